Context: an optimization exercise on an open-source flow, tuned for small area, a short achievable clock period and few clock cycles. The choices shown serve that exercise and are no tape-out recipe.
In this exercise RTL edits were held to simulation tests only and were not proved equivalent to the original.
Order is by start time. A run may have started before the one above it ended, and the first run may already hold edits.
Some runs may be left out. An edit can pass the tests and still lose a function that they never use.
Power figures rest on the tool's default switching activity, not on a simulated workload.

===== flow/config.mk =====
export PLATFORM = sky130hd
export DESIGN_NAME = mammal
export DESIGN_NICKNAME = mammal
export VERILOG_FILES = /design/flow/design.v
export SDC_FILE = /design/flow/constraint.sdc
export NUM_CORES = 4
export LEC_CHECK = 0
export CAP_MARGIN = 20
export CORE_MARGIN = 2
export CORE_UTILIZATION = 40
export SLEW_MARGIN = 20

===== flow/constraint.sdc =====
create_clock -name core_clock -period 6.0 [get_ports {clk}]
set_input_delay 1.2000 -clock core_clock [delete_from_list [all_inputs] [get_ports {clk}]]
set_output_delay 1.2000 -clock core_clock [all_outputs]
set_load 0.01 [all_outputs]

===== flow/design.v =====
module mammal (
      input clk,
      input rst,
      input [15:0] data_in,
      output logic [15:0] data_out,
      output logic [11:0] address,
      output memwt,
      input INT,
      output logic intack
);
logic [11:0] pc,ir;  
logic [11:0] interruptreg;  
logic [4:0] state;  
logic [15:0] regbank [7:0]; 
logic zeroflag;  
logic intflag;  
logic [15:0] result;  
logic zeroresult;
localparam FETCH=5'b00000,
LDI=5'b00001,
LD=5'b00010,
ST=5'b00011,
JZ=5'b00100,
JMP=5'b00101,
ALU=5'b00111,
PUSH=5'b01000,
POP1=5'b01001,
CALL=5'b01010,
RET1=5'b01011,
STI=5'b01100,
CLI=5'b01101,
IRET1=5'b01110,
POP2= 5'b10000,
RET2= 5'b10001,
IRET2=5'b10010,
IRET3=5'b10011,
INT1= 5'b10100,
INT2= 5'b10101,
INT3= 5'b10110;
always_ff @(posedge clk)
begin
    if (rst)
    begin
        state <= FETCH;
        zeroflag <= 0;
        pc <= 0;
        intflag <= 0;  
    end
    else
    case(state)
    FETCH:
    begin
        if ( {1'b0,data_in[15:12] }==JZ)
            if (zeroflag)
               state <= JMP;
            else
               state <= FETCH;
        else
            state <= { 1'b0, data_in[15:12] };
        ir<=data_in[11:0];
        pc<=pc+1;
    end
    LDI:
    begin
        regbank[ ir[2:0] ] <= data_in;
        pc<=pc+1;
       if ( intflag & INT )
              state <= INT1;
       else
              state <= FETCH;
      end
     LD:
     begin
         regbank[ir[2:0]] <= data_in;
         if ( intflag & INT )
              state <= INT1;
         else
              state <= FETCH;
      end
      ST:
      begin
          if ( intflag & INT )
              state <= INT1;
         else
              state <= FETCH;
      end
      JMP:
      begin
           pc <= pc+ir;
           if ( intflag & INT )
                state <= INT1;
           else
                state <= FETCH;
       end
       ALU:
       begin
           regbank[ir[2:0]]<=result;
           zeroflag<=zeroresult;
           if ( intflag & INT )
                  state <= INT1;
           else
                  state <= FETCH;
           end
      PUSH:
      begin
           regbank[7]<=regbank[7]-1;
           if ( intflag & INT )
               state <= INT1;
           else
               state <= FETCH;
      end
      POP1:
      begin
           regbank[7]<=regbank[7]+1;
           state <= POP2;
      end
     POP2:  
     begin
           regbank[ir[2:0]] <= data_in;
           if ( intflag & INT )
                state <= INT1;
           else
                state <= FETCH;
      end
CALL:
begin
regbank[7]<=regbank[7]-1;
pc<=pc+ir;
if ( intflag & INT )
state <= INT1;
else
state <= FETCH;
end
RET1:
begin
regbank[7]<=regbank[7]+1;
state <= RET2;
end
RET2:
begin
pc<=data_in[11:0];
if ( intflag & INT )
state <= INT1;
else
state <= FETCH;
end
INT1:
begin
regbank[7]<=regbank[7]-1;
intflag <= 0;
state <= INT2;
end
INT2:
begin
regbank[7]<=regbank[7]-1;
interruptreg <= 12'(data_in+16'h07f0);
state <= INT3;
end
INT3:
begin
pc<=data_in[11:0];
state <= FETCH;
end
IRET1:
begin
regbank[7]<=regbank[7]+1;
state <= IRET2;
end
IRET2:
begin
regbank[7]<=regbank[7]+1;
zeroflag <= data_in[0];
state <= IRET3;
end
IRET3:
begin
pc <= data_in;
if ( intflag & INT )
state <= INT1;
else
state <= FETCH;
end
STI:
begin
intflag <= 1;
if ( intflag & INT )
state <= INT1;
else
state <= FETCH;
end
CLI:
begin
intflag <= 0;
state <= FETCH;
end
endcase
end
always_comb
case (state)
LD: address=regbank[ir[5:3]][11:0];
ST: address=regbank[ir[5:3]][11:0];
PUSH: address=regbank[7][11:0];
POP2: address=regbank[7][11:0];
CALL: address=regbank[7][11:0];
RET2: address=regbank[7][11:0];
INT1: address=regbank[7][11:0];
INT2: address=regbank[7][11:0];
INT3: address=interruptreg;
IRET1: address=regbank[7][11:0];
IRET2: address=regbank[7][11:0];
IRET3: address=regbank[7][11:0];
default: address=pc;
endcase
assign memwt=(state==ST)||(state==PUSH)||(state==CALL) || (state==INT1) || (state==INT2);
always_comb
begin
case (state)
INT2: intack = 1'b1;
default: intack = 1'b0;
endcase
end
always_comb
begin
case (state)
CALL: data_out = {4'b0,pc};
INT1: data_out = {4'b0,pc};
INT2: data_out = {15'b0, zeroflag};
default: data_out = regbank[ir[8:6]];
endcase
end
always_comb  
case (ir[11:9])
3'h0: result = regbank[ir[8:6]]+regbank[ir[5:3]];  
3'h1: result = regbank[ir[8:6]]-regbank[ir[5:3]];  
3'h2: result = regbank[ir[8:6]]&regbank[ir[5:3]];  
3'h3: result = regbank[ir[8:6]]|regbank[ir[5:3]];  
3'h4: result = regbank[ir[8:6]]^regbank[ir[5:3]];  
3'h7: case (ir[8:6])
3'h0: result = !regbank[ir[5:3]];
3'h1: result = regbank[ir[5:3]];
3'h2: result = regbank[ir[5:3]]+1;
3'h3: result = regbank[ir[5:3]]-1;
default: result=16'h0000;
endcase
default: result=16'h0000;
endcase
assign zeroresult = ~|result;
endmodule

===== flow/run.sh =====
#!/bin/bash
# synth_recipe.tcl (not shown) runs the flow's synth.tcl, then flattens the netlist and writes it again
# the make line also repeats each setting of config.mk as NAME=value (left out here)
make -C /OpenROAD-flow-scripts/flow DESIGN_CONFIG=/design/flow/config.mk WORK_HOME=/design/flow/orfs CLKGATE_MAP_FILE= SYNTH_SCRIPT=/design/flow/synth_recipe.tcl finish

==> results of run 1 <==
layout by cell type (no fill, tap or decap), types with 17 or more instances in the layout:
cell / instances
dfxtp_1: 22
nor3_1: 35
edfxtp_1: 152
mux4_2: 60
mux2i_1: 45
ha_1: 76
xor2_1: 21
xnor2_1: 39
nand2_1: 111
nor2_1: 96
nand3_1: 23
a211oi_1: 21
a21oi_1: 78
clkbuf_16: 17
buf_4: 58
and2_1: 17
inv_1: 66
o21ai_0: 73
clkdlybuf4s50_1: 48
logic make-up after synthesis:
kind of cell             synth area share, %
AND/OR/NAND/NOR                        14.07
multiplexers                           16.28
flip-flops                             37.68
XOR/XNOR                               3.910
buffers and inverters                  4.775
AO/OA/AOI/OAI                          15.92
adder cells (fa/ha/maj)                7.372
worst paths after layout:
path,startpoint,to,slack [ps]
worst max-delay path,register,regbank[0][14],400
worst max register to register,register,regbank[0][14],400
worst min-delay path,ir[3],register,510
worst min register to register,ir[3],register,510
synthesized netlist by cell type (13+ instances only):
library cell    n
a222oi_1       16
clkbuf_1       58
xor2_1         21
o21ai_0        76
edfxtp_1      152
ha_1           76
nand3_1        23
nor3_1         36
a211oi_1       21
xnor2_1        39
a31oi_1        14
nand2_1       111
a21oi_1        80
mux2i_1        45
o211ai_1       16
dfxtp_1        25
nand2b_1       13
nor2b_1        13
nor2_1        100
mux4_2         60
and2_1         17
inv_1          66
registers in the layout, indices dropped and copies added (netlist names), named ones only:
| register | count |
|---|---|
| state | 5 |
| interruptreg | 12 |
| zeroflag | 1 |
| pc | 12 |
| ir | 12 |
| intflag | 1 |
| regbank | 128 |
final cells by class:
cell class,count,area [µm²]
flip-flops and latches,177,5069
inverters,73,276.5
clock inverters,15,167.7
clock buffers,17,425.4
multi-input cells,970,7792
fillers,3107,18070
repair buffers,106,915.9
well taps,448,560.5
routing by layer:
metal	GRT usage, %	vias to the layer above	routed length, µm
li1	-	5080	-
met1	34.24	5432	18880
met2	39.55	552	20120
met3	4.315	80	3591
met4	10.16	0	1679
met5	0	-	0
tightest hold or removal path, stage by stage, from the launching register on:
cell      delay [ps]
edfxtp_1         350
nand2_1           50
nand2_1           80
power by group through the flow:
stage / clock network (mW) / logic (mW) / registers, mW
finish: 1.13 / 7.02 / 1.91
global route: 1.19 / 7.57 / 1.94
CTS: 1.15 / 6.87 / 1.90
detailed placement: 0 / 6.83 / 1.93
global placement: 0 / 6.82 / 1.93
floorplan: 0 / 4.79 / 1.71
through the flow:
step           instances  setup slack, ps
2_1_floorplan       1301             1253
6_report            1806            397.1
5_1_grt             1806            125.7
3_5_place_dp        1774            347.7
3_3_place_gp        1774            518.4
4_1_cts             1806            314.4
==> impl_metrics.toml, run 1 <==
[status]
status = "complete, no violations"

[synth]
yosys_warnings = 1
synth_top_flop_cell = "edfxtp_1"
synth_area_um2 = 13440
yosys-top-cells-area = "edfxtp_1 34%, mux4_2 10%, ha_1 7.1%"
seq_area_frac_synth_pct = 37.68
synth-edff-count = 152
yosys_register_bits = 177
synthArstFlopShare_pct = 0
yosysUniqueCellTypes = 83
synthCells = 1301
netlist.area_leader.share_pct = 33.96
synth_nets = 1398
avgSynthCellArea_um2 = 10.33
yosysTopAreaCell = "edfxtp_1"

[pwr]
power.internal_mw = 5.097
p_clk_share_pct = 11.2
seqPwrFrac_pct = 19.0
powerDensity_nw_per_um2 = 661.1
finalPower_mw = 10.05
peakVddDrop_mv = 0.2212
sw_frac_of_total_pct = 49.30
pwr-share-comb_pct = 69.8
p_leak_nw = 5.473
p_sw_mw = 4.957

[cells_and_area]
syn2layout_area_growth_pct = 13.13
diodes = 0
final_area_um2 = 15210
final_nets = 1442
drive_above_1_share_pct = 14.21
post-route-util_pct = 45.69

[clock_network]
ctsResizeCount = 0
h-tree-depth = 4
hold_buffers = 0
clock_sinks = 177
cts_root_buf = "clkbuf_16"
path_clk_slew_ps = 70
postCtsSetupBuffers = 0
cts_tree = "yes"
cts_buffer_depth = 2
worst_skew_pair.late_latency_ps = 450
cts-buffers-inserted = 17

[grt]
grt_pass1_wl_um = 66030
grt_use_total_pct = 25.05
grt_max_degree = 34
antenna_found_initial = 0
overflow = 0
grt_pass1_vias = 10650

[route]
drt_iter0_drc = 1376
drc = 0
via_per_inst = 6.171
routed_wirelength_um = 44270
wire_per_inst_um = 24.51
num_vias = 11140
first_pass_iters = 7
antenna_left = 0

[floorplan]
die-area_um2 = 35090
rows = 67
pin_count = 49
core_um2 = 33280
die_h_um = 187.3
initial_core_util_pct = 40.39
die_w_um = 187.3

[placement]
dp_hpwl_um = 33550
gp_congestion = 0.9965
port_buffers = 48
placed_area_um2 = 14610

[timing]
drv_slew = 0
max_slew.worst_pin.slew_ps = 1081
period_needed_ps = 5603
rsz0062_at_grt = "false"
fin_crit_sh_pct = 93.38
fin_setup_tns_ps = 0
fmaxAchievable_ghz = 0.1785
slew_headroom_pct = 27.53
whs_ps = 510.2
hold_violations = 0
finalSetupViolCount = 0
clock_skew_ps = 15.34

[worst_setup_path]
cpMostUsedCell = "a21oi_1"
critPathTopFamily = "compound AO/OA/AOI/OAI gates"
crit_path_max_incr_delay_ps = 660
crit_path_cell_trace = "buf_4 > mux4_1 > mux2i_4 > ha_1 > inv_1 > or3_1 > o31ai_1 > xnor2_1 > ha_1 > a21boi_0 > nand3_1 > a21boi_0 > o21ai_0 > a21oi_1 > mux2i_1 > a211oi_1 > a21oi_1 > a21oi_1 > o21ai_1"
crit_fanout = 23
r2r_cells = 19
crit_path_start_kind = "register"
cp_num_buf_inv = 2
required_ps = 6110
cp_slowest_cell = "dfxtp_2"
end_kind = "register"
crit_arrival_ps = 5720
crit_cells = 19
timing_worst_setup_path_type = "reg -> reg"

[run]
maxCapViolations = 0

[min_path]
min_path_type = "reg -> reg"
min_path_cells = 2
Testbench counts, summed over its fixed seeds: cycles 145,846.
==> inputs of run 2 (changes only) <==
==> flow/design.v (replaced) <==
module mammal (
      input clk,
      input rst,
      input [15:0] data_in,
      output logic [15:0] data_out,
      output logic [11:0] address,
      output memwt,
      input INT,
      output logic intack
);
logic [11:0] pc;
logic [15:0] ir;
logic xv;                  
logic zeroflag, intflag;
logic [15:0] regbank [7:0];
localparam S_RUN=3'd0, S_IRET2=3'd1, S_INT1=3'd2, S_INT2=3'd3, S_INT3=3'd4, S_HALT=3'd5;
logic [2:0] st;
localparam OP_NOP=4'd0, OP_LDI=4'd1, OP_LD=4'd2, OP_ST=4'd3, OP_JZ=4'd4, OP_JMP=4'd5,
           OP_ALU=4'd7, OP_PUSH=4'd8, OP_POP=4'd9, OP_CALL=4'd10, OP_RET=4'd11,
           OP_STI=4'd12, OP_CLI=4'd13, OP_IRET=4'd14;
wire [3:0] xop = ir[15:12];
wire run = (st == S_RUN);
wire x_ldi  = run & xv & (xop == OP_LDI);
wire x_ld   = run & xv & (xop == OP_LD);
wire x_st   = run & xv & (xop == OP_ST);
wire x_jz   = run & xv & (xop == OP_JZ);     
wire x_jmp  = run & xv & (xop == OP_JMP);    
wire x_alu  = run & xv & (xop == OP_ALU);
wire x_push = run & xv & (xop == OP_PUSH);
wire x_pop  = run & xv & (xop == OP_POP);
wire x_call = run & xv & (xop == OP_CALL);
wire x_ret  = run & xv & (xop == OP_RET);
wire x_sti  = run & xv & (xop == OP_STI);
wire x_cli  = run & xv & (xop == OP_CLI);
wire x_iret = run & xv & (xop == OP_IRET);
wire s_iret2 = (st == S_IRET2);
wire s_int1 = (st == S_INT1);
wire s_int2 = (st == S_INT2);
wire s_int3 = (st == S_INT3);
wire x_mem = x_ldi | x_ld | x_st | x_push | x_pop | x_call | x_ret | x_iret;
wire jz_taken = x_jz & zeroflag;             
wire int_point = x_ldi | x_ld | x_st | x_jmp | jz_taken | x_alu | x_push | x_pop |
                 x_call | x_ret | x_sti | s_iret2;
wire take_int = int_point & intflag & INT;
wire fetch = run & ~x_mem & ~jz_taken & ~take_int;
wire [3:0] fop = data_in[15:12];
wire f_jmp  = (fop == OP_JMP) | ((fop == OP_JZ) & zeroflag & ~x_alu);
wire f_jzp  = (fop == OP_JZ) & x_alu;        
wire f_halt = (fop == 4'd6) | (fop == 4'd15);
wire f_none = (fop == OP_NOP) | ((fop == OP_JZ) & ~zeroflag & ~x_alu);
wire [15:0] ra = regbank[ir[8:6]];
wire [15:0] rb = regbank[ir[5:3]];
wire [15:0] sp = regbank[7];
wire [11:0] sp_inc = sp[11:0] + 12'd1;
wire [11:0] boff = fetch ? data_in[11:0] : ir[11:0];
wire [11:0] btarget = pc + boff + {11'd0, fetch};
logic [15:0] result;
always_comb
case (ir[11:9])
3'h0: result = ra + rb;
3'h1: result = ra - rb;
3'h2: result = ra & rb;
3'h3: result = ra | rb;
3'h4: result = ra ^ rb;
3'h7: case (ir[8:6])
      3'h0: result = {15'd0, ~|rb};
      3'h1: result = rb;
      3'h2: result = rb + 16'd1;
      3'h3: result = rb - 16'd1;
      default: result = 16'h0000;
      endcase
default: result = 16'h0000;
endcase
wire wr_en = x_alu | x_ldi | x_ld | x_pop;
wire [15:0] wdata = x_alu ? result : data_in;
wire sp_dec = x_push | x_call | s_int1 | s_int2;
wire sp_inc_en = x_pop | x_ret | x_iret | s_iret2;
always_ff @(posedge clk) begin
    for (int i = 0; i < 7; i++)
        if (wr_en && ir[2:0] == 3'(i)) regbank[i] <= wdata;
    if (wr_en && ir[2:0] == 3'd7) regbank[7] <= wdata;
    else if (sp_dec) regbank[7] <= sp - 16'd1;
    else if (sp_inc_en) regbank[7] <= sp + 16'd1;
end
always_ff @(posedge clk) begin
    if (rst) begin
        st <= S_RUN;
        xv <= 1'b0;
        pc <= 12'd0;
        zeroflag <= 1'b0;
        intflag <= 1'b0;
    end else begin
        if (x_alu) zeroflag <= ~|result;
        if (x_iret) zeroflag <= data_in[0];
        if (x_sti) intflag <= 1'b1;
        if (x_cli | s_int1) intflag <= 1'b0;
        case (st)
        S_RUN: begin
            if (fetch) begin
                ir <= (fop == OP_JZ && f_jmp) ? {OP_JMP, data_in[11:0]} : data_in;
                xv <= ~f_none & ~f_halt;
                if (f_halt) st <= S_HALT;
                if (f_jmp) pc <= btarget;
                else pc <= pc + 12'd1;
            end else begin
                xv <= 1'b0;
                if (x_ldi) pc <= pc + 12'd1;
                if (x_call | jz_taken) pc <= btarget;
                if (x_ret) pc <= data_in[11:0];
                if (x_iret) st <= S_IRET2;
            end
            if (take_int) st <= S_INT1;
        end
        S_IRET2: begin
            pc <= data_in[11:0];
            st <= take_int ? S_INT1 : S_RUN;
        end
        S_INT1: st <= S_INT2;
        S_INT2: begin
            ir[11:0] <= data_in[11:0] + 12'h7f0;
            st <= S_INT3;
        end
        S_INT3: begin
            pc <= data_in[11:0];
            st <= S_RUN;
        end
        default: st <= S_HALT;
        endcase
    end
end
always_comb begin
    if (x_ld | x_st) address = rb[11:0];
    else if (x_push | x_call | s_int1 | s_int2) address = sp[11:0];
    else if (x_pop | x_ret | x_iret | s_iret2) address = sp_inc;
    else if (s_int3) address = ir[11:0];
    else address = pc;
end
assign memwt = x_st | x_push | x_call | s_int1 | s_int2;
assign intack = s_int2;
always_comb begin
    if (x_call | s_int1) data_out = {4'b0, pc};
    else if (s_int2) data_out = {15'b0, zeroflag};
    else data_out = ra;
end
endmodule
==> impl_metrics.toml, run 2 <==
[cells_and_area]
syn2layout_area_growth_pct = 12.40
drive_above_1_share_pct = 10.37
max_flop_register = "regbank"
largest_register_ffs = 128
largest_registers = "regbank x128, ir x16, pc x12"
diodes = 0
instances_no_fill = 1991
layout.area.seq_um2 = 4684
final_cell_mix = "150 x nor2_1, 150 x nand2_1, 144 x edfxtp_1"
final_area_um2 = 15240
fillers = 3234
multi_input_area_um2 = 8274
final_nets = 1643

[min_path]
min_path_type = "reg -> reg"
hp-start = "xv"
worstHoldEndpoint = "xv"
min_path_cells = 2

[clock_network]
path_clk_slew_ps = 80
cts_tree = "yes"
cts-buffers-inserted = 17
clock_sinks = 162
cts_root_buf = "clkbuf_16"
cts_buffer_depth = 2
h-tree-depth = 4
worst_skew_pair.late_latency_ps = 450

[synth]
yosys_warnings = 2
synth-simple-area-share_pct = 15.97
avgSynthCellArea_um2 = 9.052
synthCells = 1498
synthTopCellsByCount = "151 x nor2_1, 150 x nand2_1, 144 x edfxtp_1"
synth-adder-area-share_pct = 8.950
synthMuxAreaShare_pct = 8.922
yosys-top-cells-area = "edfxtp_1 32%, ha_1 8.2%, mux2i_1 4.4%"
synthArstFlopShare_pct = 0
synth_area_um2 = 13560
synth-edff-count = 144
yosysUniqueCellTypes = 85
yosys_register_bits = 162
yosysTopAreaCell = "edfxtp_1"
yosysMostFrequentCell = "nor2_1"
synth_nets = 1611
synth_compound_area_share_pct = 21.93
synth_xor_area_share_pct = 5.038
synth_top_flop_cell = "edfxtp_1"
synth_top_family_by_area = "compound AO/OA/AOI/OAI gates"
seq_area_frac_synth_pct = 34.55
netlist.area_leader.share_pct = 31.89

[pwr]
powerDensity_nw_per_um2 = 502.4
finalPower_mw = 7.657
p_clk_share_pct = 14.4
peakVddDrop_mv = 0.2995
sw_frac_of_total_pct = 48.12
pwr-share-comb_pct = 63.8
power.internal_mw = 3.973
p_leak_nw = 5.804
seqPwrFrac_pct = 21.9
p_sw_mw = 3.684

[timing]
finalSetupViolCount = 0
period_needed_ps = 5647
max_slew.worst_pin.slew_ps = 926.1
setup_slack_ps = 352.9
fmaxAchievable_ghz = 0.1771
fin_crit_sh_pct = 94.12
clock_skew_ps = 15.78
rsz0062_at_grt = "false"
slew_headroom_pct = 38.26
hold_violations = 0
drv_slew = 0
fin_setup_tns_ps = 0

[worst_setup_path]
cp_num_buf_inv = 1
cpMostUsedCell = "o21ai_0"
critPathTopFamily = "compound AO/OA/AOI/OAI gates"
crit_arrival_ps = 5860
r2r_cells = 16
required_ps = 6210
rr_endpoint = "regbank[7][14]"
timing.rr.start = "ir[4]"
crit_fanout = 18
cp_slowest_cell = "edfxtp_1"
timing_worst_setup_path_type = "reg -> reg"
crit_path_max_incr_delay_ps = 710
end_kind = "register"
r2r_slack_ps = 350
crit_path_cell_trace = "inv_1 > nand2_1 > o22ai_2 > nand3_1 > nor4_2 > a21oi_1 > xnor2_1 > ha_1 > o2111ai_1 > o21ai_0 > a31oi_1 > o21ai_0 > xor2_1 > a221oi_1 > o21ai_0 > mux2_2"
crit_path_start_kind = "register"

[route]
drt_iter0_drc = 1634
num_vias = 12540
antenna_left = 0
routed_wirelength_um = 49230
routed-wl-met2_um = 21870
wire_per_inst_um = 24.73
maxUsedRoutingLayer = "met4"
first_pass_iters = 6
route.met3.wl_um = 4566
met1_length_um = 21190
drc = 0
via_per_inst = 6.298

[floorplan]
die_h_um = 188.1
pin_count = 49
die-area_um2 = 35390
die_w_um = 188.1
core_um2 = 33450
initial_core_util_pct = 40.54
rows = 67

[grt]
grt_max_degree = 31
antenna_found_initial = 0
overflow = 0
grt_pass1_vias = 11610
grt_pass1_wl_um = 73210
grt_use_total_pct = 27.63

[placement]
port_buffers = 48
dp_cells = 1959
placed_area_um2 = 14660
dp_hpwl_um = 36840
dp_worst_setup_slack_ps = 423.5
gp_congestion = 0.9885

[run]
maxCapViolations = 0

[status]
status = "complete, no violations"
[run 2: cell count changes after synthesis, moves of 13 or more]
cell      delta
a21oi_1     +37
a221oi_1    +24
ha_1        +13
mux2_2      +16
mux2i_1     +14
mux4_2      -44
nand2_1     +39
nor2_1      +51
o22ai_1     +14
[run 2: worst max-delay path by stage]
stage / from / to / slack, ps / cells after the start
6_report: ir[4] / regbank[7][14] / 350 / 16
5_1_grt: ir[4] / regbank[7][13] / 60 / 16
3_5_place_dp: ir[4] / regbank[7][13] / 420 / 16
4_1_cts: ir[4] / regbank[7][15] / 400 / 17
2_1_floorplan: st[0] / pc[10] / 1250 / 25
3_3_place_gp: ir[4] / regbank[7][13] / 580 / 16
[run 2: area by class of cell]
cell class | instances | area share (%)
multi-input combinational | 1181 | 54.29
sequential | 162 | 30.73
timing repair buffer | 106 | 6.009
tap | 448 | 3.678
clock buffer | 17 | 2.791
inverter | 62 | 1.527
clock inverter | 15 | 0.9769
[run 2: layer usage]
layer	vias to the layer above	global-route usage (%)
met5	-	0
met4	0	10.12
met3	93	5.409
met2	680	42.22
met1	6070	38.78
li1	5697	-
[run 2: power groups by stage]
| stage | logic [mW] | clock network (mW) | registers [mW] |
|---|---|---|---|
| 2_1_floorplan | 3.40 | 0 | 1.52 |
| 6_report | 4.88 | 1.10 | 1.67 |
| 3_3_place_gp | 4.73 | 0 | 1.69 |
| 5_1_grt | 5.28 | 1.15 | 1.69 |
| 4_1_cts | 4.78 | 1.11 | 1.66 |
| 3_5_place_dp | 4.76 | 0 | 1.69 |
[run 2: what timing repair did]
item	4_1_cts	5_1_grt
endpoints found under the setup margin	0	1
buffers inserted	0	0
gates resized for setup	0	1
hold buffers	0	0
[run 2: worst register-to-register path, cell delays in order (launching register included)]
cell and delay (ps):
edfxtp_1 710, inv_1 240, nand2_1 390, o22ai_2 570
nand3_1 260, nor4_2 480, a21oi_1 180, xnor2_1 160
ha_1 360, o2111ai_1 150, o21ai_0 290, a31oi_1 170
o21ai_0 220, xor2_1 90, a221oi_1 360, o21ai_0 390
mux2_2 400
[run 2: metrics by stage]
step                      utilization, %  hold WS (ps)
after floorplan                        -         456.4
after global placement             43.83         467.6
after detailed placement           43.83         485.4
after CTS                          45.55         497.3
after global routing               45.57         560.0
final                              45.57         494.7
[run 2: kinds of logic (layout without fill, tap and decap cells)]
family	Yosys count	count (layout)
muxes	98	98
DFF	162	162
AOI/OAI and AO/OA	441	441
buffers and inverters	155	200
adders and majority gates	94	94
xor gates and xnor gates	78	78
and+or+nand+nor	470	470
Testbench counts for the RTL of run 2, summed over its fixed seeds: cycles 108,649.
==> inputs of run 3 (changes only) <==
--- a/flow/design.v
+++ b/flow/design.v
@@ -53,5 +53,23 @@
 wire [15:0] sp = regbank[7];
-wire [11:0] sp_inc = sp[11:0] + 12'd1;
-wire [11:0] boff = fetch ? data_in[11:0] : ir[11:0];
-wire [11:0] btarget = pc + boff + {11'd0, fetch};
+wire sp_dn = x_push | x_call | s_int1 | s_int2;
+logic [15:0] sp_t;
+always_comb begin
+    sp_t[0] = 1'b1;
+    for (int i = 1; i < 16; i++) sp_t[i] = sp_t[i-1] & (sp[i-1] ^ sp_dn);
+end
+wire [15:0] sp_pm = sp ^ sp_t;
+wire use_din = (fetch & f_jmp) | s_int2;
+wire use_ir = jz_taken | x_call;
+wire [11:0] boff = use_din ? data_in[11:0] : (use_ir ? ir[11:0] : 12'd0);
+wire pcin = fetch | x_ldi;
+wire [12:0] psum = {pc, 1'b1} + {boff, pcin};
+wire [11:0] pc_add = psum[12:1];
+wire alu_add = (ir[11:9] == 3'h0);
+wire alu_sub = (ir[11:9] == 3'h1);
+wire alu_inc = (ir[11:9] == 3'h7) & (ir[8:6] == 3'h2);
+wire alu_dec = (ir[11:9] == 3'h7) & (ir[8:6] == 3'h3);
+wire [15:0] ax = (alu_add | alu_sub) ? ra : {16{alu_dec}};
+wire [15:0] by = alu_sub ? ~rb : rb;
+wire acin = alu_sub | alu_inc;
+wire [16:0] asum = {ax, 1'b1} + {by, acin};
 logic [15:0] result;
@@ -59,4 +77,3 @@
 case (ir[11:9])
-3'h0: result = ra + rb;
-3'h1: result = ra - rb;
+3'h0, 3'h1: result = asum[16:1];
 3'h2: result = ra & rb;
@@ -67,4 +84,3 @@
       3'h1: result = rb;
-      3'h2: result = rb + 16'd1;
-      3'h3: result = rb - 16'd1;
+      3'h2, 3'h3: result = asum[16:1];
       default: result = 16'h0000;
@@ -75,4 +91,3 @@
 wire [15:0] wdata = x_alu ? result : data_in;
-wire sp_dec = x_push | x_call | s_int1 | s_int2;
-wire sp_inc_en = x_pop | x_ret | x_iret | s_iret2;
+wire sp_en = sp_dn | x_pop | x_ret | x_iret | s_iret2;
 always_ff @(posedge clk) begin
@@ -81,4 +96,3 @@
     if (wr_en && ir[2:0] == 3'd7) regbank[7] <= wdata;
-    else if (sp_dec) regbank[7] <= sp - 16'd1;
-    else if (sp_inc_en) regbank[7] <= sp + 16'd1;
+    else if (sp_en) regbank[7] <= sp_pm;
 end
@@ -102,8 +116,6 @@
                 if (f_halt) st <= S_HALT;
-                if (f_jmp) pc <= btarget;
-                else pc <= pc + 12'd1;
+                pc <= pc_add;
             end else begin
                 xv <= 1'b0;
-                if (x_ldi) pc <= pc + 12'd1;
-                if (x_call | jz_taken) pc <= btarget;
+                if (x_ldi | x_call | jz_taken) pc <= pc_add;
                 if (x_ret) pc <= data_in[11:0];
@@ -117,5 +129,8 @@
         end
-        S_INT1: st <= S_INT2;
+        S_INT1: begin
+            pc <= 12'h7f0;
+            st <= S_INT2;
+        end
         S_INT2: begin
-            ir[11:0] <= data_in[11:0] + 12'h7f0;
+            pc <= pc_add;
             st <= S_INT3;
@@ -133,5 +148,4 @@
     else if (x_push | x_call | s_int1 | s_int2) address = sp[11:0];
-    else if (x_pop | x_ret | x_iret | s_iret2) address = sp_inc;
-    else if (s_int3) address = ir[11:0];
-    else address = pc;
+    else if (x_pop | x_ret | x_iret | s_iret2) address = sp_pm[11:0];
+        else address = pc;
 end
==> impl_metrics.toml, run 3 <==
[route]
drc = 0
route.met3.wl_um = 4149
wire_per_inst_um = 25.62
via_per_inst = 6.319
routed_wirelength_um = 44330
num_vias = 10930
antenna_left = 0
routed-wl-met2_um = 19590
met1_length_um = 18630
drt_iter0_drc = 1293
maxUsedRoutingLayer = "met4"
first_pass_iters = 8

[floorplan]
die_w_um = 177.8
rows = 63
pin_count = 49
die_h_um = 177.8
die-area_um2 = 31600
initial_core_util_pct = 40.64
core_um2 = 29720

[status]
status = "complete, no violations"

[timing]
fmaxAchievable_ghz = 0.1753
finalSetupViolCount = 0
hold_violations = 0
period_needed_ps = 5704
slew_headroom_pct = 26.19
rsz0062_at_grt = "false"
max_slew.worst_pin.slew_ps = 1096
setup_slack_ps = 296.2
clock_skew_ps = 11.70
fin_setup_tns_ps = 0
fin_crit_sh_pct = 95.06
drv_slew = 0

[synth]
synthCells = 1285
yosys-top-cells-area = "edfxtp_1 36%, ha_1 6.1%, a21oi_1 4.4%"
yosysTopAreaCell = "edfxtp_1"
netlist.area_leader.share_pct = 35.81
yosysUniqueCellTypes = 78
synth_top_flop_cell = "edfxtp_1"
synth_nets = 1365
seq_area_frac_synth_pct = 38.79
yosys_register_bits = 162
synth_area_um2 = 12080
synth-edff-count = 144
yosys_warnings = 2
avgSynthCellArea_um2 = 9.398
yosysMostFrequentCell = "edfxtp_1"
synthArstFlopShare_pct = 0
synthTopCellsByCount = "144 x edfxtp_1, 113 x nor2_1, 109 x nand2_1"

[placement]
port_buffers = 48
gp_congestion = 0.9559
dp_worst_setup_slack_ps = 765.9
dp_hpwl_um = 33070
placed_area_um2 = 13200
dp_cells = 1698

[clock_network]
worst_skew_pair.late_latency_ps = 450
cts_buffer_depth = 2
cts-buffers-inserted = 17
cts_root_buf = "clkbuf_16"
path_clk_slew_ps = 70
clock_sinks = 162
cts_tree = "yes"
h-tree-depth = 4
hold_buffers = 0

[cells_and_area]
largest_register_ffs = 128
final_area_um2 = 13760
final_nets = 1407
syn2layout_area_growth_pct = 13.96
final_cell_mix = "144 x edfxtp_1, 109 x nand2_1, 108 x nor2_1"
drive_above_1_share_pct = 11.72
max_flop_register = "regbank"
instances_no_fill = 1730
diodes = 0
final_common_cell = "edfxtp_1"
largest_registers = "regbank x128, ir x16, pc x12"

[worst_setup_path]
critPathTopFamily = "compound AO/OA/AOI/OAI gates"
crit_path_start_kind = "register"
timing_worst_setup_path_type = "reg -> out"
cp_slowest_cell = "or4b_1"
end_kind = "primary output"
crit_path_max_incr_delay_ps = 780
crit_path_cell_trace = "or4b_1 > o31a_2 > nor3_2 > mux2i_1 > a21oi_2 > o21ai_1 > xor2_1 > o21ai_0 > a21boi_0 > clkdlybuf4s50_1"
required_ps = 4800
cp_num_buf_inv = 1
crit_fanout = 17
crit_arrival_ps = 4500

[grt]
grt_use_total_pct = 28.27
grt_max_degree = 27
overflow = 0
grt_pass1_wl_um = 65590
grt_pass1_vias = 10220
antenna_found_initial = 0

[pwr]
peakVddDrop_mv = 0.2512
powerDensity_nw_per_um2 = 460.5
p_leak_nw = 5.140
finalPower_mw = 6.337

[run]
maxCapViolations = 0

[min_path]
min_path_type = "reg -> reg"
-- run 3: changes by cell type after synthesis, moves of 8 or more --
cell / previous run / this run
a22oi_1: 8 / 18
a22o_1: 6 / 15
a31oi_1: 18 / 5
nand3_1: 34 / 17
nand2_1: 150 / 109
nor2_1: 151 / 113
a21oi_1: 117 / 105
nand2b_1: 20 / 28
a221oi_1: 29 / 14
mux2i_1: 59 / 47
xor2_1: 33 / 23
ha_1: 89 / 59
-- run 3: where the power goes --
part / internal (mW) / total [mW] / switching, mW
clock network: 0.578 / 1.08 / 0.505
registers: 1.41 / 1.71 / 0.306
logic: 1.44 / 3.54 / 2.10
-- run 3: metrics by stage --
step	hold WS [ps]	util, %
6_report	539.5	46.31
5_1_grt	574.2	46.31
4_1_cts	531.3	46.31
3_5_place_dp	522.2	44.43
3_3_place_gp	512.8	44.42
2_1_floorplan	480.5	-
-- run 3: worst paths after layout --
kind                          to  slack (ps)    start  depth (start not counted)
setup / recovery     address[10]         300    st[2]                         10
hold / removal           intflag         540  intflag                          2
setup reg to reg  regbank[7][15]         690    ir[6]                         18
hold reg to reg          intflag         540  intflag                          2
-- run 3: area by class of cell --
cell class                      count  area, µm²
Fill cell                        2805      15960
Multi-Input combinational cell    973       6835
Sequential cell                   162       4684
Timing Repair Buffer              114      975.9
Tap cell                          390      488.0
Clock buffer                       18      429.2
Inverter                           59      221.5
Clock inverter                     14      127.6
-- run 3: cells by family after synthesis --
family	count (synthesis)	synth area share [%]
xor+xnor	62	4.496
buf+inv	150	4.942
mux	84	8.838
compound gates	400	22.08
simple gates	366	14.41
fa+ha+maj	61	6.444
flops	162	38.79
-- run 3: what timing repair did --
item                                   CTS  global route
resized for setup                        0             1
endpoints found under the hold margin    0             0
setup endpoints to repair                0             2
buffers inserted                         0             0
-- run 3: worst register-to-register path: stages (launching register included) --
cell and delay, ps:
edfxtp_1 600, inv_1 350, nand2_1 360, nor2_1 180, a21oi_1 60, o221a_2 320, inv_1 150, a21oi_1 130
fa_1 440, a211oi_1 430, o21ai_0 170, o21ai_0 220, o311ai_0 190, buf_4 180, a41oi_1 250, xnor2_1 170
a21oi_1 90, a21oi_1 620, mux2_2 280
-- run 3: per-layer routing --
| layer | global-route usage (%) | up-vias |
|---|---|---|
| li1 | - | 4918 |
| met1 | 39.16 | 5315 |
| met2 | 42.88 | 599 |
| met3 | 5.163 | 100 |
| met4 | 12.81 | 0 |
| met5 | 0 | - |
Testbench counts for the RTL of run 3, summed over its fixed seeds: cycles 108,649.
==> inputs of run 4 (changes only) <==
==> flow/design.v (replaced) <==
module mammal (
      input clk,
      input rst,
      input [15:0] data_in,
      output logic [15:0] data_out,
      output logic [11:0] address,
      output memwt,
      input INT,
      output logic intack
);
localparam OP_NOP=4'd0, OP_LDI=4'd1, OP_LD=4'd2, OP_ST=4'd3, OP_JZ=4'd4, OP_JMP=4'd5,
           OP_ALU=4'd7, OP_PUSH=4'd8, OP_POP=4'd9, OP_CALL=4'd10, OP_RET=4'd11,
           OP_STI=4'd12, OP_CLI=4'd13, OP_IRET=4'd14;
logic [11:0] pc;
logic [3:0] xop;           
logic [11:0] ir;           
logic [7:0] sa, sb;        
logic zeroflag, intflag;
logic [15:0] regbank [7:0];
logic c_dec, c_inv, c_cin, c_sum, c_and, c_or, c_xor, c_b, c_not;
logic s_iretw, s_iret2, s_int1, s_int2, s_int3, s_halt;
logic [11:0] spq;          
wire x_ldi  = (xop == OP_LDI);
wire x_ld   = (xop == OP_LD);
wire x_st   = (xop == OP_ST);
wire x_jz   = (xop == OP_JZ);     
wire x_jmp  = (xop == OP_JMP);    
wire x_alu  = (xop == OP_ALU);
wire x_push = (xop == OP_PUSH);
wire x_pop  = (xop == OP_POP);
wire x_call = (xop == OP_CALL);
wire x_ret  = (xop == OP_RET);
wire x_sti  = (xop == OP_STI);
wire x_cli  = (xop == OP_CLI);
wire x_iret = (xop == OP_IRET);
wire busy = s_iretw | s_iret2 | s_int1 | s_int2 | s_int3 | s_halt;
wire x_mem = x_ldi | x_ld | x_st | x_push | x_pop | x_call | x_ret | x_iret;
wire jz_taken = x_jz & zeroflag;             
wire int_point = x_ldi | x_ld | x_st | x_jmp | jz_taken | x_alu | x_push | x_pop |
                 x_call | x_ret | x_sti | s_iret2;
wire take_int = int_point & intflag & INT;
wire fetch_raw = ~busy & ~x_mem & ~jz_taken & ~(x_alu & (ir[2:0] == 3'd7));
wire fetch = fetch_raw & ~take_int;
wire [3:0] fop = data_in[15:12];
wire f_jz   = (fop == OP_JZ);
wire f_jmp  = (fop == OP_JMP) | (f_jz & zeroflag & ~x_alu);
wire f_halt = (fop == 4'd6) | (fop == 4'd15);
wire f_none = (fop == OP_NOP) | (f_jz & ~zeroflag & ~x_alu);
logic [15:0] ra, rb;
always_comb begin
    ra = 16'd0;
    rb = 16'd0;
    for (int i = 0; i < 8; i++) begin
        ra = ra | ({16{sa[i]}} & regbank[i]);
        rb = rb | ({16{sb[i]}} & regbank[i]);
    end
end
wire [15:0] sp = regbank[7];
wire sp_dn = x_push | x_call | s_int1 | s_int2;
logic [15:0] sp_t;
always_comb begin
    sp_t[0] = 1'b1;
    for (int i = 1; i < 16; i++) sp_t[i] = sp_t[i-1] & (sp[i-1] ^ sp_dn);
end
wire [15:0] sp_pm = sp ^ sp_t;
wire use_ir = jz_taken | x_call;
wire [11:0] boff = use_ir ? ir[11:0] : data_in[11:0];
wire [12:0] psum = {pc, 1'b1} + {boff, fetch_raw};
wire [11:0] pc_add = psum[12:1];
wire [11:0] pc_inc = pc + 12'd1;
wire [15:0] ax = ra | {16{c_dec}};      
wire [15:0] by = rb ^ {16{c_inv}};
wire [16:0] asum = {ax, 1'b1} + {by, c_cin};
wire [15:0] result = ({16{c_sum}} & asum[16:1]) |
                     ({16{c_and}} & (ra & rb)) |
                     ({16{c_or}}  & (ra | rb)) |
                     ({16{c_xor}} & (ra ^ rb)) |
                     ({16{c_b}}   & rb) |
                     {15'd0, c_not & ~|rb};
wire wr_en = x_alu | x_ldi | x_ld | x_pop;
wire [15:0] wdata = x_alu ? result : data_in;
wire sp_en = sp_dn | x_pop | x_ret | x_iret | s_iret2;
always_ff @(posedge clk) begin
    for (int i = 0; i < 7; i++)
        if (wr_en && ir[2:0] == 3'(i)) regbank[i] <= wdata;
    if (wr_en && ir[2:0] == 3'd7) regbank[7] <= wdata;
    else if (sp_en) regbank[7] <= sp_pm;
end
always_ff @(posedge clk) begin
    ir <= data_in[11:0];
    spq <= sp_pm[11:0];
    for (int i = 0; i < 8; i++) begin
        sa[i] <= (data_in[8:6] == 3'(i)) & ~(data_in[15:9] == 7'b0111111);
        sb[i] <= (data_in[5:3] == 3'(i));
    end
    c_dec <= (data_in[11:6] == 6'b111011);
    c_inv <= (data_in[11:9] == 3'h1);
    c_cin <= (data_in[11:9] == 3'h1) | (data_in[11:6] == 6'b111010);
    c_sum <= (data_in[11:10] == 2'b00) | (data_in[11:7] == 5'b11101);
    c_and <= (data_in[11:9] == 3'h2);
    c_or  <= (data_in[11:9] == 3'h3);
    c_xor <= (data_in[11:9] == 3'h4);
    c_b   <= (data_in[11:6] == 6'b111001);
    c_not <= (data_in[11:6] == 6'b111000);
end
always_ff @(posedge clk) begin
    if (rst) begin
        xop <= OP_NOP;
        s_iretw <= 1'b0;
        s_iret2 <= 1'b0;
        s_int1 <= 1'b0;
        s_int2 <= 1'b0;
        s_int3 <= 1'b0;
        s_halt <= 1'b0;
        pc <= 12'd0;
        zeroflag <= 1'b0;
        intflag <= 1'b0;
    end else begin
        if (x_alu) zeroflag <= ~|result;
        if (x_iret) zeroflag <= data_in[0];
        if (x_sti) intflag <= 1'b1;
        if (x_cli | s_int1) intflag <= 1'b0;
        xop <= OP_NOP;
        if (fetch) begin
            if (f_jmp) xop <= OP_JMP;
            else if (!f_none && !f_halt) xop <= fop;
            if (f_halt) s_halt <= 1'b1;
        end
        if ((fetch & f_jmp) | x_call | jz_taken | s_int2) pc <= pc_add;
        if ((fetch & ~f_jmp) | x_ldi) pc <= pc_inc;
        if (x_ret | s_iret2 | s_int3) pc <= data_in[11:0];
        if (s_int1) pc <= 12'h7f0;
        s_iretw <= x_iret;
        s_iret2 <= s_iretw;
        s_int1 <= take_int;
        s_int2 <= s_int1;
        s_int3 <= s_int2;
    end
end
always_comb begin
    if (x_ld | x_st) address = rb[11:0];
    else if (x_push | x_call | s_int1 | s_int2) address = sp[11:0];
    else if (x_pop | x_ret | x_iret | s_iret2) address = spq;
    else address = pc;
end
assign memwt = x_st | x_push | x_call | s_int1 | s_int2;
assign intack = s_int2;
always_comb begin
    if (x_call | s_int1) data_out = {4'b0, pc};
    else if (s_int2) data_out = {15'b0, zeroflag};
    else data_out = ra;
end
endmodule
--- a/flow/config.mk
+++ b/flow/config.mk
@@ -10,2 +10,3 @@
 export CORE_UTILIZATION = 40
+export SETUP_SLACK_MARGIN = 2
 export SLEW_MARGIN = 20
==> impl_metrics.toml, run 4 <==
[cells_and_area]
final_common_cell = "a22oi_1"
largest_register_ffs = 128
max_flop_register = "regbank"
fillers = 2755
final_area_um2 = 14260
syn2layout_area_growth_pct = 18.42
instances_no_fill = 1669
diodes = 0
drive_above_1_share_pct = 18.14
final_cell_mix = "130 x a22oi_1, 128 x edfxtp_1, 105 x nand2_1"
final_nets = 1342

[synth]
synth_nets = 1276
synthCells = 1196
synth_area_um2 = 12040
synthArstFlopShare_pct = 0
netlist.area_leader.share_pct = 31.92
yosysUniqueCellTypes = 80
yosys_warnings = 2
yosysTopAreaCell = "edfxtp_1"
synth_top_flop_cell = "edfxtp_1"
synth-edff-count = 128
yosysMostFrequentCell = "a22oi_1"
yosys-top-cells-area = "edfxtp_1 32%, dfxtp_1 12%, a22oi_1 8.1%"
avgSynthCellArea_um2 = 10.07
yosys_register_bits = 201
synthTopCellsByCount = "130 x a22oi_1, 128 x edfxtp_1, 106 x nand2_1"
seq_area_frac_synth_pct = 44.06

[worst_setup_path]
cpMostUsedCell = "a21o_1"
end_kind = "register"
cp_num_buf_inv = 0
crit_fanout = 16
crit_path_start_kind = "register"
critPathTopFamily = "compound AO/OA/AOI/OAI gates"
cp_slowest_cell = "dfxtp_4"
required_ps = 6270
crit_path_max_incr_delay_ps = 440
crit_arrival_ps = 4220
timing_worst_setup_path_type = "reg -> reg"
crit_path_cell_trace = "a22oi_1 > nand4_1 > or2_2 > ha_1 > or2_1 > a21o_1 > a31o_1 > a21o_1 > a21oi_1 > xnor2_1 > a221oi_2 > o21ai_4 > mux2_2"

[timing]
drv_slew = 0
hold_violations = 0
clock_skew_ps = 14.71
fin_crit_sh_pct = 65.85
fmaxAchievable_ghz = 0.2531
whs_ps = 482.7
fin_setup_tns_ps = 0
finalSetupViolCount = 0
max_slew.worst_pin.slew_ps = 1001
rsz0062_at_grt = "true"
slew_headroom_pct = 32.59
period_needed_ps = 3951

[route]
met1_length_um = 17550
antenna_left = 0
maxUsedRoutingLayer = "met4"
wire_per_inst_um = 25.39
routed-wl-met2_um = 18550
via_per_inst = 6.229
drt_iter0_drc = 1509
drc = 0
routed_wirelength_um = 42380
first_pass_iters = 6
route.met3.wl_um = 4691
num_vias = 10400

[floorplan]
die_w_um = 177.5
core_um2 = 29640
initial_core_util_pct = 40.62
pin_count = 49
die_h_um = 177.5
die-area_um2 = 31500
rows = 63

[clock_network]
cts_root_buf = "clkbuf_16"
path_clk_slew_ps = 60
clock_sinks = 201
hold_buffers = 0
cts-buffers-inserted = 24
cts_buffer_depth = 3
worst_skew_pair.late_latency_ps = 520
cts_tree = "yes"
h-tree-depth = 1

[run]
maxCapViolations = 0

[placement]
dp_hpwl_um = 28490
placed_area_um2 = 12780
gp_congestion = 0.9166
dp_cells = 1568
port_buffers = 48

[grt]
grt_pass1_wl_um = 61400
grt_pass1_vias = 9483
grt_max_degree = 31
antenna_found_initial = 0
overflow = 0
grt_use_total_pct = 26.15

[pwr]
powerDensity_nw_per_um2 = 315.3
peakVddDrop_mv = 0.1863
p_leak_nw = 5.378

[status]
status = "complete, no violations"

[min_path]
min_path_type = "reg -> reg"
==> run 4: cell types whose count changed in the layout (fill, tap and decap cells not counted), sizes merged, moves of 16 or more <==
cell | previous run | this run
a21oi | 107 | 43
a22oi | 18 | 131
buf | 66 | 85
dfxtp | 18 | 73
edfxtp | 144 | 128
mux2i | 47 | 18
mux4 | 16 | 0
nand2b | 28 | 11
nand4 | 7 | 34
nor2 | 113 | 47
o21ai | 88 | 60
==> run 4: worst paths after layout <==
check / start / to / slack (ps) / cells past startpoint
setup / recovery: sa[3] / regbank[7][9] / 2050 / 13
setup reg to reg: sa[3] / regbank[7][9] / 2050 / 13
hold / removal: s_iretw / s_iret2 / 480 / 1
hold reg to reg: s_iretw / s_iret2 / 480 / 1
==> run 4: cell families after synthesis <==
logic type,Yosys count,share of synthesized area [%]
XOR/XNOR,72,5.237
buffers and inverters,149,5.570
multiplexers,47,4.209
adder cells (fa/ha/maj),61,6.464
AND/OR/NAND/NOR,319,13.58
AO/OA/AOI/OAI,347,20.88
flip-flops,201,44.06
==> run 4: cell type report <==
class                   instances  area [µm²]  share of cell area, %
multi-input cells             847        6243                  43.79
flip-flops and latches        201        5361                  37.60
repair buffers                133        1172                  8.222
clock buffers                  28       636.9                  4.466
well taps                     390       488.0                  3.422
inverters                      55       206.4                  1.448
clock inverters                15       150.1                  1.053
==> run 4: report_power, final <==
part	switching (mW)	internal (mW)
Combinational	0.700	0.573
Clock	0.579	0.884
Sequential	0.203	1.56
Total	1.48	3.01
==> run 4: worst register-to-register path: cells and delay by family, from the launching register on <==
kind / cells / cell delay (ps)
compound gates: 7 / 1630
simple gates: 3 / 900
flops: 1 / 440
fa+ha+maj: 1 / 330
mux: 1 / 290
xor+xnor: 1 / 100
==> run 4: layer usage <==
layer | GRT usage (%) | vias up
met5 | 0 | -
met4 | 8.743 | 0
met3 | 6.084 | 112
met2 | 40.05 | 669
met1 | 36.33 | 4987
li1 | - | 4629
==> run 4: timing repair <==
item,CTS,global route
gates resized for setup,46,29
gates cloned,1,0
pin swaps,8,15
buffers inserted,13,44
setup endpoints to repair,79,59
==> run 4: through the flow <==
stage | util (%) | total power [mW] | setup WS [ps]
floorplan | - | 2.509 | 2157
global placement | 43.14 | 2.935 | 1471
detailed placement | 43.14 | 2.939 | 1467
CTS | 46.63 | 4.418 | 2010
global route | 48.11 | 4.676 | 1938
finish | 48.11 | 4.496 | 2049
Testbench counts for the RTL of run 4, summed over its fixed seeds: cycles 108,649.
==> inputs of run 5 (changes only) <==
==> flow/design.v (replaced) <==
module mammal (
      input clk,
      input rst,
      input [15:0] data_in,
      output logic [15:0] data_out,
      output logic [11:0] address,
      output memwt,
      input INT,
      output logic intack
);
localparam OP_NOP=4'd0, OP_LDI=4'd1, OP_LD=4'd2, OP_ST=4'd3, OP_JZ=4'd4, OP_JMP=4'd5,
           OP_ALU=4'd7, OP_PUSH=4'd8, OP_POP=4'd9, OP_CALL=4'd10, OP_RET=4'd11,
           OP_STI=4'd12, OP_CLI=4'd13, OP_IRET=4'd14;
logic [11:0] pc;
logic [3:0] xop;           
logic [2:0] rd;            
logic [15:0] opa, opb;     
logic zeroflag, intflag;
logic [15:0] regbank [7:0];
logic c_cin, c_sum, c_and, c_or, c_xor, c_not;
logic s_iretw, s_iret2, s_int0, s_int1, s_int2, s_int3, s_halt;
logic [11:0] addr_q;       
logic a_data;              
logic memwt_q, d_pc, d_z;
wire x_ldi  = (xop == OP_LDI);
wire x_ld   = (xop == OP_LD);
wire x_st   = (xop == OP_ST);
wire x_jz   = (xop == OP_JZ);     
wire x_jmp  = (xop == OP_JMP);    
wire x_alu  = (xop == OP_ALU);
wire x_push = (xop == OP_PUSH);
wire x_pop  = (xop == OP_POP);
wire x_call = (xop == OP_CALL);   
wire x_ret  = (xop == OP_RET);
wire x_sti  = (xop == OP_STI);
wire x_cli  = (xop == OP_CLI);
wire x_iret = (xop == OP_IRET);
wire busy = s_iretw | s_iret2 | s_int0 | s_int1 | s_int2 | s_int3 | s_halt;
wire x_mem = x_ldi | x_ld | x_st | x_push | x_pop | x_call | x_ret | x_iret;
wire jz_taken = x_jz & zeroflag;             
wire int_point = x_ldi | x_ld | x_st | x_jmp | jz_taken | x_alu | x_push | x_pop |
                 x_call | x_ret | x_sti | s_iret2;
wire take_int = int_point & intflag & INT;
wire fetch_raw = ~busy & ~x_mem & ~jz_taken & ~(x_alu & (rd == 3'd7));
wire fetch = fetch_raw & ~take_int;
wire [3:0] fop = data_in[15:12];
wire f_jz   = (fop == OP_JZ);
wire f_call = (fop == OP_CALL);
wire f_jmp  = (fop == OP_JMP) | f_call | (f_jz & zeroflag & ~x_alu);
wire f_halt = (fop == 4'd6) | (fop == 4'd15);
wire f_none = (fop == OP_NOP) | (f_jz & ~zeroflag & ~x_alu);
wire f_alu  = (fop == OP_ALU);
wire f_spinc = (fop == OP_POP) | (fop == OP_RET) | (fop == OP_IRET);
wire f_spdec = (fop == OP_PUSH) | f_call;
wire f_ldst  = (fop == OP_LD) | (fop == OP_ST);
wire f_wt    = (fop == OP_ST) | (fop == OP_PUSH) | f_call;
wire f_unary = f_alu & (data_in[11:9] == 3'h7);
wire f_dec   = f_unary & (data_in[8:6] == 3'h3);
wire f_sub   = f_alu & (data_in[11:9] == 3'h1);
wire [15:0] sp = regbank[7];
wire sp_dn = x_push | x_call | s_int1 | s_int2;
logic [15:0] sp_t;
always_comb begin
    sp_t[0] = 1'b1;
    for (int i = 1; i < 16; i++) sp_t[i] = sp_t[i-1] & (sp[i-1] ^ sp_dn);
end
wire [15:0] sp_pm = sp ^ sp_t;
wire [12:0] psum = {pc, 1'b1} + {data_in[11:0], fetch_raw};
wire [11:0] pc_add = psum[12:1];
wire [11:0] pc_inc = pc + 12'd1;
wire [16:0] asum_w = {opa, 1'b1} + {opb, c_cin};
wire [15:0] asum = asum_w[16:1];
wire [15:0] lres = ({16{c_and}} & (opa & opb)) |
                   ({16{c_or}}  & (opa | opb)) |
                   ({16{c_xor}} & (opa ^ opb)) |
                   {15'd0, c_not & ~|opb};
wire [15:0] zk = {opa[14:0] | opb[14:0], c_cin};
wire zsum = &((opa ^ opb) ~^ zk);
wire zres = c_sum ? zsum : ~|lres;
wire wr_en = x_alu | x_ldi | x_ld | x_pop;
wire w_sum = x_alu & c_sum;
wire [15:0] wother = x_alu ? lres : data_in;
wire [15:0] wdata = w_sum ? asum : wother;
wire sp_en = sp_dn | x_pop | x_ret | x_iret | s_iret2;
wire wr7 = wr_en & (rd == 3'd7);
wire [15:0] r7other = wr7 ? wother : sp_pm;
always_ff @(posedge clk) begin
    for (int i = 0; i < 7; i++)
        if (wr_en && rd == 3'(i)) regbank[i] <= wdata;
    if (wr7 | sp_en) regbank[7] <= (wr7 & w_sum) ? asum : r7other;
end
wire [15:0] rda = regbank[data_in[8:6]];
wire [15:0] rdb = regbank[data_in[5:3]];
wire fwda = x_alu & (data_in[8:6] == rd);
wire fwdb = x_alu & (data_in[5:3] == rd);
wire [15:0] oa_other = f_unary ? {16{f_dec}} : (f_call ? {4'b0, pc_inc} : (fwda ? lres : rda));
wire oa_sum = fwda & c_sum & ~f_unary & ~f_call;
wire [15:0] ob_other = f_jz ? {4'b0, pc_add} : (fwdb ? lres : rdb);
wire ob_sum = fwdb & c_sum & ~f_jz;
always_ff @(posedge clk) begin
    rd <= data_in[2:0];
    opa <= oa_sum ? asum : oa_other;
    opb <= (ob_sum ? asum : ob_other) ^ {16{f_sub}};
    if (s_iretw | s_int1) addr_q <= sp_pm[11:0];
    else if (s_int0) addr_q <= sp[11:0];
    else if (f_spinc) addr_q <= sp_pm[11:0];
    else if (f_spdec) addr_q <= sp[11:0];
    else addr_q <= fwdb ? wdata[11:0] : rdb[11:0];
    c_cin <= (data_in[11:9] == 3'h1) | (data_in[11:6] == 6'b111010);
    c_sum <= (data_in[11:10] == 2'b00) | (data_in[11:7] == 5'b11101);
    c_and <= (data_in[11:9] == 3'h2);
    c_or  <= (data_in[11:9] == 3'h3) | (data_in[11:6] == 6'b111001);
    c_xor <= (data_in[11:9] == 3'h4);
    c_not <= (data_in[11:6] == 6'b111000);
end
always_ff @(posedge clk) begin
    if (rst) begin
        xop <= OP_NOP;
        s_iretw <= 1'b0;
        s_iret2 <= 1'b0;
        s_int0 <= 1'b0;
        s_int1 <= 1'b0;
        s_int2 <= 1'b0;
        s_int3 <= 1'b0;
        s_halt <= 1'b0;
        a_data <= 1'b0;
        memwt_q <= 1'b0;
        d_pc <= 1'b0;
        d_z <= 1'b0;
        pc <= 12'd0;
        zeroflag <= 1'b0;
        intflag <= 1'b0;
    end else begin
        if (x_alu) zeroflag <= zres;
        if (x_iret) zeroflag <= data_in[0];
        if (x_sti) intflag <= 1'b1;
        if (x_cli | s_int1) intflag <= 1'b0;
        xop <= OP_NOP;
        if (fetch) begin
            if (f_jmp && !f_call) xop <= OP_JMP;
            else if (!f_none && !f_halt) xop <= fop;
            if (f_halt) s_halt <= 1'b1;
        end
        if ((fetch & f_jmp) | s_int2) pc <= pc_add;
        if ((fetch & ~f_jmp) | x_ldi) pc <= pc_inc;
        if (jz_taken) pc <= opb[11:0];
        if (x_ret | s_iret2 | s_int3) pc <= data_in[11:0];
        if (s_int1) pc <= 12'h7f0;
        s_iretw <= x_iret;
        s_iret2 <= s_iretw;
        s_int0 <= take_int;
        s_int1 <= s_int0;
        s_int2 <= s_int1;
        s_int3 <= s_int2;
        a_data <= (fetch & (f_ldst | f_spinc | f_spdec)) | s_int0 | s_int1 | s_iretw;
        memwt_q <= (fetch & f_wt) | s_int0 | s_int1;
        d_pc <= s_int0;
        d_z <= s_int1;
    end
end
assign address = a_data ? addr_q : pc;
assign memwt = memwt_q;
assign intack = s_int2;
always_comb begin
    if (d_pc) data_out = {4'b0, pc};
    else if (d_z) data_out = {15'b0, zeroflag};
    else data_out = opa;
end
endmodule
--- a/flow/config.mk
+++ b/flow/config.mk
@@ -7,2 +7,3 @@
 export LEC_CHECK = 0
+export ABC_AREA = 1
 export CAP_MARGIN = 20
@@ -10,3 +11,3 @@
 export CORE_UTILIZATION = 40
-export SETUP_SLACK_MARGIN = 2
+export SETUP_SLACK_MARGIN = 3
 export SLEW_MARGIN = 20
==> impl_metrics.toml, run 5 <==
[timing]
period_needed_ps = 3048
clock_skew_ps = 12.29
slew_headroom_pct = 32.47
drv_slew = 0
rsz0062_at_grt = "true"
fmaxAchievable_ghz = 0.3281
hold_violations = 0
fin_crit_sh_pct = 50.80
whs_ps = 449.4
finalSetupViolCount = 0
fin_setup_tns_ps = 0
max_slew.worst_pin.slew_ps = 1013

[synth]
netlist.area_leader.share_pct = 27.42
synth_top_flop_cell = "edfxtp_1"
yosys_register_bits = 208
yosysUniqueCellTypes = 61
synthArstFlopShare_pct = 0
synthCells = 1918
yosysTopAreaCell = "edfxtp_1"
synth_nets = 1983
yosys-top-cells-area = "edfxtp_1 27%, nand2_1 13%, dfxtp_1 11%"
yosys_warnings = 2
synth-edff-count = 128
seq_area_frac_synth_pct = 38.85
synth_area_um2 = 14020
avgSynthCellArea_um2 = 7.308
yosysMostFrequentCell = "nand2_1"
synthTopCellsByCount = "491 x nand2_1, 240 x inv_1, 155 x nor2_1"

[cells_and_area]
final_cell_mix = "481 x nand2_1, 221 x inv_1, 150 x nor2_1"
final_common_cell = "nand2_1"
fillers = 3535
final_nets = 2067
drive_above_1_share_pct = 14.75
largest_register_ffs = 128
largest_registers = "regbank x128, opa x16, opb x16"
max_flop_register = "regbank"
syn2layout_area_growth_pct = 18.50

[pwr]
p_leak_nw = 7.171
power.internal_mw = 3.073
peakVddDrop_mv = 0.2287
powerDensity_nw_per_um2 = 299.3
sw_frac_of_total_pct = 38.19
p_sw_mw = 1.899
p_clk_share_pct = 30.7
pwr-share-comb_pct = 33.9
seqPwrFrac_pct = 35.4

[min_path]
min_path_cells = 2
worstHoldEndpoint = "intflag"
hp-start = "intflag"
min_path_type = "reg -> reg"

[run]
maxCapViolations = 0

[clock_network]
cts_tree = "yes"
path_clk_slew_ps = 70
cts_root_buf = "clkbuf_16"
h-tree-depth = 1
hold_buffers = 0
cts_buffer_depth = 3
worst_skew_pair.late_latency_ps = 530
cts-buffers-inserted = 24
clock_sinks = 208

[floorplan]
core_um2 = 34540
initial_core_util_pct = 40.58
pin_count = 49
die_w_um = 191.2
rows = 68
die_h_um = 191.2
die-area_um2 = 36550

[placement]
port_buffers = 48
gp_congestion = 0.9939
dp_hpwl_um = 45910

[worst_setup_path]
crit_path_start_kind = "register"
timing.rr.start = "d_pc"
required_ps = 4800
crit_arrival_ps = 1850
rr_endpoint = "opb[7]"
r2r_slack_ps = 3110
r2r_cells = 18
timing_worst_setup_path_type = "reg -> out"
crit_fanout = 4
end_kind = "primary output"

[route]
routed_wirelength_um = 60250
drt_iter0_drc = 1707
antenna_left = 0
wire_per_inst_um = 24.33
via_per_inst = 5.781
first_pass_iters = 5
num_vias = 14310
drc = 0

[grt]
overflow = 0
grt_pass1_vias = 13520
antenna_found_initial = 0
grt_use_total_pct = 32.45
grt_max_degree = 26
grt_pass1_wl_um = 88110

[status]
status = "complete, no violations"
run 5: cell types whose count changed after synthesis, sizes merged, moves of 29 or more:
cell	before	now
nand2	107	499
inv	55	251
nor2	47	166
a22oi	131	23
nand3	19	125
a21oi	43	142
o21ai	59	123
clkbuf	79	31
o22ai	3	39
xnor2	40	9
mux2	29	0
run 5: how the worst max path moves through the flow:
stage,start,endpoint,depth (start not counted)
3_5_place_dp,data_in[8],opa[6],10
3_3_place_gp,data_in[8],opa[6],10
6_report,d_z,data_out[1],6
5_1_grt,d_pc,opb[9],21
2_1_floorplan,xop[1],regbank[0][0],7
4_1_cts,xop[1],opb[9],19
run 5: logic make-up (layout without fill, tap and decap cells):
| family | count (synthesis) | count (layout) | share of synthesized area [%] |
|---|---|---|---|
| flops | 208 | 208 | 38.85 |
| other cells | 0 | 1 | 0 |
| fa+ha+maj | 46 | 46 | 4.214 |
| buf+inv | 321 | 423 | 9.195 |
| compound gates | 415 | 415 | 17.47 |
| simple gates | 885 | 885 | 27.58 |
| xor+xnor | 43 | 43 | 2.687 |
run 5: power by group through the flow:
stage	Sequential, mW	Combinational, mW	Clock (mW)
2_1_floorplan	1.72	1.00	0
3_3_place_gp	1.77	1.56	0
3_5_place_dp	1.77	1.56	0
4_1_cts	1.75	1.59	1.54
5_1_grt	1.77	1.82	1.59
6_report	1.76	1.69	1.52
run 5: critical path: stages, from the launching register on:
cell           delay [ps]
dfxtp_2               350
nor2_4                150
clkinvlp_4            150
buf_4                 160
buf_4                 120
o22ai_1                90
dlygate4sd2_1         290
run 5: area by class of cell:
class                      count  area [µm²]  area share [%]
antenna                        1       2.502         0.01507
multi-input combinational   1389        7690           46.30
sequential                   208        5487           33.03
inverter                     258        1046           6.298
clock inverter                16       178.9           1.077
tap                          455       569.3           3.428
timing repair buffer         121       998.5           6.012
clock buffer                  28       636.9           3.835
run 5: metrics by stage:
stage               utilization, %  setup slack (ps)  area [µm²]  cells  total power [mW]
global placement             43.30              1283       14960   2380             3.337
finish                       48.08              2952       16610   2476             4.971
CTS                          46.86              2823       16190   2454             4.872
floorplan                        -              3068       14020   1918             2.723
detailed placement           43.30              1336       14960   2380             3.337
global route                 48.07              2876       16610   2475             5.182
run 5: repair_timing:
action | in CTS | in global routing
resized for setup | 135 | 105
pin swaps | 5 | 4
buffers inserted | 30 | 21
endpoints found under the setup margin | 112 | 100
endpoints found under the hold margin | 0 | 0
run 5: routing by layer:
layer / global-route usage, % / up-vias / share of wire (%)
li1: - / 6645 / -
met1: 44.78 / 6733 / 42
met3: 4.112 / 137 / 8.9
met5: 0 / - / 0
met2: 52.23 / 798 / 45
met4: 11.54 / 0 / 4.6
Testbench counts for the RTL of run 5, summed over its fixed seeds: cycles 108,649.
==> inputs of run 6 (changes only) <==
==> flow/flow/run.sh (new file) <==
#!/bin/bash
# The standard layout (standard.sh, unchanged synthesis and flow), with
# one change: the port buffers that ORFS inserts at placement are buf_4 cells
# instead of the default delay buffer.
set -euo pipefail
export BUFFER_PORTS_ARGS="-buffer_cell sky130_fd_sc_hd__buf_4"
bash standard.sh > standard_flow.log 2>&1
==> flow/standard.sh (new file) <==
#!/bin/bash
# synth_recipe.tcl (not shown) runs the flow's synth.tcl, then flattens the netlist and writes it again
# the make line also repeats each setting of config.mk as NAME=value (left out here)
make -C /OpenROAD-flow-scripts/flow DESIGN_CONFIG=/design/flow/config.mk WORK_HOME=/design/flow/orfs CLKGATE_MAP_FILE= SYNTH_SCRIPT=/design/flow/synth_recipe.tcl "${@:-finish}"
--- a/flow/config.mk
+++ b/flow/config.mk
@@ -10,3 +10,3 @@
 export CORE_MARGIN = 2
-export CORE_UTILIZATION = 40
+export CORE_UTILIZATION = 55
 export SETUP_SLACK_MARGIN = 3
removed: flow/run.sh
==> impl_metrics.toml, run 6 <==
[synth]
yosys_warnings = 2
synth-edff-count = 128
avgSynthCellArea_um2 = 7.308
seq_area_frac_synth_pct = 38.85
yosys-top-cells-area = "edfxtp_1 27%, nand2_1 13%, dfxtp_1 11%"
yosys_register_bits = 208
synthTopCellsByCount = "491 x nand2_1, 240 x inv_1, 155 x nor2_1"
netlist.area_leader.share_pct = 27.42
synthArstFlopShare_pct = 0
synthCells = 1918
yosysTopAreaCell = "edfxtp_1"
synth_nets = 1983
yosysMostFrequentCell = "nand2_1"
yosysUniqueCellTypes = 61
synth_area_um2 = 14020
synth_top_flop_cell = "edfxtp_1"

[clock_network]
cts_root_buf = "clkbuf_16"
h-tree-depth = 1
clock_sinks = 208
path_clk_slew_ps = 60
cts_tree = "yes"
cts_buffer_depth = 3
cts-buffers-inserted = 24
worst_skew_pair.late_latency_ps = 560

[cells_and_area]
syn2layout_area_growth_pct = 12.86
final_nets = 2037
largest_registers = "regbank x128, opa x16, opb x16"
final_common_cell = "nand2_1"
fillers = 2287
drive_above_1_share_pct = 11.36
final_cell_mix = "486 x nand2_1, 233 x inv_1, 155 x nor2_1"
post-route-util_pct = 63.00
max_flop_register = "regbank"
largest_register_ffs = 128
final_area_um2 = 15820

[pwr]
p_clk_share_pct = 29.8
sw_frac_of_total_pct = 38.54
p_sw_mw = 1.839
p_leak_nw = 6.884
pwr-share-comb_pct = 33.6
seqPwrFrac_pct = 36.6
powerDensity_nw_per_um2 = 301.7
peakVddDrop_mv = 0.2773
power.internal_mw = 2.933

[timing]
max_slew.worst_pin.slew_ps = 991.0
drv_slew = 0
fmaxAchievable_ghz = 0.3354
rsz0062_at_grt = "true"
clock_skew_ps = 39.36
fin_setup_tns_ps = 0
period_needed_ps = 2981
hold_violations = 0
slew_headroom_pct = 33.93
finalSetupViolCount = 0
setup_slack_ps = 3019
whs_ps = 464.6
fin_crit_sh_pct = 49.69

[grt]
grt_pass1_vias = 13650
overflow = 0
grt_pass1_wl_um = 83570
grtUsageMet1_pct = 53.41
grt_util_met2_pct = 65.81
antenna_found_initial = 3
grt_use_total_pct = 41.91
grt_max_degree = 26
gr-usage-met3_pct = 9.624
busiest_layer = "met2"

[route]
via_per_inst = 6.352
antenna_left = 0
wire_per_inst_um = 24.48
routed_wirelength_um = 56790
drt_iter0_drc = 2207
first_pass_iters = 5
num_vias = 14740
drc = 0

[placement]
dp_worst_setup_slack_ps = 2243
gp_congestion = 1.018
port_buffers = 48
dp_hpwl_um = 42660
placed_area_um2 = 14650

[floorplan]
rows = 58
die_h_um = 163.6
die-area_um2 = 26780
initial_core_util_pct = 55.82
die_w_um = 163.6
core_um2 = 25110
pin_count = 49

[worst_setup_path]
required_ps = 6410
timing_worst_setup_path_type = "in -> reg"
crit_path_start_kind = "primary input"
crit_fanout = 10
crit_arrival_ps = 3390
end_kind = "register"

[min_path]
min_path_type = "reg -> reg"

[run]
maxCapViolations = 0

[status]
status = "complete, no violations"
==> run 6: cell counts after synthesis <==
No cell type changed its count.
==> run 6: worst paths after layout <==
check / start / end / slack (ps) / cells after the start
worst max-delay path: data_in[3] / opb[0] / 3020 / 12
worst min-delay path: intflag / intflag / 460 / 2
worst min register to register: intflag / intflag / 460 / 2
worst max register to register: opb[3] / addr_q[5] / 3070 / 14
==> run 6: critical path, stage by stage <==
cell        delay, ps
buf_4             190
inv_1             120
nand3_1           250
clkinvlp_4        330
buf_4             250
a21oi_1           150
nand4_1           130
nor2_1            270
o21ai_0           190
nand2_1           100
nand2_1            60
xor2_1            140
==> run 6: per-layer routing <==
layer / vias to the layer above / part of all wire, % / routed length, µm
met3: 270 / 12 / 6878
met2: 1083 / 44 / 24910
met4: 6 / 7.2 / 4114
met1: 6793 / 37 / 20800
li1: 6584 / - / -
met5: - / 0.16 / 89
==> run 6: power by group through the flow <==
| stage | combinational, mW | clock, mW | sequential, mW |
|---|---|---|---|
| floorplan | 1.00 | 0 | 1.72 |
| finish | 1.60 | 1.42 | 1.75 |
| detailed placement | 1.51 | 0 | 1.77 |
| CTS | 1.52 | 1.42 | 1.74 |
| global route | 1.71 | 1.48 | 1.76 |
| global placement | 1.50 | 0 | 1.77 |
==> run 6: logic make-up after synthesis <==
family / synth area share [%]
AO/OA/AOI/OAI: 17.47
XOR/XNOR: 2.687
adder cells (fa/ha/maj): 4.214
buffers and inverters: 9.195
flip-flops: 38.85
AND/OR/NAND/NOR: 27.58
==> run 6: repair_timing <==
item | CTS | global route
hold buffers | 0 | 0
buffers inserted | 9 | 16
resized for setup | 17 | 37
hold endpoints to repair | 0 | 0
setup endpoints to repair | 77 | 56
pin swaps | 4 | 2
==> run 6: layout make-up <==
| type | instances | area, µm² | share of cell area (%) |
|---|---|---|---|
| inverters | 258 | 1015 | 6.415 |
| clock buffers | 37 | 694.4 | 4.390 |
| diodes | 1 | 2.502 | 0.01582 |
| well taps | 330 | 412.9 | 2.610 |
| repair buffers | 91 | 720.7 | 4.556 |
| flip-flops and latches | 208 | 5470 | 34.58 |
| clock inverters | 6 | 58.81 | 0.3717 |
| multi-input cells | 1389 | 7445 | 47.06 |
==> run 6: per-stage QoR <==
step	power (mW)	instances
6_report	4.773	2320
2_1_floorplan	2.723	1918
3_3_place_gp	3.268	2251
4_1_cts	4.683	2303
3_5_place_dp	3.276	2251
5_1_grt	4.945	2319
==> inputs of run 7 (changes only) <==
==> flow/run.sh (new file) <==
#!/bin/bash
# synth_recipe.tcl (not shown) runs the flow's synth.tcl, then flattens the netlist and writes it again
# the make line also repeats each setting of config.mk as NAME=value (left out here)
make -C /OpenROAD-flow-scripts/flow DESIGN_CONFIG=/design/flow/config.mk WORK_HOME=/design/flow/orfs CLKGATE_MAP_FILE= SYNTH_SCRIPT=/design/flow/synth_recipe.tcl finish
removed: flow/flow/run.sh
removed: flow/standard.sh
==> impl_metrics.toml, run 7 <==
[synth]
synth-edff-count = 128
synth_top_flop_cell = "edfxtp_1"
synth_nets = 1983
yosys_warnings = 2
synth_area_um2 = 14020
yosys_register_bits = 208
yosysMostFrequentCell = "nand2_1"
yosysTopAreaCell = "edfxtp_1"
netlist.area_leader.share_pct = 27.42
yosysUniqueCellTypes = 61
seq_area_frac_synth_pct = 38.85
synthTopCellsByCount = "491 x nand2_1, 240 x inv_1, 155 x nor2_1"
synthCells = 1918
synthArstFlopShare_pct = 0
avgSynthCellArea_um2 = 7.308
yosys-top-cells-area = "edfxtp_1 27%, nand2_1 13%, dfxtp_1 11%"

[worst_setup_path]
cp_num_buf_inv = 5
end_kind = "register"
timing_worst_setup_path_type = "in -> reg"
cp_slowest_cell = "clkdlybuf4s15_2"
crit_path_start_kind = "primary input"
critPathTopFamily = "buffers and inverters"
r2r_cells = 12
crit_fanout = 10
required_ps = 6420
r2r_slack_ps = 3010
crit_path_cell_trace = "clkdlybuf4s15_2 > inv_1 > nand3_2 > clkinvlp_4 > buf_4 > buf_4 > a21oi_1 > o2111ai_1 > o211ai_1 > a21oi_1"
crit_path_max_incr_delay_ps = 440
rr_endpoint = "addr_q[4]"
crit_arrival_ps = 3460
timing.rr.start = "opb[3]"

[run]
maxCapViolations = 0

[clock_network]
cts_tree = "yes"
cts-buffers-inserted = 25
worst_skew_pair.late_latency_ps = 550
clock_sinks = 208
cts_buffer_depth = 3
cts_root_buf = "clkbuf_16"
path_clk_slew_ps = 60
h-tree-depth = 1

[route]
drt_iter0_drc = 2347
drc = 0
wire_per_inst_um = 24.76
num_vias = 14940
via_per_inst = 6.366
first_pass_iters = 7
routed_wirelength_um = 58090
antenna_left = 0

[floorplan]
pin_count = 49
rows = 58
die-area_um2 = 26780
die_w_um = 163.6
initial_core_util_pct = 55.82
die_h_um = 163.6
core_um2 = 25110

[pwr]
peakVddDrop_mv = 0.2393
powerDensity_nw_per_um2 = 314.2
seqPwrFrac_pct = 34.0
p_sw_mw = 1.934
power.internal_mw = 3.222
p_leak_nw = 7.148
sw_frac_of_total_pct = 37.51
pwr-share-comb_pct = 32.2
p_clk_share_pct = 33.8

[min_path]
min_path_type = "reg -> reg"
worstHoldEndpoint = "intflag"
min_path_cells = 2
hp-start = "intflag"

[placement]
dp_worst_setup_slack_ps = 1494
dp_hpwl_um = 42890
port_buffers = 48
gp_congestion = 1.065

[cells_and_area]
largest_registers = "regbank x128, opa x16, opb x16"
final_nets = 2062
drive_above_1_share_pct = 13.49
largest_register_ffs = 128
max_flop_register = "regbank"
diodes = 0
syn2layout_area_growth_pct = 17.08
final_common_cell = "nand2_1"
final_cell_mix = "481 x nand2_1, 221 x inv_1, 153 x nor2_1"

[status]
status = "complete, no violations"

[grt]
grt_pass1_vias = 13630
grt_use_total_pct = 42.79
grt_pass1_wl_um = 84790
overflow = 0
antenna_found_initial = 1
grt_max_degree = 26

[timing]
rsz0062_at_grt = "true"
fin_crit_sh_pct = 50.77
hold_violations = 0
max_slew.worst_pin.slew_ps = 1024
finalSetupViolCount = 0
period_needed_ps = 3046
fmaxAchievable_ghz = 0.3283
fin_setup_tns_ps = 0
setup_slack_ps = 2954
drv_slew = 0
clock_skew_ps = 21.84
slew_headroom_pct = 31.25
[run 7: cell types whose count changed in the layout (fill, tap and decap cells not counted), moves of 5 or more]
cell             before  now
clkbuf_1              7    1
inv_1               233  221
clkbuf_2              3   11
nand3_1             115  110
o21ai_0             108  101
o21ai_1              10   17
clkdlybuf4s50_1       0    6
buf_4                88   62
bufinv_16             0    7
clkinv_4              0    5
clkinvlp_4            8   16
dlygate4sd2_1         0   21
nand2_1             486  481
[run 7: per-layer routing]
layer  up-vias  wire length [µm]  global-route usage [%]
met5         -                 7                       0
met3       277              7120                   7.872
li1       6655                 -                       -
met2      1200             24840                   65.26
met1      6801             21330                   55.23
met4         2              4796                   29.11
[run 7: final cells by class]
| type | count | area [µm²] |
|---|---|---|
| Multi-Input combinational cell | 1389 | 7587 |
| Clock buffer | 26 | 629.4 |
| Tap cell | 330 | 412.9 |
| Sequential cell | 208 | 5483 |
| Fill cell | 2205 | 8700 |
| Inverter | 258 | 1050 |
| Timing Repair Buffer | 115 | 939.7 |
| Clock inverter | 20 | 307.8 |
[run 7: worst register-to-register path: cells and delay by family (launching register included)]
kind	cells	cell delay (ps)
AND/OR/NAND/NOR	7	1300
flip-flops	1	400
buffers and inverters	1	120
AO/OA/AOI/OAI	3	670
adder cells (fa/ha/maj)	1	400
[run 7: kinds of logic after synthesis]
family	synth area share, %
adders and majority gates	4.214
DFF	38.85
buffers and inverters	9.195
and+or+nand+nor	27.58
xor gates and xnor gates	2.687
AOI/OAI and AO/OA	17.47
[run 7: repair_timing]
action / CTS / global route
pin swaps: 6 / 5
setup endpoints to repair: 111 / 98
endpoints found under the hold margin: 0 / 0
resized for setup: 118 / 87
hold buffers: 0 / 0
buffers inserted: 26 / 21
[run 7: how the worst max path moves through the flow]
| stage | from | end | depth (start not counted) |
|---|---|---|---|
| 6_report | data_in[8] | opa[0] | 10 |
| 5_1_grt | opb[3] | addr_q[4] | 12 |
| 4_1_cts | a_data | address[2] | 3 |
| 3_5_place_dp | data_in[8] | opa[5] | 10 |
| 3_3_place_gp | data_in[8] | opa[5] | 10 |
| 2_1_floorplan | xop[1] | regbank[0][0] | 7 |
[run 7: through the flow]
stage | utilization [%] | total power [mW] | hold slack [ps] | cell area (µm²) | std cells
after floorplan | - | 2.723 | 423.8 | 14020 | 1918
after global placement | 58.88 | 3.313 | 439.0 | 14780 | 2253
after detailed placement | 58.88 | 3.316 | 439.4 | 14780 | 2253
after CTS | 63.99 | 5.033 | 447.7 | 16070 | 2325
after global routing | 65.35 | 5.311 | 467.9 | 16410 | 2346
final | 65.35 | 5.155 | 448.4 | 16410 | 2346
[run 7: power by group through the flow]
stage	Clock, mW	Sequential (mW)	Combinational, mW
floorplan	0	1.72	1.00
global placement	0	1.77	1.55
detailed placement	0	1.77	1.55
CTS	1.73	1.74	1.55
global route	1.78	1.76	1.77
finish	1.74	1.75	1.66
==> inputs of run 8 (changes only) <==
--- a/flow/design.v
+++ b/flow/design.v
@@ -27,3 +27,2 @@
 wire x_st   = (xop == OP_ST);
-wire x_jz   = (xop == OP_JZ);     
 wire x_jmp  = (xop == OP_JMP);    
@@ -39,8 +38,8 @@
 wire x_mem = x_ldi | x_ld | x_st | x_push | x_pop | x_call | x_ret | x_iret;
-wire jz_taken = x_jz & zeroflag;             
-wire int_point = x_ldi | x_ld | x_st | x_jmp | jz_taken | x_alu | x_push | x_pop |
+wire int_point = x_ldi | x_ld | x_st | x_jmp | x_alu | x_push | x_pop |
                  x_call | x_ret | x_sti | s_iret2;
 wire take_int = int_point & intflag & INT;
-wire fetch_raw = ~busy & ~x_mem & ~jz_taken & ~(x_alu & (rd == 3'd7));
+wire fetch_raw = ~busy & ~x_mem & ~(x_alu & (rd == 3'd7));
 wire fetch = fetch_raw & ~take_int;
+wire zfwd;                 
 wire [3:0] fop = data_in[15:12];
@@ -48,5 +47,6 @@
 wire f_call = (fop == OP_CALL);
-wire f_jmp  = (fop == OP_JMP) | f_call | (f_jz & zeroflag & ~x_alu);
+wire f_jmpc = (fop == OP_JMP) | f_call;
+wire f_jmp  = f_jmpc | (f_jz & zfwd);
 wire f_halt = (fop == 4'd6) | (fop == 4'd15);
-wire f_none = (fop == OP_NOP) | (f_jz & ~zeroflag & ~x_alu);
+wire f_none = (fop == OP_NOP) | (f_jz & ~zfwd);
 wire f_alu  = (fop == OP_ALU);
@@ -67,3 +67,3 @@
 wire [15:0] sp_pm = sp ^ sp_t;
-wire [12:0] psum = {pc, 1'b1} + {data_in[11:0], fetch_raw};
+wire [12:0] psum = {pc, 1'b1} + {data_in[11:0], ~s_int2};
 wire [11:0] pc_add = psum[12:1];
@@ -79,2 +79,3 @@
 wire zres = c_sum ? zsum : ~|lres;
+assign zfwd = x_alu ? zres : zeroflag;
 wire wr_en = x_alu | x_ldi | x_ld | x_pop;
@@ -97,4 +98,4 @@
 wire oa_sum = fwda & c_sum & ~f_unary & ~f_call;
-wire [15:0] ob_other = f_jz ? {4'b0, pc_add} : (fwdb ? lres : rdb);
-wire ob_sum = fwdb & c_sum & ~f_jz;
+wire [15:0] ob_other = fwdb ? lres : rdb;
+wire ob_sum = fwdb & c_sum;
 always_ff @(posedge clk) begin
@@ -143,7 +144,7 @@
         end
-        if ((fetch & f_jmp) | s_int2) pc <= pc_add;
-        if ((fetch & ~f_jmp) | x_ldi) pc <= pc_inc;
-        if (jz_taken) pc <= opb[11:0];
+        if ((fetch & ~f_jmpc & ~f_jz) | x_ldi) pc <= pc_inc;
         if (x_ret | s_iret2 | s_int3) pc <= data_in[11:0];
         if (s_int1) pc <= 12'h7f0;
+        if ((fetch & f_jmpc) | s_int2) pc <= pc_add;
+        if (fetch & f_jz) pc <= zfwd ? pc_add : pc_inc;
         s_iretw <= x_iret;
==> flow/flow/run.sh (new file) <==
#!/bin/bash
# The standard layout (standard.sh, unchanged synthesis and flow), with
# one change: the port buffers that ORFS inserts at placement are buf_4 cells
# instead of the default delay buffer.
set -euo pipefail
export BUFFER_PORTS_ARGS="-buffer_cell sky130_fd_sc_hd__buf_4"
bash standard.sh > standard_flow.log 2>&1
==> flow/standard.sh (new file) <==
#!/bin/bash
# synth_recipe.tcl (not shown) runs the flow's synth.tcl, then flattens the netlist and writes it again
# the make line also repeats each setting of config.mk as NAME=value (left out here)
make -C /OpenROAD-flow-scripts/flow DESIGN_CONFIG=/design/flow/config.mk WORK_HOME=/design/flow/orfs CLKGATE_MAP_FILE= SYNTH_SCRIPT=/design/flow/synth_recipe.tcl "${@:-finish}"
--- a/flow/config.mk
+++ b/flow/config.mk
@@ -11,3 +11,3 @@
 export CORE_UTILIZATION = 55
-export SETUP_SLACK_MARGIN = 3
+export SETUP_SLACK_MARGIN = 3.2
 export SLEW_MARGIN = 20
removed: flow/run.sh
==> impl_metrics.toml, run 8 <==
[status]
status = "complete, no violations"

[synth]
synth_top_flop_cell = "edfxtp_1"
netlist.area_leader.share_pct = 26.59
synthTopCellsByCount = "521 x nand2_1, 307 x inv_1, 204 x nor2_1"
yosys_register_bits = 208
synthArstFlopShare_pct = 0
yosysTopAreaCell = "edfxtp_1"
synth_area_um2 = 14460
yosysUniqueCellTypes = 58
yosys_warnings = 2
yosys-top-cells-area = "edfxtp_1 27%, nand2_1 14%, dfxtp_1 11%"
synthCells = 2062
yosysMostFrequentCell = "nand2_1"
synth-edff-count = 128
seq_area_frac_synth_pct = 37.66
synth_nets = 2127
avgSynthCellArea_um2 = 7.011

[timing]
slew_headroom_pct = 31.16
finalSetupViolCount = 0
fmaxAchievable_ghz = 0.3462
hold_violations = 0
fin_setup_tns_ps = 0
max_slew.worst_pin.slew_ps = 1032
period_needed_ps = 2888
clock_skew_ps = 13.98
fin_crit_sh_pct = 48.14
rsz0062_at_grt = "true"
drv_slew = 0

[floorplan]
initial_core_util_pct = 55.80
pin_count = 49
core_um2 = 25910
rows = 59
die_w_um = 166.1
die-area_um2 = 27600
die_h_um = 166.1

[min_path]
min_path_type = "reg -> reg"

[clock_network]
cts_root_buf = "clkbuf_16"
cts_tree = "yes"
path_clk_slew_ps = 60
h-tree-depth = 1
clock_sinks = 208
cts-buffers-inserted = 24
worst_skew_pair.late_latency_ps = 550
cts_buffer_depth = 3

[placement]
port_buffers = 48
dp_hpwl_um = 42440
gp_congestion = 1.036

[pwr]
peakVddDrop_mv = 0.2644
p_leak_nw = 7.473
powerDensity_nw_per_um2 = 286.3

[worst_setup_path]
timing_worst_setup_path_type = "reg -> out"
crit_arrival_ps = 1690
crit_end = "data_out[3]"
crit_start = "d_pc"
crit_fanout = 5
crit_path_start_kind = "register"
end_kind = "primary output"
rr_endpoint = "opb[3]"
required_ps = 4800
r2r_cells = 7
r2r_slack_ps = 3160
timing.rr.start = "c_sum"

[route]
drt_iter0_drc = 2225
antenna_left = 0
drc = 0
num_vias = 15100
first_pass_iters = 6
wire_per_inst_um = 23.56
routed_wirelength_um = 57790
via_per_inst = 6.154

[grt]
grt_max_degree = 25
grt_pass1_wl_um = 84260
grt_pass1_vias = 13750
antenna_found_initial = 0
grt_use_total_pct = 40.34
overflow = 0

[cells_and_area]
final_common_cell = "nand2_1"
largest_register_ffs = 128
post-route-util_pct = 63.95
syn2layout_area_growth_pct = 14.62
final_cell_mix = "509 x nand2_1, 294 x inv_1, 195 x nor2_1"
max_flop_register = "regbank"
largest_registers = "regbank x128, opa x16, opb x16"
drive_above_1_share_pct = 12.56
final_nets = 2168
diodes = 0

[run]
maxCapViolations = 0
-- run 8: routing by layer --
| layer | track usage (%) | share of wire, % | vias to the layer above | wire length, µm |
|---|---|---|---|---|
| met3 | 7.936 | 11 | 235 | 6523 |
| li1 | - | - | 6888 | - |
| met1 | 52.75 | 38 | 6938 | 21930 |
| met5 | 0 | 0 | - | 0 |
| met4 | 21.66 | 7.1 | 0 | 4084 |
| met2 | 63.41 | 44 | 1035 | 25250 |
-- run 8: logic make-up (layout without fill, tap and decap cells) --
| logic type | count (synthesis) | after routing | share of synthesized area, % |
|---|---|---|---|
| and+or+nand+nor | 1000 | 1001 | 29.87 |
| buffers and inverters | 391 | 446 | 10.95 |
| AOI/OAI and AO/OA | 376 | 376 | 14.95 |
| DFF | 208 | 208 | 37.66 |
| adders and majority gates | 46 | 46 | 4.085 |
| xor gates and xnor gates | 41 | 41 | 2.484 |
-- run 8: how the worst min path moves through the flow --
stage	endpoint	depth (start not counted)	slack, ps	startpoint
global placement	s_iret2	2	440	s_iretw
global route	s_iret2	2	490	s_iretw
floorplan	s_iret2	2	440	s_iretw
CTS	s_iret2	2	470	s_iretw
detailed placement	s_iret2	2	470	s_iretw
finish	s_iret2	2	480	s_iretw
-- run 8: area by class of cell --
class	instances	area, µm²
clock buffers	27	611.8
multi-input cells	1464	7914
fillers	2346	9340
repair inverters	3	20.02
inverters	321	1267
well taps	335	419.2
clock inverters	14	190.2
repair buffers	81	690.7
flip-flops and latches	208	5458
-- run 8: timing repair --
item | 4_1_cts | 5_1_grt
hold endpoints to repair | 0 | 0
resized for setup | 72 | 74
setup endpoints to repair | 178 | 121
gates cloned | 1 | 4
pin swaps | 3 | 3
buffers inserted | 10 | 17
hold buffers | 0 | 0
-- run 8: worst max-delay path, stage by stage (launching register included) --
cell	delay, ps
dfxtp_4	400
clkinvlp_4	150
buf_12	150
clkbuf_16	150
o22ai_1	160
buf_4	140
-- run 8: report_power, final --
part	leakage, nW	switching [mW]	internal (mW)	total [mW]
combinational	5.26	1.00	0.467	1.47
sequential	1.83	0.119	1.62	1.74
clock	0.382	0.625	0.905	1.53
total	7.47	1.75	3.00	4.75
-- run 8: per-stage QoR --
stage               setup WS (ps)  cells  instance area, µm²  power [mW]  hold slack, ps
floorplan                    3357   2062               14460       2.626           437.1
global placement             1880   2380               14900       3.098           440.8
detailed placement           1814   2380               14900       3.108           466.6
CTS                          3112   2432               16090       4.639           474.7
global route                 3084   2453               16570       4.927           494.4
finish                       3112   2453               16570       4.745           475.9
Testbench counts for the RTL of run 8, summed over its fixed seeds: cycles 107,349.
==> inputs of run 9 (changes only) <==
--- a/flow/design.v
+++ b/flow/design.v
@@ -4,3 +4,3 @@
       input [15:0] data_in,
-      output logic [15:0] data_out,
+      output [15:0] data_out,
       output logic [11:0] address,
@@ -23,3 +23,3 @@
 logic a_data;              
-logic memwt_q, d_pc, d_z;
+logic memwt_q;
 wire x_ldi  = (xop == OP_LDI);
@@ -96,4 +96,7 @@
 wire fwdb = x_alu & (data_in[5:3] == rd);
-wire [15:0] oa_other = f_unary ? {16{f_dec}} : (f_call ? {4'b0, pc_inc} : (fwda ? lres : rda));
-wire oa_sum = fwda & c_sum & ~f_unary & ~f_call;
+wire oa_k = s_int0 | s_int1 | f_unary | f_call;
+wire [15:0] oa_c = s_int0 ? {4'b0, pc} : s_int1 ? {15'b0, zeroflag} :
+                   f_unary ? {16{f_dec}} : {4'b0, pc_inc};
+wire [15:0] oa_other = oa_k ? oa_c : (fwda ? lres : rda);
+wire oa_sum = fwda & c_sum & ~oa_k;
 wire [15:0] ob_other = fwdb ? lres : rdb;
@@ -128,4 +131,2 @@
         memwt_q <= 1'b0;
-        d_pc <= 1'b0;
-        d_z <= 1'b0;
         pc <= 12'd0;
@@ -157,4 +158,2 @@
         memwt_q <= (fetch & f_wt) | s_int0 | s_int1;
-        d_pc <= s_int0;
-        d_z <= s_int1;
     end
@@ -164,7 +163,3 @@
 assign intack = s_int2;
-always_comb begin
-    if (d_pc) data_out = {4'b0, pc};
-    else if (d_z) data_out = {15'b0, zeroflag};
-    else data_out = opa;
-end
+assign data_out = opa;
 endmodule
--- a/flow/config.mk
+++ b/flow/config.mk
@@ -11,3 +11,3 @@
 export CORE_UTILIZATION = 55
-export SETUP_SLACK_MARGIN = 3.2
+export SETUP_SLACK_MARGIN = 3.4
 export SLEW_MARGIN = 20
==> impl_metrics.toml, run 9 <==
[status]
status = "complete, no violations"

[route]
drc = 0
drt_iter0_drc = 2299
routed_wirelength_um = 56130
wire_per_inst_um = 23.18
num_vias = 15000
first_pass_iters = 8
via_per_inst = 6.196
antenna_left = 0

[cells_and_area]
syn2layout_area_growth_pct = 16.35
max_flop_register = "regbank"
drive_above_1_share_pct = 16.49
final_common_cell = "nand2_1"
largest_registers = "regbank x128, opa x16, opb x16"
final_cell_mix = "532 x nand2_1, 249 x inv_1, 152 x nand3_1"
multi_input_area_um2 = 8004
final_nets = 2135
layout.area.seq_um2 = 5485
final_area_um2 = 16760
fillers = 2339
diodes = 0
largest_register_ffs = 128

[worst_setup_path]
crit_arrival_ps = 3120
end_kind = "register"
required_ps = 6390
crit_path_start_kind = "primary input"
r2r_cells = 8
r2r_slack_ps = 3470
timing.rr.start = "c_xor"
rr_endpoint = "regbank[7][15]"
crit_fanout = 11
timing_worst_setup_path_type = "in -> reg"

[synth]
netlist.area_leader.share_pct = 26.68
yosysUniqueCellTypes = 63
synth-edff-count = 128
avgSynthCellArea_um2 = 7.206
yosysTopAreaCell = "edfxtp_1"
yosys_warnings = 2
synthCells = 1999
yosys-top-cells-area = "edfxtp_1 27%, nand2_1 14%, dfxtp_1 11%"
synthTopCellsByCount = "545 x nand2_1, 261 x inv_1, 165 x nand3_1"
synth_area_um2 = 14410
synth_top_flop_cell = "edfxtp_1"
yosys_register_bits = 208
synthArstFlopShare_pct = 0
synth_nets = 2064
yosysMostFrequentCell = "nand2_1"
seq_area_frac_synth_pct = 37.80

[grt]
grt_pass1_wl_um = 83170
grt_max_degree = 23
grt_pass1_vias = 13750
overflow = 0
grt_use_total_pct = 39.30
antenna_found_initial = 0

[timing]
fmaxAchievable_ghz = 0.3667
max_slew.worst_pin.slew_ps = 984.4
rsz0062_at_grt = "true"
fin_crit_sh_pct = 45.45
slew_headroom_pct = 33.68
setup_slack_ps = 3273
drv_slew = 0
clock_skew_ps = 19.03
finalSetupViolCount = 0
period_needed_ps = 2727
hold_violations = 0
fin_setup_tns_ps = 0

[floorplan]
core_um2 = 25910
die-area_um2 = 27500
pin_count = 49
die_h_um = 165.8
initial_core_util_pct = 55.59
die_w_um = 165.8
rows = 59

[clock_network]
cts_root_buf = "clkbuf_16"
h-tree-depth = 1
cts-buffers-inserted = 23
path_clk_slew_ps = 60
worst_skew_pair.late_latency_ps = 540
cts_tree = "yes"
cts_buffer_depth = 3
clock_sinks = 208

[placement]
port_buffers = 48
placed_area_um2 = 14850
gp_congestion = 1.007
dp_hpwl_um = 41400
dp_worst_setup_slack_ps = 2357

[min_path]
hp-start = "s_iretw"
worstHoldEndpoint = "s_iret2"
min_path_cells = 2
min_path_type = "reg -> reg"

[pwr]
powerDensity_nw_per_um2 = 283.9
peakVddDrop_mv = 0.2799
p_leak_nw = 7.552
finalPower_mw = 4.759

[run]
maxCapViolations = 0
## run 9: changes by cell type in the layout (fill, tap and decap cells not counted), moves of 6 or more
cell / previous run / this run
inv_1: 294 / 249
inv_2: 9 / 18
o21ai_0: 112 / 95
dfxtp_1: 72 / 60
dfxtp_2: 7 / 14
buf_4: 72 / 102
o22ai_1: 45 / 24
o21ai_2: 6 / 17
clkinvlp_4: 17 / 11
nand2_1: 509 / 532
nor2_1: 195 / 143
a221oi_1: 3 / 9
o2111ai_1: 1 / 8
## run 9: metal layers
layer  share of wire [%]  GRT usage (%)  routed length (µm)
met1                  39          54.06               22050
met2                  42          59.37               23840
met3                  12          7.531                6850
met4                 6.0          19.92                3386
met5                   0              0                   0
## run 9: where the power goes
| group | switching [mW] | total [mW] | internal, mW |
|---|---|---|---|
| logic | 0.968 | 1.46 | 0.493 |
| clock network | 0.618 | 1.54 | 0.923 |
| registers | 0.130 | 1.76 | 1.63 |
| total | 1.72 | 4.76 | 3.04 |
## run 9: worst max-delay path, cell delays in order
cell and delay [ps]:
buf_4 210, nor2_1 150, nand2_2 270, clkinv_2 250
a221oi_1 560, o2111ai_2 260, nand3_1 120, o21ai_1 80
## run 9: through the flow
step,hold slack (ps),utilization [%],instances
3_5_place_dp,446.0,57.32,2324
4_1_cts,455.0,62.20,2394
3_3_place_gp,440.6,57.27,2322
5_1_grt,504.0,64.68,2421
6_report,463.7,64.68,2421
2_1_floorplan,437.1,-,1999
## run 9: final cells by class
type                    instances  area share [%]
multi-input cells            1441           47.76
flip-flops and latches        208           32.73
repair buffers                113           5.510
clock buffers                  25           3.479
clock inverters                16           1.359
inverters                     283           6.667
well taps                     335           2.501
## run 9: cell families (layout without fill, tap and decap cells)
family                     count (synthesis)  in the layout  synth area share (%)
and+or+nand+nor                          976            978                 29.60
AOI/OAI and AO/OA                        372            372                 15.32
buffers and inverters                    352            437                 10.30
DFF                                      208            208                 37.80
adders and majority gates                 46             46                 4.100
xor gates and xnor gates                  43             43                 2.719
muxes                                      2              2                0.1563
## run 9: repair_timing
item | in CTS | in global routing
endpoints found under the setup margin | 152 | 130
buffers inserted | 28 | 25
gates cloned | 1 | 2
pin swaps | 6 | 9
resized for setup | 78 | 107
hold buffers | 0 | 0
## run 9: how the worst max path moves through the flow
stage | from | to
after floorplan | data_in[4] | addr_q[5]
after global placement | data_in[8] | opa[13]
after global routing | data_in[6] | opa[8]
after CTS | data_in[5] | addr_q[11]
after detailed placement | data_in[8] | opa[14]
final | data_in[6] | opa[5]
Testbench counts for the RTL of run 9, summed over its fixed seeds: cycles 107,349.
==> inputs of run 10 (changes only) <==
--- a/flow/config.mk
+++ b/flow/config.mk
@@ -11,2 +11,3 @@
 export CORE_UTILIZATION = 55
+export CTS_BUF_LIST = sky130_fd_sc_hd__clkbuf_8
 export SETUP_SLACK_MARGIN = 3.4
==> impl_metrics.toml, run 10 <==
[worst_setup_path]
crit_path_start_kind = "primary input"
end_kind = "register"
crit_fanout = 11
crit_arrival_ps = 3250
crit_path_cell_trace = "buf_4 > nor2_1 > nand2_2 > clkinv_2 > a221oi_1 > nand4_1 > o2111ai_1 > nand3_1"
cp_slowest_cell = "a221oi_1"
timing_worst_setup_path_type = "in -> reg"
required_ps = 6400
crit_path_max_incr_delay_ps = 640
r2r_cells = 11

[timing]
whs_ps = 458.3
drv_slew = 0
period_needed_ps = 2844
hold_violations = 0
finalSetupViolCount = 0
setup_slack_ps = 3156
fin_setup_tns_ps = 0
fin_crit_sh_pct = 47.41
clock_skew_ps = 28.24
fmaxAchievable_ghz = 0.3516
slew_headroom_pct = 38.83
max_slew.worst_pin.slew_ps = 916.6
rsz0062_at_grt = "true"

[route]
drc = 0
num_vias = 15240
via_per_inst = 6.208
wire_per_inst_um = 22.94
antenna_left = 0
drt_iter0_drc = 2194
first_pass_iters = 6
routed_wirelength_um = 56310

[grt]
antenna_found_initial = 0
grt_pass1_vias = 13860
grt_use_total_pct = 39.33
overflow = 0
grt_pass1_wl_um = 83210
grt_max_degree = 23

[cells_and_area]
final_common_cell = "nand2_1"
max_flop_register = "regbank"
post-route-util_pct = 64.46
largest_register_ffs = 128
final_cell_mix = "531 x nand2_1, 264 x inv_1, 153 x nand3_1"
syn2layout_area_growth_pct = 15.94
final_nets = 2159
diodes = 0
largest_registers = "regbank x128, opa x16, opb x16"
final_area_um2 = 16700
drive_above_1_share_pct = 17.13

[synth]
synth_nets = 2064
synth_area_um2 = 14410
synthArstFlopShare_pct = 0
yosys_warnings = 2
yosys-top-cells-area = "edfxtp_1 27%, nand2_1 14%, dfxtp_1 11%"
synthCells = 1999
yosysUniqueCellTypes = 63
yosys_register_bits = 208
synthTopCellsByCount = "545 x nand2_1, 261 x inv_1, 165 x nand3_1"
yosysMostFrequentCell = "nand2_1"
netlist.area_leader.share_pct = 26.68
synth-edff-count = 128
seq_area_frac_synth_pct = 37.80
synth_top_flop_cell = "edfxtp_1"
avgSynthCellArea_um2 = 7.206
yosysTopAreaCell = "edfxtp_1"

[floorplan]
die_h_um = 165.8
initial_core_util_pct = 55.59
pin_count = 49
core_um2 = 25910
die-area_um2 = 27500
die_w_um = 165.8
rows = 59

[clock_network]
h-tree-depth = 2
cts_buffer_depth = 3
cts-buffers-inserted = 36
cts_tree = "yes"
clock_sinks = 208
worst_skew_pair.late_latency_ps = 550
hold_buffers = 0
cts_root_buf = "clkbuf_8"
path_clk_slew_ps = 60

[placement]
gp_congestion = 1.007
port_buffers = 48
dp_worst_setup_slack_ps = 2357
dp_hpwl_um = 41400
placed_area_um2 = 14850

[min_path]
min_path_type = "reg -> reg"
min_path_cells = 2

[pwr]
p_leak_nw = 7.604
powerDensity_nw_per_um2 = 267.5
peakVddDrop_mv = 0.2210

[run]
maxCapViolations = 0

[status]
status = "complete, no violations"
-- run 10: cell count changes in the layout (fill, tap and decap cells not counted), sizes merged, moves of 4 or more --
cell,previous run,this run
buf,112,122
bufinv,5,1
clkbuf,26,40
inv,270,283
-- run 10: cells by family after synthesis --
group                      share of synthesized area, %
AOI/OAI and AO/OA                                 15.32
xor gates and xnor gates                          2.719
adders and majority gates                         4.100
buffers and inverters                             10.30
DFF                                               37.80
muxes                                            0.1563
and+or+nand+nor                                   29.60
-- run 10: per-stage QoR --
step / std cells / power [mW]
6_report: 2454 / 4.468
2_1_floorplan: 1999 / 2.613
5_1_grt: 2454 / 4.656
3_5_place_dp: 2324 / 3.066
4_1_cts: 2415 / 4.348
3_3_place_gp: 2322 / 3.057
-- run 10: area by class of cell --
cell class | instances | area, µm²
fill | 2343 | 9210
multi-input combinational | 1441 | 8003
sequential | 208 | 5485
inverter | 283 | 1116
timing repair buffer | 123 | 997.2
clock buffer | 39 | 536.8
tap | 335 | 419.2
clock inverter | 24 | 138.9
timing repair inverter | 1 | 5.005
-- run 10: worst paths after layout --
kind	startpoint	endpoint	slack [ps]
worst min register to register	s_iretw	s_iret2	460
worst max-delay path	data_in[6]	opa[2]	3160
worst max register to register	opa[7]	regbank[7][12]	3450
worst min-delay path	s_iretw	s_iret2	460
-- run 10: critical path: cells and delay by family --
kind                   cells  cell delay, ps
and+or+nand+nor            4             780
buffers and inverters      2             460
AOI/OAI and AO/OA          2             800
-- run 10: repair_timing --
item	in CTS	in global routing
buffers inserted	27	36
gates cloned	1	3
endpoints found under the setup margin	143	126
pin swaps	7	22
resized for setup	79	107
-- run 10: layer usage --
metal | global-route usage (%) | share of wire (%) | wire length, µm | vias to the layer above
li1 | - | - | - | 6893
met1 | 53.64 | 40 | 22260 | 7023
met2 | 59.07 | 43 | 24050 | 1081
met3 | 7.936 | 11 | 6386 | 238
met4 | 21.13 | 6.4 | 3602 | 0
met5 | 0 | 0 | 0 | -
-- run 10: power by group --
group | internal (mW) | total [mW] | switching (mW)
registers | 1.63 | 1.76 | 0.129
logic | 0.496 | 1.47 | 0.970
clock network | 0.644 | 1.25 | 0.602
==> inputs of run 11 (changes only) <==
==> flow/run.sh (new file) <==
#!/bin/bash
# synth_recipe.tcl (not shown) runs the flow's synth.tcl, then flattens the netlist and writes it again
# the make line also repeats each setting of config.mk as NAME=value (left out here)
make -C /OpenROAD-flow-scripts/flow DESIGN_CONFIG=/design/flow/config.mk WORK_HOME=/design/flow/orfs CLKGATE_MAP_FILE= SYNTH_SCRIPT=/design/flow/synth_recipe.tcl finish
--- a/flow/config.mk
+++ b/flow/config.mk
@@ -11,3 +11,2 @@
 export CORE_UTILIZATION = 55
-export CTS_BUF_LIST = sky130_fd_sc_hd__clkbuf_8
 export SETUP_SLACK_MARGIN = 3.4
removed: flow/flow/run.sh
removed: flow/standard.sh
==> impl_metrics.toml, run 11 <==
[status]
status = "complete, no violations"

[worst_setup_path]
cpMostUsedCell = "buf_6"
crit_path_cell_trace = "buf_6 > mux2_4 > buf_6"
timing_worst_setup_path_type = "reg -> out"
critPathTopFamily = "flip-flops"
crit_path_max_incr_delay_ps = 400
crit_path_start_kind = "register"
crit_fanout = 6
cp_num_buf_inv = 2
end_kind = "primary output"
cp_slowest_cell = "dfxtp_4"
crit_arrival_ps = 1460
required_ps = 4800

[cells_and_area]
largest_register_ffs = 128
final_cell_mix = "531 x nand2_1, 245 x inv_1, 150 x nand3_1"
max_flop_register = "regbank"
drive_above_1_share_pct = 15.42
layout.area.seq_um2 = 5488
multi_input_area_um2 = 8104
syn2layout_area_growth_pct = 16.88
diodes = 0
fillers = 2303
final_common_cell = "nand2_1"
post-route-util_pct = 64.98
final_nets = 2131
largest_registers = "regbank x128, opa x16, opb x16"

[synth]
synth_top_flop_cell = "edfxtp_1"
yosys_register_bits = 208
avgSynthCellArea_um2 = 7.206
yosysTopAreaCell = "edfxtp_1"
synthArstFlopShare_pct = 0
synth_area_um2 = 14410
yosysMostFrequentCell = "nand2_1"
synthCells = 1999
synthTopCellsByCount = "545 x nand2_1, 261 x inv_1, 165 x nand3_1"
yosysUniqueCellTypes = 63
yosys-top-cells-area = "edfxtp_1 27%, nand2_1 14%, dfxtp_1 11%"
seq_area_frac_synth_pct = 37.80
synth_nets = 2064
yosys_warnings = 2
netlist.area_leader.share_pct = 26.68
synth-edff-count = 128

[placement]
dp_hpwl_um = 41790
gp_congestion = 1.016
port_buffers = 48

[timing]
fin_setup_tns_ps = 0
fin_crit_sh_pct = 44.36
hold_violations = 0
clock_skew_ps = 12.43
drv_slew = 0
finalSetupViolCount = 0
rsz0062_at_grt = "true"
slew_headroom_pct = 37.05
fmaxAchievable_ghz = 0.3757
period_needed_ps = 2662
max_slew.worst_pin.slew_ps = 943.2

[clock_network]
worst_skew_pair.late_latency_ps = 530
clock_sinks = 208
cts_root_buf = "clkbuf_16"
h-tree-depth = 1
cts_buffer_depth = 3
hold_buffers = 0
cts-buffers-inserted = 23
cts_tree = "yes"
path_clk_slew_ps = 60

[route]
via_per_inst = 6.260
first_pass_iters = 9
drc = 0
routed_wirelength_um = 56330
antenna_left = 0
drt_iter0_drc = 2060
num_vias = 15130
wire_per_inst_um = 23.31

[pwr]
peakVddDrop_mv = 0.3309
p_leak_nw = 7.531
powerDensity_nw_per_um2 = 279.1

[floorplan]
die_h_um = 165.8
initial_core_util_pct = 55.59
core_um2 = 25910
die_w_um = 165.8
rows = 59
pin_count = 49
die-area_um2 = 27500

[grt]
grt_pass1_wl_um = 83130
overflow = 0
grt_max_degree = 23
grt_use_total_pct = 39.25
antenna_found_initial = 0
grt_pass1_vias = 13800

[min_path]
min_path_type = "reg -> reg"

[run]
maxCapViolations = 0
[run 11: metal layers]
metal	wire, µm	vias to the layer above	share of wire, %	track usage [%]
met3	6890	211	12	7.745
met5	0	-	0	0
met4	3365	0	6.0	18.71
met2	24040	1114	43	59.37
li1	-	6821	-	-
met1	22030	6984	39	54.29
[run 11: tightest hold or removal path, stage by stage (launching register included)]
cell     delay [ps]
dfxtp_1         340
inv_1            60
nor2_1           30
[run 11: worst paths after layout]
kind            from    endpoint  slack [ps]  depth (start not counted)
min          s_iretw     s_iret2         470                          2
max reg2reg   opa[6]      opb[8]        3420                         10
min reg2reg  s_iretw     s_iret2         470                          2
max           a_data  address[4]        3340                          3
[run 11: stage by stage]
| step | cell area, µm² | hold slack [ps] | total power, mW | cells | setup slack (ps) |
|---|---|---|---|---|---|
| after floorplan | 14410 | 437.1 | 2.613 | 1999 | 3402 |
| after detailed placement | 14960 | 453.6 | 3.091 | 2323 | 1725 |
| after global routing | 16840 | 504.4 | 4.884 | 2417 | 3330 |
| after CTS | 16420 | 462.8 | 4.564 | 2405 | 3285 |
| final | 16840 | 465.4 | 4.700 | 2417 | 3338 |
| after global placement | 14960 | 442.7 | 3.081 | 2323 | 1788 |
[run 11: power by group]
part / internal (mW) / switching, mW / total, mW / leakage (nW)
combinational: 0.504 / 0.994 / 1.50 / 5.34
clock: 0.832 / 0.618 / 1.45 / 0.355
sequential: 1.63 / 0.124 / 1.75 / 1.83
[run 11: repair_timing]
item,4_1_cts,5_1_grt
setup buffers,35,11
hold endpoints to repair,0,0
pin swaps,10,20
gates resized for setup,239,114
setup endpoints to repair,334,114
cloned,6,1
[run 11: kinds of logic after synthesis]
kind of cell / count (synthesis) / share of synthesized area (%)
flops: 208 / 37.80
compound gates: 372 / 15.32
mux: 2 / 0.1563
fa+ha+maj: 46 / 4.100
xor+xnor: 43 / 2.719
simple gates: 976 / 29.60
buf+inv: 352 / 10.30
[run 11: final cells by class]
| type | instances | share of cell area [%] |
|---|---|---|
| Timing Repair Buffer | 106 | 5.388 |
| Clock inverter | 14 | 0.8398 |
| Multi-Input combinational cell | 1441 | 48.13 |
| Inverter | 283 | 6.726 |
| Tap cell | 335 | 2.490 |
| Sequential cell | 208 | 32.60 |
| Timing Repair inverter | 3 | 0.1338 |
| Clock buffer | 27 | 3.694 |

==> afterwards: timing with drivers on the ports <==
No port has a modelled driver above. Below, the same layouts with a new extraction and two added sets of constraints. Step 1: set_driving_cell puts a clkbuf_16 on clk and a buf_2 on each other input, an assumption about the parent block. Step 2 times the ports against the registers' clock, not the clock port: input delays grow and output delays shrink by t, the midpoint of the rising clock arrivals with the driver on. Slacks: ideal ports / drivers / drivers and shift; pairs: ideal ports / drivers.
run | t (ns) | slack for setup (ns) | cell pins on the clock port's net
run 1 | 0.485 | 0.397 / 0.397 / 0.397 | 1
run 2 | 0.499 | 0.353 / 0.353 / 0.353 | 1
run 3 | 0.493 | 0.296 / 0.245 / 0.686 | 1
run 4 | 0.565 | 2.049 / 2.031 / 1.642 | 1
run 5 | 0.577 | 2.952 / 2.897 / 2.452 | 1
run 6 | 0.593 | 3.019 / 3.038 / 2.453 | 1
run 7 | 0.591 | 2.954 / 2.971 / 2.392 | 1
run 8 | 0.590 | 3.112 / 3.063 / 2.550 | 1
run 9 | 0.575 | 3.273 / 3.293 / 2.717 | 1
run 10 | 0.580 | 3.156 / 3.171 / 2.591 | 1
run 11 | 0.575 | 3.338 / 3.289 / 2.821 | 1
After both steps setup and hold are still met in every run listed. The setup slack of run 6, which loses most, moves by +0.019 ns with the drivers and by -0.566 ns with both steps.
